This design comes from an exercise in tuning for small area on the open sky130 flow, not from production work.
The RTL was checked by simulation tests, not by an equivalence proof against the original design.
The runs stand in the order in which they began. Some may have run side by side, so a run need not build on the results above it, and the first need not be the original design.
Some runs may be left out. An edit can pass the tests and still lose a function that they never use.
The clock port is modelled as an ideal driver, which makes a skipped or thinned clock tree look cheaper than it is; a real chip needs a root buffer or a tree.
Power and IR drop assume default switching activity.

[design/flow/design.v]
module simple_stack(in, out, clk, direction, enable);
	input [15:0] in;
	output [15:0] out;
	input clk, enable, direction;
	reg [15:0] stack[0:27];
	integer i;
	assign out = stack[0];
	always @(posedge clk) begin
		if (enable && ~direction) begin   
			for (i = 0; i < 27; i = i + 1)
				stack[i+1] <= stack[i];
			stack[0] <= in;
		end else if (enable && direction) begin   
			for (i = 0; i < 27; i = i + 1)
				stack[i] <= stack[i+1];
		end
	end
endmodule
[design/flow/run.sh]
#!/bin/bash
# synth_recipe.tcl (not shown) runs the flow's synth.tcl, then flattens the netlist and writes it again
# the make line also repeats each setting of config.mk as NAME=value (left out here)
make -C /OpenROAD-flow-scripts/flow DESIGN_CONFIG=/design/flow/config.mk WORK_HOME=/design/flow/orfs CLKGATE_MAP_FILE= SYNTH_SCRIPT=/design/flow/synth_recipe.tcl finish
[design/flow/config.mk]
export PLATFORM = sky130hd
export DESIGN_NAME = simple_stack
export DESIGN_NICKNAME = simple_stack
export VERILOG_FILES = /design/flow/design.v
export SDC_FILE = /design/flow/constraint.sdc
export NUM_CORES = 4
export LEC_CHECK = 0
export CAP_MARGIN = 20
export CORE_MARGIN = 2
export CORE_UTILIZATION = 40
export SLEW_MARGIN = 20
[design/flow/constraint.sdc]
create_clock -name core_clock -period 5.0 [get_ports {clk}]
set_input_delay 1.0000 -clock core_clock [delete_from_list [all_inputs] [get_ports {clk}]]
set_output_delay 1.0000 -clock core_clock [all_outputs]
set_load 0.01 [all_outputs]
==> flow_summary_export.csv, run 1 <==
group,metric,value,unit
timing,fin_hold_ws,450.8,ps
global_route,grt_max_degree,166,
timing,timing.final.crit_share,0.5678,
worst_setup_path,critPathMaxFanout,77,
worst_setup_path,cp_common_cell,"buf_4",
drt,drc,0,
clock_network,cts_root_buffer,"clkbuf_16",
drt,drt-pass1-iter-count,4,
drt,wirelength,25970,um
timing,grt_setup_unrepaired,"no",
worst_setup_path,cp_slowest_cell,"buf_4",
synthesis,synthCells,930,
drt,vias,7986,
clock_network,clkSlewWorstSetupHoldPaths,60,ps
clock_network,clock_sinks,448,
timing,final.min_clock_period,2839,ps
cells_and_area,reg_top3,"stack: 448 flops",
place,place_congestion,0.6457,
synthesis,syn_avg_cell_area,20.60,um2
worst_setup_path,worst_setup_path_end_kind,"register",
worst_setup_path,r2r-start,"stack[0][8]$_DFFE_PP_",
clock_network,post-cts-setup-buffers,0,
place,port_buffers,34,
drt,drtIter0Drc,418,
clock_network,post_cts_resized,0,
timing,maxSlewViolCount,0,
worst_setup_path,crit_arrival,3020,ps
job,maxCapViolCount,0,
cells_and_area,multi_input_area,0.005366,mm2
synthesis,syn-num-nets,949,
cells_and_area,top_register,"stack",
worst_setup_path,slowest_delay,900,ps
timing,report.final.hold_viol_count,0,
clock_network,cts_hold_buf,0,
hold_path,min_from,"stack[26][2]$_DFFE_PP_",
floorplan,core_area,0.04755,mm2
synthesis,ys.warnings.count,2,
cells_and_area,area_delta_synth_final,12.05,%
timing,setup_viol,0,
global_route,antenna_found_initial,0,
hold_path,min_path_type,"register to register",
synthesis,syn_area,0.01916,mm2
power,p_clk_frac,0.377,
floorplan,die-height,222.9,um
power,power_switching,0.001772,W
power,swShare,0.2080,
power,p_seq_frac,0.549,
floorplan,die_x,222.9,um
worst_setup_path,cp-startpoint,"enable",
floorplan,die-area,0.04967,mm2
worst_setup_path,cp_top_family,"buffers and inverters",
global_route,overflow,0,
power,ir_drop,0.0002555,V
global_route,grt_pass1_wl,42590,um
worst_setup_path,crit_required,5180,ps
clock_network,clk_path_buf_depth,3,
drt,ant_nets,0,
synthesis,ys_seq_area_frac,0.7021,
cells_and_area,num-nets-final,993,
timing,clock_skew,21.47,ps
power,internal_power,0.006749,W
floorplan,num_rows,80,
timing,slew_headroom,0.3407,
clock_network,clock_latency,570,ps
power,p_leak,7.672,nW
global_route,grt_use_total,0.1045,
cells_and_area,nFillCells,4079,
synthesis,synth.ff_latch_count,448,
clock_network,cts_tree,"yes",
cells_and_area,largest_reg_flops,448,
clock_network,htree_levels,2,
timing,timing.fmax,0.3523,GHz
place,dp_hpwl,13980,um
worst_setup_path,crit_buf_inv,3,
worst_setup_path,worstPathCellList,"buf_8 -> buf_4 -> buf_4",
cells_and_area,final_layout_size_suffix_gt1_frac,0.4990,
run_status,status,"finished clean",
floorplan,initial_core_util,0.4030,
cells_and_area,regArea,0.01345,mm2
worst_setup_path,critPathLaunchType,"input pin",
drt,viasPerCell,4.914,
drt,drt-wirelength-per-cell,15.98,um
power,p_comb_frac,0.074,
global_route,grt_pass1_vias,8190,
worst_setup_path,crit_type,"input pin to register",
synthesis,synth.distinct_cells,9,
power,p_per_area,396.9,mW/mm2
timing,tightest_slew,988.9,ps
clock_network,numCtsBuffers,47,
timing,fin_setup_tns,0,ps
floorplan,ios,35,
cells_and_area,antennaDiodeCount,0,
routing by layer:
layer,part of all wire,vias up,global-route usage
li1,-,3796,-
met4,0.024,0,0.04005
met5,0,-,0
met3,0.038,49,0.02713
met2,0.40,92,0.1370
met1,0.54,4049,0.1634
Yosys cell counts (all sizes together):
cell    number  area share
inv          1     0.00020
mux2       432        0.28
nand2b       1     0.00033
edfxtp     448        0.70
clkbuf       1     0.00020
buf         47       0.018
power groups by stage:
| stage | clock network [W] | logic, W | registers [W] |
|---|---|---|---|
| 2_1_floorplan | 0 | 0.000543 | 0.00471 |
| 3_3_place_gp | 0 | 0.000621 | 0.00475 |
| 3_5_place_dp | 0 | 0.000640 | 0.00475 |
| 4_1_cts | 0.00334 | 0.000643 | 0.00468 |
| 5_1_grt | 0.00345 | 0.000688 | 0.00471 |
| 6_report | 0.00321 | 0.000632 | 0.00468 |
final cells by class:
class	count	share of cell area
sequential	448	0.6266
multi-input combinational	433	0.2500
clock buffer	66	0.05909
tap	615	0.03584
timing repair buffer	43	0.02215
clock inverter	19	0.006178
inverter	1	0.0001748
through the flow:
stage	worst slack (ps)	cell area [um2]	power (W)	cells	util
after floorplan	428.1	19160	0.005248	930	-
after global placement	1595	20070	0.005369	1540	0.4221
after detailed placement	1532	20070	0.005393	1540	0.4221
after CTS	2165	21470	0.008658	1625	0.4516
after global routing	2010	21470	0.008855	1625	0.4516
final	2161	21470	0.008521	1625	0.4516
cells by family after synthesis:
group | Yosys count | share of synthesized area
muxes | 432 | 0.2794
and+or+nand+nor | 1 | 0.0003267
buffers and inverters | 49 | 0.01815
DFF | 448 | 0.7021
layout by cell type (no fill, tap or decap), drive strengths merged:
master / count
inv: 2
clkbuf: 66
edfxtp: 448
nand2b: 1
clkinv: 16
mux2: 432
clkinvlp: 1
clkdlybuf4s50: 33
buf: 10
bufinv: 1
final timing paths:
check | to | slack (ps) | depth (start not counted)
max | stack[15][12]$_DFFE_PP_ | 2160 | 3
min | stack[27][2]$_DFFE_PP_ | 450 | 0
max reg2reg | stack[1][8]$_DFFE_PP_ | 3980 | 1
min reg2reg | stack[27][2]$_DFFE_PP_ | 450 | 0
==> run 2, diff against run 1 <==
==> design/flow/design.v (replaced) <==
module simple_stack(in, out, clk, direction, enable);
	input [15:0] in;
	output [15:0] out;
	input clk, enable, direction;
	reg [15:0] t;
	reg [15:0] mem[0:26];
	reg [4:0] q;
	reg [4:0] g;
	integer i;
	wire push = enable & ~direction;
	wire pop  = enable & direction & (g != 5'd0);
	wire [4:0] q_inc = (q >= 5'd26) ? 5'd0 : q + 5'd1;
	wire [4:0] q_dec = (q == 5'd0) ? 5'd26 : q - 5'd1;
	assign out = t;
	always @(posedge clk) begin
		for (i = 0; i < 27; i = i + 1)
			if (push && q_inc == i)
				mem[i] <= t;
		if (push) begin
			t <= in;
			q <= q_inc;
			g <= (g >= 5'd27) ? 5'd27 : g + 5'd1;
		end else if (pop) begin
			t <= mem[q];
			q <= q_dec;
			g <= g - 5'd1;
		end
	end
endmodule
==> design/flow/flow/run.sh (new file) <==
#!/bin/bash
# Own layout flow: the standard flow, with an area-oriented ABC script in
# synthesis, port buffers of the smallest size and a leaner clock tree.
# Each step's output goes to a log file here; ORFS keeps its own logs in orfs/logs.
set -euo pipefail
here=$(pwd)
export AREA_ABC_SCRIPT=$here/flow/area.abc
bash standard.sh SYNTH_SCRIPT=$here/flow/my_synth.tcl synth > synth.log 2>&1
CTS="-sink_clustering_enable -repair_clock_nets -dont_use_dummy_load"
CTS="$CTS -buf_list sky130_fd_sc_hd__clkbuf_16 -sink_clustering_size 30 -sink_clustering_max_diameter 80"
bash standard.sh SYNTH_SCRIPT=$here/flow/my_synth.tcl "CTS_ARGS=$CTS" \
  "BUFFER_PORTS_ARGS=-buffer_cell sky130_fd_sc_hd__buf_1" finish > layout.log 2>&1
==> design/flow/flow/area.abc (new file) <==
strash
&get -n
&fraig -x
&put
scorr
dc2
strash
&get -n
&dch -f
&nf -R 1000
&put
==> design/flow/flow/my_synth.tcl (new file) <==
# The standard synthesis (synth_recipe.tcl), except that ABC maps the logic with
# the area-oriented script in area.abc instead of ORFS's speed script. Yosys
# maps the flip-flops before ABC runs, so the registers and their names are
# the standard synthesis's.
proc synth {args} { yosys synth -nofsm -noshare {*}$args }
proc abc {args} {
  set i [lsearch -exact $args -script]
  if {$i >= 0} { set args [lreplace $args $i [expr {$i + 1}]] }
  set i [lsearch -exact $args -D]
  if {$i >= 0} { set args [lreplace $args $i [expr {$i + 1}]] }
  yosys abc -script $::env(AREA_ABC_SCRIPT) {*}$args
}
source $::env(SCRIPTS_DIR)/synth.tcl
# left out here: clear keep_hierarchy, flatten, clean up, hide names made inside functions, write 1_2_yosys.v
==> design/flow/standard.sh (new file) <==
#!/bin/bash
# synth_recipe.tcl (not shown) runs the flow's synth.tcl, then flattens the netlist and writes it again
# the make line also repeats each setting of config.mk as NAME=value (left out here)
make -C /OpenROAD-flow-scripts/flow DESIGN_CONFIG=/design/flow/config.mk WORK_HOME=/design/flow/orfs CLKGATE_MAP_FILE= SYNTH_SCRIPT=/design/flow/synth_recipe.tcl "${@:-finish}"
==> design/flow/config.mk (replaced) <==
export PLATFORM = sky130hd
export DESIGN_NAME = simple_stack
export DESIGN_NICKNAME = simple_stack
export VERILOG_FILES = /design/flow/design.v
export SDC_FILE = /design/flow/constraint.sdc
export NUM_CORES = 4
export LEC_CHECK = 0
export CAP_MARGIN = 0
export CORE_MARGIN = 2
export CORE_UTILIZATION = 55
export SLEW_MARGIN = 0
removed: design/flow/run.sh
==> run 2 against run 1 <==
Area after synthesis decreased by 13%. Global-route usage grew 23 points. Hold slack improved by 180 ps. Synthesized cell count down 3.8%. Sequential share of layout area grew 12 points. Via count grew 27%. Total power shrank 15%. First-iteration DRC count rose to 4.4 times the previous value. Flip-flop and latch count is 10 higher. Largest power group unchanged.
==> flow_summary_export.csv, run 2 <==
group,metric,value,unit
run_status,status,"finished clean",
clock_network,numCtsBuffers,20,
drt,viasPerCell,7.236,
synthesis,syn_area,0.01661,mm2
cells_and_area,final_layout_size_suffix_gt1_frac,0.1194,
worst_setup_path,worstPathCellList,"clkinv_1 -> ha_1 -> o311a_1 -> nor2_1 -> nand3_1 -> nor2_2",
timing,final.min_clock_period,3621,ps
global_route,grt_max_degree,31,
synthesis,async_flop_share,0,
cells_and_area,reg_top3,"mem: 432 flops, t: 16 flops",
global_route,grt_pass1_vias,9699,
timing,clock_skew,53.82,ps
floorplan,core_area,0.02972,mm2
drt,vias,10150,
clock_network,clock_sinks,458,
worst_setup_path,critPathMaxFanout,16,
synthesis,ys.warnings.count,2,
floorplan,initial_core_util,0.5590,
synthesis,syn_avg_cell_area,18.56,um2
drt,drt-wirelength-per-cell,36.55,um
place,port_buffers,34,
timing,report.final.hold_viol_count,0,
synthesis,synth-edff-count,458,
power,swShare,0.2500,
cells_and_area,area_delta_synth_final,10.27,%
timing,grt_setup_unrepaired,"no",
cells_and_area,multi_input_area,0.002938,mm2
worst_setup_path,crit_buf_inv,1,
timing,timing.fmax,0.2762,GHz
power,p_comb_frac,0.111,
worst_setup_path,crit_arrival,3760,ps
synthesis,synthTopCellsByCount,"edfxtp_1 (458), nor2_1 (88), a222oi_1 (83)",
worst_setup_path,worst_setup_path_end_kind,"register",
timing,maxSlewViolCount,0,
timing,slew_headroom,0.1294,
clock_network,post-cts-setup-buffers,0,
hold_path,min_path_type,"register to register",
clock_network,clk_path_buf_depth,3,
place,dp_hpwl,31400,um
worst_setup_path,crit_required,5140,ps
global_route,antenna_found_initial,0,
drt,drc,0,
global_route,grt_use_total,0.3307,
worst_setup_path,path_depth,6,
synthesis,synth.distinct_cells,31,
drt,wirelength,51280,um
job,maxCapViolCount,0,
clock_network,post_cts_resized,0,
timing,setup_ws,1379,ps
synthesis,yosys.area.top_type_share,0.8280,
synthesis,synth_ff_type,"edfxtp_1",
power,internal_power,0.005444,W
power,p_leak,5.609,nW
cells_and_area,regArea,0.01375,mm2
clock_network,clkSlewWorstSetupHoldPaths,110,ps
cells_and_area,antennaDiodeCount,0,
power,p_clk_frac,0.248,
worst_setup_path,r2r_cells,6,
power,power_switching,0.001815,W
worst_setup_path,critPathLaunchType,"register",
timing,fin_setup_tns,0,ps
floorplan,die_x,177.8,um
power,p_seq_frac,0.641,
place,post-place-ws,1243,ps
clock_network,htree_levels,1,
cells_and_area,final_cell_mix,"edfxtp_1 (458), a222oi_1 (83), buf_4 (64)",
synthesis,ys_seq_area_frac,0.8280,
synthesis,synth.ff_latch_count,458,
drt,drtIter0Drc,1845,
global_route,grt_pass1_wl,71960,um
cells_and_area,nFillCells,2136,
power,ir_drop,0.0003580,V
drt,drt-pass1-iter-count,9,
synthesis,synth_area_leader_cell,"edfxtp_1",
drt,ant_nets,0,
floorplan,die-area,0.03161,mm2
synthesis,syn-num-nets,923,
worst_setup_path,slowest_delay,970,ps
clock_network,cts_hold_buf,0,
cells_and_area,num-nets-final,1043,
timing,timing.final.crit_share,0.7242,
global_route,overflow,0,
clock_network,clock_latency,570,ps
floorplan,ios,35,
timing,setup_viol,0,
floorplan,num_rows,63,
power,p_per_area,396.3,mW/mm2
worst_setup_path,crit_type,"register to register",
clock_network,cts_tree,"yes",
synthesis,synthCells,895,
place,place_congestion,0.9131,
clock_network,cts_root_buffer,"clkbuf_16",
floorplan,die-height,177.8,um
cells_and_area,top_register,"mem",
worst_setup_path,cp_slowest_cell,"nor2_2",
worst_setup_path,cp_top_family,"simple AND/OR/NAND/NOR gates",
timing,tightest_slew,1304,ps
cells_and_area,final_common_cell,"edfxtp_1",
synthesis,ys_top_cells_by_area,"edfxtp_1 (83%), a222oi_1 (5.0%), a22oi_1 (2.2%)",
cells_and_area,largest_reg_flops,432,
hold_path,whs_path_depth,2,
synthesis,yosysMostFrequentCell,"edfxtp_1",
## run 2: path summary, 6_finish.rpt
check	from	to	slack, ps
min reg2reg	mem[0][8]$_DFFE_PP_	t[8]$_DFFE_PP_	630
min	mem[0][8]$_DFFE_PP_	t[8]$_DFFE_PP_	630
max reg2reg	q[0]$_DFFE_PP_	mem[3][8]$_DFFE_PP_	1380
max	q[0]$_DFFE_PP_	mem[3][8]$_DFFE_PP_	1380
## run 2: power groups by stage
stage                     Clock, W  Combinational (W)  Sequential, W
after global placement           0           0.000784        0.00474
after floorplan                  0           0.000320        0.00475
after detailed placement         0           0.000794        0.00474
after global routing       0.00193           0.000851        0.00467
final                      0.00180           0.000806        0.00466
after CTS                  0.00180           0.000794        0.00465
## run 2: kinds of logic after synthesis
group | Yosys count | synth area share
buffers and inverters | 8 | 0.001808
xor gates and xnor gates | 7 | 0.003691
DFF | 458 | 0.8280
AOI/OAI and AO/OA | 207 | 0.1039
and+or+nand+nor | 206 | 0.05589
adders and majority gates | 9 | 0.006779
## run 2: area by class of cell
class,instances,area share
repair buffers,98,0.03320
flip-flops and latches,458,0.7508
clock buffers,20,0.02732
inverters,8,0.001639
well taps,390,0.02664
multi-input cells,429,0.1604
## run 2: worst reg2reg max path: cells and delay by family (launching register included)
kind	cells	cell delay, ps
flops	1	580
fa+ha+maj	1	320
simple gates	3	1650
compound gates	1	410
buf+inv	1	280
## run 2: routing by layer
| layer | GRT usage | share of wire | routed length, um |
|---|---|---|---|
| met1 | 0.4783 | 0.37 | 18910 |
| met2 | 0.5120 | 0.46 | 23740 |
| met3 | 0.06362 | 0.13 | 6766 |
| met4 | 0.1107 | 0.036 | 1860 |
| met5 | 0 | 0 | 0 |
## run 2: metrics by stage
stage	util	instance area (um2)	hold WS [ps]	cells	power, W
2_1_floorplan	-	16610	546.6	895	0.005069
5_1_grt	0.6164	18320	638.9	1403	0.007450
3_3_place_gp	0.5996	17820	591.4	1383	0.005522
4_1_cts	0.6164	18320	622.9	1403	0.007252
6_report	0.6164	18320	626.0	1403	0.007259
3_5_place_dp	0.5996	17820	598.8	1383	0.005535
==> run 3, diff against run 2 <==
==> design/flow/design.v (replaced) <==
module simple_stack(in, out, clk, direction, enable);
	input [15:0] in;
	output [15:0] out;
	input clk, enable, direction;
	reg [15:0] t;
	reg [15:0] mem[0:26];
	reg [4:0] q;
	reg [4:0] g;
	integer i;
	wire push = enable & ~direction;
	wire pop  = enable & direction & (g != 5'd0);
	reg [26:0] at;
	reg [15:0] rd;
	always @(*) begin
		for (i = 0; i < 27; i = i + 1)
			at[i] = (q == i);
		rd = 16'd0;
		for (i = 0; i < 27; i = i + 1)
			rd = rd | ({16{at[i]}} & mem[i]);
	end
	assign out = t;
	always @(posedge clk) begin
		for (i = 0; i < 27; i = i + 1)
			if (push && at[(i + 26) % 27])
				mem[i] <= t;
		if (push) begin
			t <= in;
			q <= (q >= 5'd26) ? 5'd0 : q + 5'd1;
			g <= (g >= 5'd27) ? 5'd27 : g + 5'd1;
		end else if (pop) begin
			t <= rd;
			q <= (q == 5'd0) ? 5'd26 : q - 5'd1;
			g <= g - 5'd1;
		end
	end
endmodule
==> design/flow/flow/run.sh (replaced) <==
#!/bin/bash
# Own layout flow: the standard flow, with an area-oriented ABC script in
# synthesis, port buffers of the smallest size, drivers upsized instead of
# buffered after placement, and a leaner clock tree. Each step's output goes
# to a log file here; ORFS keeps its own logs in orfs/logs.
set -euo pipefail
here=$(pwd)
export AREA_ABC_SCRIPT=$here/flow/area.abc
CTS="-sink_clustering_enable -repair_clock_nets -dont_use_dummy_load"
CTS="$CTS -buf_list sky130_fd_sc_hd__clkbuf_16 -sink_clustering_size 30 -sink_clustering_max_diameter 80"
std() {
  bash standard.sh SYNTH_SCRIPT=$here/flow/my_synth.tcl "CTS_ARGS=$CTS" \
    "BUFFER_PORTS_ARGS=-buffer_cell sky130_fd_sc_hd__buf_1" "$@"
}
std synth > synth.log 2>&1
std place > place.log 2>&1
RESULTS=$here/orfs/results/sky130hd/simple_stack/base \
DONT_USE="$(make -s -C "$FLOW_HOME" DESIGN_CONFIG=$here/config.mk WORK_HOME=$here/orfs print-DONT_USE_CELLS | sed 's/^DONT_USE_CELLS: //')" \
  openroad -no_init -exit $here/flow/upsize_place.tcl > upsize.log 2>&1
std ${LF_TARGET:-finish} > layout.log 2>&1
==> design/flow/flow/area.abc (replaced) <==
strash
&get -n
&fraig -x
&put
scorr
dc2
strash
&get -n
&dch -f
&nf -R 1000
&put
strash
&get -n
&dch -f
&nf -R 1000
&put
==> design/flow/flow/upsize_place.tcl (new file) <==
# After placement: take out the resizer's slew/cap repair buffers and upsize the
# weak drivers instead, where a bigger version of the same cell fixes the
# violation; repair_design then buffers whatever is left. Legalizes the
# placement and writes 3_place.odb back.
set P $::env(FLOW_HOME)/platforms/sky130hd
set R $::env(RESULTS)
read_lef $P/lef/sky130_fd_sc_hd.tlef
read_lef $P/lef/sky130_fd_sc_hd_merged.lef
read_liberty $P/lib/sky130_fd_sc_hd__tt_025C_1v80.lib
read_db $R/3_place.odb
read_sdc $R/3_place.sdc
source $P/setRC.tcl
set_dont_use $::env(DONT_USE)
proc master_area {m} { return [expr {[$m getWidth] * [$m getHeight]}] }
proc bigger_masters {m} {
  set name [$m getName]
  if {![regexp {^(.*)_(\d+)$} $name -> base drv]} { return {} }
  set out {}
  foreach lib [[ord::get_db] getLibs] {
    foreach mm [$lib getMasters] {
      set n [$mm getName]
      if {[regexp "^[string map {. \\.} $base]_(\\d+)\$" $n -> d] && $d > $drv} {
        if {[llength [get_lib_cells -quiet $n]]} { lappend out [list [master_area $mm] $n] }
      }
    }
  }
  return [lsort -real -index 0 $out]
}
proc slew_violators {} {
  set drivers {}
  with_output_to_variable r { report_check_types -max_slew -max_capacitance -violators }
  foreach line [split $r "\n"] {
    if {[regexp {^(\S+)/(\S+)\s+[\d.]+\s+[\d.]+\s+-[\d.]+ \(VIOLATED\)} $line -> inst pin]} {
      set p [get_pins -quiet $inst/$pin]
      if {$p eq ""} continue
      if {[get_property $p direction] eq "output"} { lappend drivers $inst } else {
        foreach d [get_pins -quiet -of_objects [get_nets -of_objects $p] -filter "direction == output"] {
          set fn [get_full_name $d]
          lappend drivers [string range $fn 0 [expr {[string last / $fn] - 1}]]
        }
      }
    }
  }
  return [lsort -unique $drivers]
}
set block [ord::get_db_block]
set bufs {}
foreach inst [$block getInsts] {
  if {[regexp {^(place|rebuffer|split|wire)\d+} [$inst getName]]} { lappend bufs [$inst getName] }
}
puts "UPSIZE removing [llength $bufs] resizer buffers"
foreach name $bufs {
  set inst [$block findInst $name]
  set in_net [[$inst findITerm A] getNet]
  set out_net [[$inst findITerm X] getNet]
  if {[llength [$out_net getBTerms]]} { continue }
  foreach it [$out_net getITerms] {
    if {[$it getInst] eq $inst} continue
    $it disconnect
    $it connect $in_net
  }
  odb::dbInst_destroy $inst
  odb::dbNet_destroy $out_net
}
estimate_parasitics -placement
for {set it 0} {$it < 8} {incr it} {
  set changed 0
  foreach name [slew_violators] {
    set inst [$block findInst $name]
    if {$inst eq "NULL"} continue
    set m [$inst getMaster]
    if {[$m isSequential]} continue
    set cands [bigger_masters $m]
    if {![llength $cands]} continue
    set new [lindex $cands 0 1]
    replace_cell [get_cells $name] [get_lib_cells $new]
    incr changed
  }
  puts "UPSIZE iteration $it: upsized $changed"
  if {!$changed} break
  estimate_parasitics -placement
}
repair_design -slew_margin 0 -cap_margin 0
detailed_placement
check_placement -verbose
estimate_parasitics -placement
report_check_types -max_slew -max_capacitance -violators
report_worst_slack -max
write_db $R/3_place.odb
==> run 3 against run 2 <==
Critical endpoint is now t[7]$_DFFE_PP_. Non-clock buffer count is 64 lower. Largest power group unchanged. Largest cell class unchanged. Combinational power shrank 29%. Highest routed layer unchanged. Routed wire length shrank 9.4%.
==> flow_summary_export.csv, run 3 <==
group,metric,value,unit
run_status,status,"finished clean",
cells_and_area,finalNonFillerCells,1306,
clock_network,post_cts_resized,0,
drt,drt-pass1-iter-count,8,
drt,wirelength,46470,um
global_route,grt_pass1_vias,9209,
floorplan,num_rows,63,
clock_network,cts_hold_buf,0,
power,ir_drop,0.0004643,V
worst_setup_path,worst_setup_path_end_kind,"register",
timing,timing.fmax,0.2509,GHz
global_route,overflow,0,
power,power_switching,0.001730,W
synthesis,syn_avg_cell_area,19.11,um2
drt,viasPerCell,7.266,
place,dp_hpwl,29690,um
cells_and_area,area_delta_synth_final,8.882,%
synthesis,synth_area_leader_cell,"edfxtp_1",
timing,final.min_clock_period,3985,ps
cells_and_area,antennaDiodeCount,0,
power,p_per_area,394.2,mW/mm2
cells_and_area,largest_reg_flops,432,
synthesis,synthCells,863,
global_route,antenna_found_initial,0,
synthesis,synth_ff_type,"edfxtp_1",
cells_and_area,fin_util,0.6076,
synthesis,yosys.area.top_type_share,0.8338,
power,swShare,0.2444,
timing,maxSlewViolCount,0,
clock_network,cts_tree,"yes",
clock_network,numCtsBuffers,19,
worst_setup_path,cp_top_family,"simple AND/OR/NAND/NOR gates",
power,p_leak,5.392,nW
floorplan,ios,35,
job,maxCapViolCount,0,
synthesis,ys_top_cells_by_area,"edfxtp_1 (83%), a222oi_1 (3.9%), a22oi_1 (3.1%)",
timing,report.final.hold_viol_count,0,
worst_setup_path,critPathLaunchType,"register",
clock_network,cts_root_buffer,"clkbuf_16",
floorplan,die-area,0.03139,mm2
clock_network,htree_levels,1,
cells_and_area,num-nets-final,946,
timing,clock_skew,25.53,ps
clock_network,clock_latency,540,ps
place,placed_cells,1354,
hold_path,min_path_type,"register to register",
global_route,grt_max_degree,54,
power,p_comb_frac,0.081,
floorplan,die-height,177.2,um
drt,ant_nets,0,
synthesis,synth-edff-count,458,
worst_setup_path,crit_type,"register to register",
global_route,grt_use_total,0.3016,
synthesis,ys.warnings.count,2,
synthesis,syn-num-nets,891,
worst_setup_path,slowest_delay,1110,ps
drt,vias,9489,
synthesis,synth.ff_latch_count,458,
cells_and_area,top_register,"mem",
timing,slew_headroom,0.05203,
cells_and_area,reg_top3,"mem: 432 flops, t: 16 flops",
synthesis,synthTopCellsByCount,"edfxtp_1 (458), a22oi_1 (69), a222oi_1 (65)",
synthesis,synth.distinct_cells,27,
worst_setup_path,cp_slowest_cell,"nand2b_1",
clock_network,clk_path_buf_depth,3,
floorplan,initial_core_util,0.5580,
floorplan,core_area,0.02956,mm2
timing,fin_setup_tns,0,ps
drt,drt-wirelength-per-cell,35.58,um
synthesis,syn_area,0.01649,mm2
worst_setup_path,worstPathCellList,"nand2b_1 -> nor2_2 -> a222oi_1 -> nand4_1 -> a221oi_1 -> nand4_1 -> a221oi_1 -> a21oi_1",
place,port_buffers,34,
timing,timing.final.crit_share,0.7970,
power,total_power,0.007079,W
power,p_seq_frac,0.670,
timing,setup_viol,0,
clock_network,post-cts-setup-buffers,0,
cells_and_area,final_cell_mix,"edfxtp_1 (458), a22oi_1 (69), a222oi_1 (65)",
power,p_clk_frac,0.249,
cells_and_area,final_common_cell,"edfxtp_1",
cells_and_area,nFillCells,2216,
worst_setup_path,critPathMaxFanout,16,
synthesis,ys_seq_area_frac,0.8338,
power,internal_power,0.005349,W
clock_network,clock_sinks,458,
floorplan,die_x,177.2,um
cells_and_area,final_layout_size_suffix_gt1_frac,0.08079,
worst_setup_path,crit_arrival,4270,ps
timing,tightest_slew,1420,ps
place,place_congestion,0.8641,
timing,grt_setup_unrepaired,"no",
global_route,grt_pass1_wl,65980,um
synthesis,yosysMostFrequentCell,"edfxtp_1",
worst_setup_path,crit_buf_inv,0,
worst_setup_path,crit_required,5280,ps
clock_network,clkSlewWorstSetupHoldPaths,110,ps
drt,drtIter0Drc,1799,
drt,drc,0,
synthesis,async_flop_share,0,
[run 3: cell types whose count changed after synthesis, moves of 8 or more]
cell and change:
nor2_1 -42, nor3_1 +21, a22oi_1 +20, a222oi_1 -18, nand2_1 -16, a221oi_1 +12
nand3_1 +8, nand4_1 -8
[run 3: final cells by class]
| cell class | count | area [um2] | share of cell area |
|---|---|---|---|
| Sequential cell | 458 | 13750 | 0.7658 |
| Multi-Input combinational cell | 399 | 3093 | 0.1722 |
| Tap cell | 390 | 488.0 | 0.02717 |
| Timing Repair Buffer | 34 | 127.6 | 0.007106 |
| Clock buffer | 19 | 475.5 | 0.02647 |
| Inverter | 6 | 22.52 | 0.001254 |
[run 3: layer usage]
layer	vias up	routed length, um	global-route usage
li1	3861	-	-
met3	74	4103	0.03071
met2	576	22900	0.4945
met1	4978	18010	0.4345
met4	0	1459	0.09091
met5	-	0	0
[run 3: power by group through the flow]
stage | combinational [W] | sequential (W) | clock, W
6_report | 0.000570 | 0.00474 | 0.00177
5_1_grt | 0.000605 | 0.00477 | 0.00189
4_1_cts | 0.000567 | 0.00474 | 0.00177
3_5_place_dp | 0.000672 | 0.00472 | 0
3_3_place_gp | 0.000653 | 0.00471 | 0
2_1_floorplan | 0.000287 | 0.00472 | 0
[run 3: tightest hold or removal path, stage by stage (launching register included)]
cell and delay, ps:
edfxtp_1 340, a221oi_1 70, a21oi_1 130
[run 3: path summary, 6_finish.rpt]
path / startpoint / end / slack [ps] / cells after the start
worst min-delay path: mem[22][7]$_DFFE_PP_ / t[7]$_DFFE_PP_ / 650 / 2
worst max register to register: q[3]$_DFFE_PP_ / t[7]$_DFFE_PP_ / 1010 / 8
worst max-delay path: q[3]$_DFFE_PP_ / t[7]$_DFFE_PP_ / 1010 / 8
worst min register to register: mem[22][7]$_DFFE_PP_ / t[7]$_DFFE_PP_ / 650 / 2
[run 3: cell families after synthesis]
family,Yosys count,share of synthesized area
DFF,458,0.8338
AOI/OAI and AO/OA,220,0.1076
and+or+nand+nor,162,0.04612
adders and majority gates,9,0.006827
xor gates and xnor gates,8,0.004248
buffers and inverters,6,0.001365
[run 3: through the flow]
step,area (um2),hold slack (ps),setup slack [ps]
2_1_floorplan,16490,574.1,1407
3_3_place_gp,17770,503.6,1502
3_5_place_dp,17770,512.5,1406
4_1_cts,17960,646.0,1039
5_1_grt,17960,679.4,788.9
6_report,17960,648.2,1015
==> run 4, diff against run 3 <==
==> design/flow/design.v (replaced) <==
module simple_stack(in, out, clk, direction, enable);
	input [15:0] in;
	output [15:0] out;
	input clk, enable, direction;
	reg [15:0] t;
	reg [15:0] mem[0:26];
	reg [4:0] q;
	reg [4:0] g;
	integer i;
	wire push = enable & ~direction;
	wire pop  = enable & direction & (g != 5'd0);
	reg [3:0] lo, lo_r, lo_w;
	reg [6:0] hi;
	reg [26:0] at_w;
	reg [15:0] rd;
	reg [26:0] sel;
	reg [15:0] grp[0:8];
	always @(*) begin
		for (i = 0; i < 4; i = i + 1) begin
			lo[i]   = (q[1:0] == i);
			lo_r[i] = lo[i] & ~push;
			lo_w[i] = lo[i] & push;
		end
		for (i = 0; i < 7; i = i + 1)
			hi[i] = (q[4:2] == i);
		for (i = 0; i < 27; i = i + 1) begin
			sel[i] = hi[i / 4] & lo_r[i % 4];
			at_w[i] = hi[i / 4] & lo_w[i % 4];
		end
		for (i = 0; i < 9; i = i + 1)
			grp[i] = ({16{sel[3*i]}} & mem[3*i]) | ({16{sel[3*i+1]}} & mem[3*i+1])
			       | ({16{sel[3*i+2]}} & mem[3*i+2]);
		rd = (({16{push}} & in) | grp[0] | grp[1]) | (grp[2] | grp[3] | grp[4])
		   | (grp[5] | grp[6] | grp[7] | grp[8]);
	end
	assign out = t;
	always @(posedge clk) begin
		for (i = 0; i < 27; i = i + 1)
			if (at_w[(i + 26) % 27])
				mem[i] <= t;
		if (push | pop)
			t <= rd;
		if (push) begin
			q <= (q >= 5'd26) ? 5'd0 : q + 5'd1;
			g <= (g >= 5'd27) ? 5'd27 : g + 5'd1;
		end else if (pop) begin
			q <= (q == 5'd0) ? 5'd26 : q - 5'd1;
			g <= g - 5'd1;
		end
	end
endmodule
==> design/flow/flow/area.abc (replaced) <==
strash
scorr
strash
&get -n
&nf -R 1000 -C 32
&put
strash
&get -n
&nf -R 1000 -C 32
&put
--- a/design/flow/flow/upsize_place.tcl
+++ b/design/flow/flow/upsize_place.tcl
@@ -11,6 +11,9 @@
 read_sdc $R/3_place.sdc
 source $P/setRC.tcl
 set_dont_use $::env(DONT_USE)
+# aim 20% below the library's slew limit, as ORFS's repair does by default,
+# so that routing does not push the slews over it
+set_max_transition 1.2 [current_design]
 proc master_area {m} { return [expr {[$m getWidth] * [$m getHeight]}] }
 proc bigger_masters {m} {
   set name [$m getName]
@@ -80,7 +83,9 @@
   if {!$changed} break
   estimate_parasitics -placement
 }
-repair_design -slew_margin 0 -cap_margin 0
+# what is left is mostly flip-flop outputs with many loads: small buffers do
+set_dont_use [concat $::env(DONT_USE) sky130_fd_sc_hd__buf_6 sky130_fd_sc_hd__buf_8 sky130_fd_sc_hd__buf_12 sky130_fd_sc_hd__buf_16 sky130_fd_sc_hd__bufbuf_*]
+repair_design
 detailed_placement
 check_placement -verbose
 estimate_parasitics -placement
--- a/design/flow/config.mk
+++ b/design/flow/config.mk
@@ -5,7 +5,7 @@
 export SDC_FILE = /design/flow/constraint.sdc
 export NUM_CORES = 4
 export LEC_CHECK = 0
-export CAP_MARGIN = 0
+export CAP_MARGIN = 20
 export CORE_MARGIN = 2
 export CORE_UTILIZATION = 55
-export SLEW_MARGIN = 0
+export SLEW_MARGIN = 20
==> run 4 against run 3 <==
Register-to-register slack better by 450 ps. First-iteration DRC count is 6.2% lower. Still clean on timing, DRC and antenna. Die area is 0.96% lower. Non-clock buffer count is 7 higher. Area after synthesis is 0.99% lower. Clock skew is 16 ps higher. Maximum frequency is 8.5% higher. Clock-buffer cell count stayed put.
==> flow_summary_export.csv, run 4 <==
group,metric,value,unit
synthesis,yosys.area.top_type_share,0.8421,
synthesis,synth_ff_type,"edfxtp_1",
clock_network,post-cts-setup-buffers,0,
cells_and_area,num-nets-final,910,
power,swShare,0.2426,
worst_setup_path,rrSetupSlack,1460,ps
clock_network,cts_root_buffer,"clkbuf_16",
cells_and_area,final_cell_mix,"edfxtp_1 (458), a222oi_1 (144), nor2_2 (51)",
clock_network,post_cts_resized,0,
global_route,grt_use_total,0.2650,
power,p_per_area,403.7,mW/mm2
floorplan,ios,35,
place,port_buffers,34,
timing,timing.fmax,0.2724,GHz
power,p_clk_frac,0.243,
synthesis,synth.ff_latch_count,458,
drt,viasPerCell,7.100,
synthesis,ys_seq_area_frac,0.8421,
clock_network,cts_tree,"yes",
floorplan,core_area,0.02940,mm2
clock_network,numCtsBuffers,19,
global_route,top_usage_layer,"met2",
cells_and_area,top_register,"mem",
cells_and_area,area_delta_synth_final,8.381,%
power,power_switching,0.001734,W
synthesis,synth-edff-count,458,
cells_and_area,reg_top3,"mem: 432 flops, t: 16 flops",
clock_network,clkSlewWorstSetupHoldPaths,110,ps
synthesis,syn-num-nets,848,
global_route,grt_max_degree,35,
synthesis,syn_area,0.01633,mm2
timing,slew_headroom,0.2354,
power,p_seq_frac,0.673,
synthesis,synth.distinct_cells,22,
cells_and_area,final_common_cell,"edfxtp_1",
clock_network,clk_path_buf_depth,3,
worst_setup_path,critPathLaunchType,"input pin",
drt,ant_nets,0,
clock_network,clock_sinks,458,
timing,report.final.hold_viol_count,0,
hold_path,min_path_type,"register to register",
place,place_congestion,0.8684,
global_route,use_met2,0.4258,
drt,drc,0,
synthesis,synthCells,821,
global_route,overflow,0,
drt,drt-pass1-iter-count,11,
floorplan,die-height,176.3,um
timing,timing.final.crit_share,0.7343,
synthesis,ys.warnings.count,3,
synthesis,syn_avg_cell_area,19.89,um2
power,internal_power,0.005412,W
worst_setup_path,critPathMaxFanout,16,
cells_and_area,final_layout_size_suffix_gt1_frac,0.09308,
synthesis,synth_area_leader_cell,"edfxtp_1",
synthesis,ys_top_cells_by_area,"edfxtp_1 (84%), a222oi_1 (8.8%), nor2_1 (1.7%)",
worst_setup_path,worstPathCellList,"buf_1 -> nand2b_1 -> nand2_1 -> nor2_2 -> a222oi_1 -> nand4_1 -> nor2_1 -> nand4_1",
drt,drt-wirelength-per-cell,32.47,um
clock_network,cts_hold_buf,0,
worst_setup_path,r2r_cells,8,
worst_setup_path,cp_slowest_cell,"a222oi_1",
worst_setup_path,worst_setup_path_end_kind,"register",
synthesis,yosysMostFrequentCell,"edfxtp_1",
timing,tightest_slew,1147,ps
timing,clock_skew,41.39,ps
power,total_power,0.007145,W
worst_setup_path,slowest_delay,810,ps
global_route,grt.met1_usage,0.3759,
global_route,grt_pass1_vias,8558,
synthesis,async_flop_share,0,
floorplan,die_x,176.3,um
timing,setup_viol,0,
worst_setup_path,cp_common_cell,"nand4_1",
worst_setup_path,cp_top_family,"simple AND/OR/NAND/NOR gates",
cells_and_area,antennaDiodeCount,0,
floorplan,die-area,0.03109,mm2
global_route,grt_pass1_wl,58570,um
worst_setup_path,crit_type,"input pin to register",
floorplan,initial_core_util,0.5555,
timing,final.min_clock_period,3672,ps
global_route,use_met3,0.04436,
cells_and_area,largest_reg_flops,432,
global_route,antenna_found_initial,0,
place,dp_hpwl,26350,um
run_status,status,"finished clean",
worst_setup_path,crit_buf_inv,1,
clock_network,clock_latency,540,ps
synthesis,synthTopCellsByCount,"edfxtp_1 (458), a222oi_1 (144), nor2_1 (75)",
worst_setup_path,path_depth,8,
drt,vias,9024,
power,p_comb_frac,0.084,
drt,wirelength,41270,um
worst_setup_path,crit_required,5240,ps
floorplan,num_rows,63,
timing,fin_setup_tns,0,ps
worst_setup_path,crit_arrival,3920,ps
job,maxCapViolCount,0,
timing,grt_setup_unrepaired,"no",
drt,drtIter0Drc,1687,
hold_path,whs_path_depth,2,
power,p_leak,5.220,nW
timing,maxSlewViolCount,0,
power,ir_drop,0.0002549,V
clock_network,htree_levels,1,
run 4: through the flow:
stage / hold slack (ps) / cell area, um2 / instances / utilization / setup WS (ps)
detailed placement: 559.4 / 17470 / 1312 / 0.5942 / 1013
CTS: 584.8 / 17600 / 1266 / 0.5987 / 1384
floorplan: 537.4 / 16330 / 821 / - / 1414
global route: 602.8 / 17700 / 1271 / 0.6020 / 1277
finish: 585.1 / 17700 / 1271 / 0.6020 / 1328
global placement: 555.1 / 17470 / 1312 / 0.5941 / 941.1
run 4: worst register-to-register path, stage by stage (launching register included):
cell and delay (ps):
edfxtp_1 450, clkinv_1 180, ha_1 280, nand2_1 380, nor2_2 290, a222oi_1 820
nand4_1 520, nor2_1 240, nand4_1 110
run 4: power by group through the flow:
| stage | registers, W | clock network, W | logic [W] |
|---|---|---|---|
| floorplan | 0.00479 | 0 | 0.000267 |
| global placement | 0.00473 | 0 | 0.000731 |
| detailed placement | 0.00473 | 0 | 0.000757 |
| CTS | 0.00486 | 0.00176 | 0.000530 |
| global route | 0.00483 | 0.00188 | 0.000640 |
| finish | 0.00481 | 0.00173 | 0.000603 |
run 4: kinds of logic after synthesis:
kind of cell | Yosys count | share of synthesized area
adders and majority gates | 8 | 0.006129
and+or+nand+nor | 178 | 0.04995
buffers and inverters | 5 | 0.001149
xor gates and xnor gates | 11 | 0.005899
DFF | 458 | 0.8421
AOI/OAI and AO/OA | 161 | 0.09477
run 4: final cells by class:
type	instances	area, um2
sequential	458	13750
tap	390	488.0
timing repair buffer	41	232.7
inverter	5	18.77
multi-input combinational	358	2733
clock buffer	19	475.5
fill	2148	11700
run 4: routing by layer:
layer | wire, um | up-vias | share of wire
li1 | - | 3763 | -
met1 | 15900 | 4667 | 0.39
met2 | 19970 | 538 | 0.48
met3 | 3975 | 56 | 0.096
met4 | 1434 | 0 | 0.035
met5 | 0 | - | 0
run 4: worst paths after layout:
check | from | to
worst max-delay path | direction | t[5]$_DFFE_PP_
worst max register to register | q[0]$_DFFE_PP_ | t[5]$_DFFE_PP_
worst min-delay path | mem[4][1]$_DFFE_PP_ | t[1]$_DFFE_PP_
worst min register to register | mem[4][1]$_DFFE_PP_ | t[1]$_DFFE_PP_
==> run 5, diff against run 4 <==
--- a/design/flow/flow/run.sh
+++ b/design/flow/flow/run.sh
@@ -17,4 +17,7 @@
 RESULTS=$here/orfs/results/sky130hd/simple_stack/base \
 DONT_USE="$(make -s -C "$FLOW_HOME" DESIGN_CONFIG=$here/config.mk WORK_HOME=$here/orfs print-DONT_USE_CELLS | sed 's/^DONT_USE_CELLS: //')" \
   openroad -no_init -exit $here/flow/upsize_place.tcl > upsize.log 2>&1
+std cts > cts.log 2>&1
+RESULTS=$here/orfs/results/sky130hd/simple_stack/base \
+  openroad -no_init -exit $here/flow/flatten_clock.tcl > flatten_clock.log 2>&1
 std ${LF_TARGET:-finish} > layout.log 2>&1
==> design/flow/flow/flatten_clock.tcl (new file) <==
# After CTS: take out the tree's middle level, so that the root buffer drives
# the leaf buffers directly. Every flip-flop keeps a leaf buffer, and all of
# them lose the same level, so the clock still reaches them together.
set P $::env(FLOW_HOME)/platforms/sky130hd
set R $::env(RESULTS)
read_lef $P/lef/sky130_fd_sc_hd.tlef
read_lef $P/lef/sky130_fd_sc_hd_merged.lef
read_liberty $P/lib/sky130_fd_sc_hd__tt_025C_1v80.lib
read_db $R/4_cts.odb
read_sdc $R/4_cts.sdc
source $P/setRC.tcl
set_propagated_clock [all_clocks]
proc clkreport {tag} {
  estimate_parasitics -placement
  set ms 0
  foreach pin [get_pins -hierarchical */CLK] {
    set s [get_property $pin slew_max]
    if {$s > $ms} { set ms $s }
  }
  puts "$tag: largest flip-flop clock slew $ms, setup slack [worst_slack -max], hold slack [worst_slack -min]"
}
clkreport before
set block [ord::get_db_block]
set root [$block findInst clkbuf_0_clk]
set rnet [[$root findITerm X] getNet]
set mids {}
foreach it [$rnet getITerms] {
  set inst [$it getInst]
  if {$inst eq $root} continue
  if {![string match sky130_fd_sc_hd__clkbuf_* [[$inst getMaster] getName]]} { set mids {}; break }
  lappend mids $inst
}
foreach inst $mids {
  set onet [[$inst findITerm X] getNet]
  foreach jt [$onet getITerms] {
    if {[$jt getInst] ne $inst} { $jt disconnect; $jt connect $rnet }
  }
  puts "removed [$inst getName]"
  odb::dbInst_destroy $inst
  odb::dbNet_destroy $onet
}
clkreport after
write_db $R/4_cts.odb
--- a/design/flow/config.mk
+++ b/design/flow/config.mk
@@ -5,7 +5,7 @@
 export SDC_FILE = /design/flow/constraint.sdc
 export NUM_CORES = 4
 export LEC_CHECK = 0
-export CAP_MARGIN = 20
+export CAP_MARGIN = 10
 export CORE_MARGIN = 2
 export CORE_UTILIZATION = 55
-export SLEW_MARGIN = 20
+export SLEW_MARGIN = 10
==> run 5 against run 4 <==
Sequential power rose by 0.8%. Synthesized cell count stayed put. Design area fell by 0.87%. Non-clock buffer count decreased by 5. Utilization shrank 0.52 points. Flip-flop and latch count unchanged. Critical path type unchanged. Critical endpoint unchanged. Largest power group unchanged. Highest routed layer unchanged.
==> flow_summary_export.csv, run 5 <==
group,metric,value,unit
run_status,status,"finished clean",
synthesis,syn_avg_cell_area,19.89,um2
timing,grt_setup_unrepaired,"no",
cells_and_area,num-nets-final,903,
worst_setup_path,rr_endpoint,"t[5]$_DFFE_PP_",
timing,report.final.hold_viol_count,0,
power,p_leak,5.154,nW
clock_network,clock_latency,510,ps
global_route,grt_pass1_vias,8525,
cells_and_area,reg_top3,"mem: 432 flops, t: 16 flops",
floorplan,die_x,176.3,um
drt,drt-pass1-iter-count,12,
synthesis,ys_seq_area_frac,0.8421,
synthesis,synthCells,821,
synthesis,syn-num-nets,848,
floorplan,ios,35,
cells_and_area,final_common_cell,"edfxtp_1",
floorplan,initial_core_util,0.5555,
place,place_congestion,0.8684,
worst_setup_path,r2r-start,"q[0]$_DFFE_PP_",
timing,timing.fmax,0.2724,GHz
drt,drc,0,
worst_setup_path,crit_required,5230,ps
worst_setup_path,crit_type,"input pin to register",
timing,slew_headroom,0.2212,
power,p_per_area,399.5,mW/mm2
cells_and_area,finalNonFillerCells,1264,
worst_setup_path,r2r_cells,8,
synthesis,synth_area_leader_cell,"edfxtp_1",
global_route,grt_use_total,0.2730,
synthesis,syn_area,0.01633,mm2
power,ir_drop,0.0002753,V
worst_setup_path,cp-startpoint,"direction",
cells_and_area,top_register,"mem",
cells_and_area,antennaDiodeCount,0,
drt,vias,8996,
global_route,overflow,0,
place,dpl_cell_area,0.01747,mm2
clock_network,post-cts-setup-buffers,0,
worst_setup_path,worstPathCellList,"buf_1 -> nand2b_1 -> nand2_1 -> nor2_2 -> a222oi_1 -> nand4_1 -> nor2_1 -> nand4_1",
drt,viasPerCell,7.117,
place,dp_hpwl,26350,um
timing,final.min_clock_period,3670,ps
synthesis,synth-edff-count,458,
worst_setup_path,cp_slowest_cell,"a222oi_1",
cells_and_area,largest_reg_flops,432,
job,maxCapViolCount,0,
floorplan,core_area,0.02940,mm2
cells_and_area,final_layout_size_suffix_gt1_frac,0.08352,
synthesis,synth.ff_latch_count,458,
drt,drt-wirelength-per-cell,32.58,um
worst_setup_path,slowest_delay,810,ps
clock_network,cts_hold_buf,0,
clock_network,clkSlewWorstSetupHoldPaths,110,ps
synthesis,yosys.area.top_type_share,0.8421,
timing,maxSlewViolCount,0,
synthesis,synth.distinct_cells,22,
synthesis,async_flop_share,0,
cells_and_area,regArea,0.01375,mm2
cells_and_area,area_delta_synth_final,7.439,%
worst_setup_path,crit_arrival,3900,ps
floorplan,die-height,176.3,um
clock_network,post_cts_resized,0,
timing,fin_setup_tns,0,ps
synthesis,synthTopCellsByCount,"edfxtp_1 (458), a222oi_1 (144), nor2_1 (75)",
cells_and_area,final_cell_area,0.01755,mm2
cells_and_area,nFillCells,2164,
synthesis,ys.warnings.count,3,
drt,drtIter0Drc,1736,
floorplan,die-area,0.03109,mm2
floorplan,num_rows,63,
place,placed_cells,1312,
global_route,grt_pass1_wl,58770,um
timing,tightest_slew,1167,ps
worst_setup_path,endpoint,"t[5]$_DFFE_PP_",
timing,timing.final.crit_share,0.7341,
global_route,antenna_found_initial,0,
drt,wirelength,41180,um
worst_setup_path,critPathLaunchType,"input pin",
worst_setup_path,rrSetupSlack,1440,ps
cells_and_area,final_cell_mix,"edfxtp_1 (458), a222oi_1 (144), nor2_2 (52)",
clock_network,clock_sinks,458,
worst_setup_path,critPathMaxFanout,16,
worst_setup_path,cp_common_cell,"nand4_1",
timing,clock_skew,50.12,ps
cells_and_area,multi_input_area,0.002713,mm2
synthesis,yosysMostFrequentCell,"edfxtp_1",
worst_setup_path,worst_setup_path_end_kind,"register",
place,port_buffers,34,
drt,ant_nets,0,
timing,setup_viol,0,
synthesis,ys_top_cells_by_area,"edfxtp_1 (84%), a222oi_1 (8.8%), nor2_1 (1.7%)",
synthesis,synth_ff_type,"edfxtp_1",
global_route,grt_max_degree,35,
hold_path,min_path_type,"register to register",
[run 5: layer usage]
layer | GRT usage | up-vias | share of wire
met5 | 0 | - | 0
met4 | 0.1198 | 0 | 0.038
met3 | 0.05426 | 62 | 0.098
met2 | 0.4286 | 523 | 0.48
met1 | 0.3772 | 4665 | 0.38
li1 | - | 3746 | -
[run 5: metrics by stage]
| stage | hold slack, ps | setup WS [ps] | total power, W | utilization |
|---|---|---|---|---|
| detailed placement | 559.4 | 1007 | 0.005491 | 0.5941 |
| floorplan | 537.4 | 1414 | 0.005062 | - |
| CTS | 584.6 | 1428 | 0.007139 | 0.5985 |
| global route | 604.6 | 1302 | 0.007221 | 0.5968 |
| global placement | 555.1 | 941.1 | 0.005457 | 0.5941 |
| finish | 583.4 | 1330 | 0.007010 | 0.5968 |
[run 5: critical path: cells and delay by family]
kind                   cells  cell delay [ps]
and+or+nand+nor            6             1930
buffers and inverters      1              140
AOI/OAI and AO/OA          1              810
[run 5: cells by family after synthesis]
| family | synth area share |
|---|---|
| DFF | 0.8421 |
| and+or+nand+nor | 0.04995 |
| AOI/OAI and AO/OA | 0.09477 |
| xor gates and xnor gates | 0.005899 |
| adders and majority gates | 0.006129 |
| buffers and inverters | 0.001149 |
[run 5: layout make-up]
class | instances | share of cell area
sequential | 458 | 0.7838
clock buffer | 17 | 0.02424
multi-input combinational | 358 | 0.1546
tap | 390 | 0.02781
inverter | 5 | 0.001070
timing repair buffer | 36 | 0.008485
[run 5: how the worst min path moves through the flow]
stage	start	endpoint	slack, ps	depth (start not counted)
2_1_floorplan	mem[4][0]$_DFFE_PP_	t[0]$_DFFE_PP_	540	2
4_1_cts	mem[4][0]$_DFFE_PP_	t[0]$_DFFE_PP_	580	2
3_5_place_dp	mem[4][0]$_DFFE_PP_	t[0]$_DFFE_PP_	560	2
6_report	mem[4][0]$_DFFE_PP_	t[0]$_DFFE_PP_	580	2
5_1_grt	mem[1][8]$_DFFE_PP_	t[8]$_DFFE_PP_	600	2
3_3_place_gp	mem[4][0]$_DFFE_PP_	t[0]$_DFFE_PP_	560	2
[run 5: where the power goes]
group | internal (W) | leakage [nW] | switching (W)
Combinational | 0.000161 | 0.785 | 0.000369
Sequential | 0.00455 | 4.16 | 0.000308
Clock | 0.000608 | 0.209 | 0.00102
==> run 6, diff against run 5 <==
--- a/design/flow/design.v
+++ b/design/flow/design.v
@@ -40,12 +40,12 @@
 				mem[i] <= t;
 		if (push | pop)
 			t <= rd;
-		if (push) begin
-			q <= (q >= 5'd26) ? 5'd0 : q + 5'd1;
-			g <= (g >= 5'd27) ? 5'd27 : g + 5'd1;
-		end else if (pop) begin
-			q <= (q == 5'd0) ? 5'd26 : q - 5'd1;
-			g <= g - 5'd1;
+		if (push | pop) begin
+			if (push & (q >= 5'd26)) q <= 5'd0;
+			else if (pop & (q == 5'd0)) q <= 5'd26;
+			else q <= q + {{4{pop}}, 1'b1};
+			if (push & (g >= 5'd27)) g <= 5'd27;
+			else g <= g + {{4{pop}}, 1'b1};
 		end
 	end
 endmodule
==> run 6 against run 5 <==
Hold slack worse by 1.8 ps. Die area is 0.31% lower. Global-route usage is 0.57 points higher. Register-to-register slack better by 210 ps. Total power is 12% higher. Design area hardly changed. Flip-flop and latch count stayed put. Largest power group unchanged. Highest routed layer is now met5.
==> flow_summary_export.csv, run 6 <==
group,metric,value,unit
worst_setup_path,critPathLaunchType,"input pin",
worst_setup_path,slowest_delay,970,ps
synthesis,synth.distinct_cells,23,
timing,final.min_clock_period,3428,ps
cells_and_area,area_delta_synth_final,7.816,%
floorplan,die-area,0.03099,mm2
clock_network,clkSlewWorstSetupHoldPaths,110,ps
worst_setup_path,worstPathCellList,"buf_1 -> nor2b_2 -> nand2_1 -> nor2_2",
worst_setup_path,crit_arrival,3570,ps
timing,timing.fmax,0.2917,GHz
synthesis,synth_area_leader_cell,"edfxtp_1",
global_route,grt_pass1_wl,59730,um
cells_and_area,regArea,0.01375,mm2
global_route,overflow,0,
global_route,grt_use_total,0.2787,
clock_network,cts_hold_buf,0,
hold_path,min_path_type,"register to register",
worst_setup_path,worst_setup_path_end_kind,"register",
timing,tightest_slew,1245,ps
global_route,grt_pass1_vias,8654,
synthesis,async_flop_share,0,
synthesis,synthCells,813,
run_status,status,"finished clean",
timing,fin_setup_tns,0,ps
synthesis,synth.ff_latch_count,458,
worst_setup_path,cp_top_family,"simple AND/OR/NAND/NOR gates",
drt,viasPerCell,7.056,
synthesis,syn_area,0.01628,mm2
power,p_per_area,448.3,mW/mm2
clock_network,clock_latency,520,ps
drt,ant_nets,0,
synthesis,ys.warnings.count,3,
cells_and_area,multi_input_area,0.002638,mm2
floorplan,die_x,176.1,um
cells_and_area,final_cell_mix,"edfxtp_1 (458), a222oi_1 (144), nor2_2 (48)",
cells_and_area,num-nets-final,904,
synthesis,yosys.area.top_type_share,0.8448,
global_route,grt_max_degree,31,
global_route,antenna_found_initial,1,
cells_and_area,reg_top3,"mem: 432 flops, t: 16 flops",
worst_setup_path,crit_required,5140,ps
cells_and_area,antennaDiodeCount,0,
power,p_leak,5.208,nW
floorplan,initial_core_util,0.5627,
synthesis,syn-num-nets,840,
synthesis,syn_avg_cell_area,20.03,um2
drt,vias,8883,
drt,drtIter0Drc,2002,
worst_setup_path,critPathMaxFanout,23,
worst_setup_path,crit_type,"input pin to register",
clock_network,post-cts-setup-buffers,0,
drt,drt-wirelength-per-cell,33.14,um
clock_network,post_cts_resized,0,
synthesis,synth-edff-count,458,
floorplan,die-height,176.1,um
cells_and_area,largest_reg_flops,432,
timing,report.final.hold_viol_count,0,
worst_setup_path,crit_buf_inv,1,
timing,setup_viol,0,
floorplan,num_rows,62,
floorplan,core_area,0.02894,mm2
job,maxCapViolCount,0,
synthesis,ys_top_cells_by_area,"edfxtp_1 (84%), a222oi_1 (8.9%), nor2_1 (1.8%)",
synthesis,synthTopCellsByCount,"edfxtp_1 (458), a222oi_1 (144), nor2_1 (76)",
drt,wirelength,41730,um
floorplan,ios,35,
timing,slew_headroom,0.1670,
cells_and_area,final_common_cell,"edfxtp_1",
synthesis,yosysMostFrequentCell,"edfxtp_1",
cells_and_area,top_register,"mem",
cells_and_area,fin_util,0.6066,
clock_network,clock_sinks,458,
power,ir_drop,0.0002866,V
synthesis,ys_seq_area_frac,0.8448,
timing,grt_setup_unrepaired,"no",
drt,drc,0,
timing,clock_skew,40.51,ps
place,port_buffers,34,
worst_setup_path,cp_slowest_cell,"nor2_2",
timing,timing.final.crit_share,0.6856,
synthesis,synth_ff_type,"edfxtp_1",
place,dp_hpwl,26440,um
cells_and_area,nFillCells,2046,
cells_and_area,final_layout_size_suffix_gt1_frac,0.08914,
place,place_congestion,0.8921,
timing,maxSlewViolCount,0,
drt,drt-pass1-iter-count,9,
## run 6: cell count changes in the layout (fill, tap and decap cells not counted), moves of 3 or more
cell,previous run,this run
nor2_1,22,28
o21ai_0,7,1
a31o_1,4,0
clkbuf_8,1,5
nand2_1,33,37
nor2_2,52,48
clkbuf_4,0,3
nor2b_1,0,3
nor3_1,4,1
## run 6: cell families after synthesis
group                      share of synthesized area
DFF                                           0.8448
and+or+nand+nor                              0.05018
AOI/OAI and AO/OA                            0.09276
xor gates and xnor gates                    0.004304
adders and majority gates                   0.007070
buffers and inverters                      0.0009220
## run 6: area by class of cell
class                      instances  area share
clock buffer                      17     0.02424
inverter                           4   0.0008554
multi-input combinational        351      0.1503
sequential                       458      0.7835
tap                              384     0.02737
timing repair buffer              45     0.01376
## run 6: worst reg2reg max path, cell delays in order (launching register included)
cell,delay (ps)
edfxtp_1,460
or4_1,540
o211ai_1,650
clkinv_1,460
ha_1,450
a21oi_1,140
nand2_1,80
xor2_1,150
o21a_1,190
## run 6: final timing paths
kind                       start  slack [ps]              endpoint  cells after the start
max                       enable        1570  mem[18][4]$_DFFE_PP_                      4
min          mem[1][2]$_DFFE_PP_         580        t[2]$_DFFE_PP_                      2
max reg2reg   g[0]$_SDFFCE_PP1P_        1650    q[3]$_SDFFCE_PP0P_                      8
min reg2reg  mem[1][2]$_DFFE_PP_         580        t[2]$_DFFE_PP_                      2
## run 6: report_power, final
group / internal [W] / switching (W)
clock: 0.000608 / 0.00102
combinational: 0.000316 / 0.000773
sequential: 0.00477 / 0.000384
## run 6: metrics by stage
| stage | cells | hold WS, ps | power [W] | cell area, um2 | worst slack [ps] |
|---|---|---|---|---|---|
| global route | 1259 | 617.6 | 0.008094 | 17550 | 1379 |
| CTS | 1261 | 579.4 | 0.007967 | 17600 | 1617 |
| global placement | 1295 | 545.3 | 0.006225 | 17370 | 1428 |
| floorplan | 813 | 537.4 | 0.005576 | 16280 | 1738 |
| detailed placement | 1295 | 563.5 | 0.006298 | 17370 | 1366 |
| finish | 1259 | 581.6 | 0.007868 | 17550 | 1572 |
## run 6: layer usage
metal  wire length (um)  global-route usage
met1              16340              0.3923
met5                 46             0.01122
met4               1508              0.1174
met2              19350              0.4198
met3               4476             0.07041
==> run 7, diff against run 6 <==
--- a/design/flow/design.v
+++ b/design/flow/design.v
@@ -18,7 +18,7 @@
 	always @(*) begin
 		for (i = 0; i < 4; i = i + 1) begin
 			lo[i]   = (q[1:0] == i);
-			lo_r[i] = lo[i] & ~push;
+			lo_r[i] = lo[i] & pop;
 			lo_w[i] = lo[i] & push;
 		end
 		for (i = 0; i < 7; i = i + 1)
@@ -30,7 +30,7 @@
 		for (i = 0; i < 9; i = i + 1)
 			grp[i] = ({16{sel[3*i]}} & mem[3*i]) | ({16{sel[3*i+1]}} & mem[3*i+1])
 			       | ({16{sel[3*i+2]}} & mem[3*i+2]);
-		rd = (({16{push}} & in) | grp[0] | grp[1]) | (grp[2] | grp[3] | grp[4])
+		rd = (({16{push}} & in) | ({16{~(push | pop)}} & t) | grp[0] | grp[1]) | (grp[2] | grp[3] | grp[4])
 		   | (grp[5] | grp[6] | grp[7] | grp[8]);
 	end
 	assign out = t;
@@ -38,14 +38,11 @@
 		for (i = 0; i < 27; i = i + 1)
 			if (at_w[(i + 26) % 27])
 				mem[i] <= t;
-		if (push | pop)
-			t <= rd;
-		if (push | pop) begin
-			if (push & (q >= 5'd26)) q <= 5'd0;
-			else if (pop & (q == 5'd0)) q <= 5'd26;
-			else q <= q + {{4{pop}}, 1'b1};
-			if (push & (g >= 5'd27)) g <= 5'd27;
-			else g <= g + {{4{pop}}, 1'b1};
-		end
+		t <= rd;
+		if (push & (q >= 5'd26)) q <= 5'd0;
+		else if (pop & (q == 5'd0)) q <= 5'd26;
+		else q <= q + {{4{pop}}, push | pop};
+		if (push & (g >= 5'd27)) g <= 5'd27;
+		else g <= g + {{4{pop}}, push | pop};
 	end
 endmodule
==> run 7 against run 6 <==
Highest routed layer is now met4. Via count down 1.7%. Worst setup slack worse by 260 ps. Combinational power shrank 19%. Critical endpoint is now q[4]$_SDFF_PP0_. Still clean on timing, DRC and antenna. Utilization decreased by 0.59 points. Global-route usage decreased by 1.2 points. Design area down 1.5%.
==> flow_summary_export.csv, run 7 <==
group,metric,value,unit
hold_path,min_from,"mem[4][3]$_DFFE_PP_",
synthesis,ys.warnings.count,3,
worst_setup_path,critPathMaxFanout,17,
synthesis,ys_seq_area_frac,0.8378,
drt,drtIter0Drc,1871,
worst_setup_path,crit_buf_inv,1,
power,p_leak,5.133,nW
worst_setup_path,slowest_delay,820,ps
run_status,status,"finished clean",
global_route,grt_pass1_vias,8435,
job,maxCapViolCount,0,
cells_and_area,antennaDiodeCount,0,
global_route,grt_pass1_wl,57690,um
drt,vias,8736,
timing,fin_setup_tns,0,ps
synthesis,synth.distinct_cells,27,
cells_and_area,final_common_cell,"edfxtp_1",
worst_setup_path,cp-startpoint,"g[2]$_SDFF_PP0_",
synthesis,ys_top_cells_by_area,"edfxtp_1 (81%), a222oi_1 (8.9%), dfxtp_1 (3.2%)",
cells_and_area,final_layout_size_suffix_gt1_frac,0.09546,
clock_network,clkSlewWorstSetupHoldPaths,110,ps
worst_setup_path,r2r-start,"g[2]$_SDFF_PP0_",
timing,clock_skew,30.58,ps
synthesis,synth_area_leader_cell,"edfxtp_1",
synthesis,syn_avg_cell_area,19.93,um2
floorplan,die-area,0.03067,mm2
timing,timing.fmax,0.2714,GHz
floorplan,initial_core_util,0.5596,
worst_setup_path,crit_type,"register to register",
cells_and_area,nFillCells,2055,
worst_setup_path,critPathLaunchType,"register",
drt,ant_nets,0,
place,dp_hpwl,25130,um
synthesis,synthTopCellsByCount,"edfxtp_1 (432), a222oi_1 (144), nor2_1 (76)",
power,ir_drop,0.0003127,V
place,dpl_cell_area,0.01724,mm2
global_route,grt_use_total,0.2669,
drt,viasPerCell,7.028,
global_route,grt_max_degree,31,
timing,timing.final.crit_share,0.7368,
synthesis,async_flop_share,0,
floorplan,ios,35,
worst_setup_path,cp_top_family,"simple AND/OR/NAND/NOR gates",
synthesis,synthCells,808,
timing,setup_viol,0,
clock_network,post_cts_resized,0,
worst_setup_path,worstPathCellList,"or3_1 -> o311a_1 -> nor2_2 -> clkinv_1 -> ha_1 -> fa_1 -> nand3_1 -> nand2_1 -> xnor2_1 -> o21a_1",
cells_and_area,reg_top3,"mem: 432 flops, t: 16 flops",
synthesis,yosysMostFrequentCell,"edfxtp_1",
timing,tightest_slew,1223,ps
place,place_congestion,0.8929,
cells_and_area,num-nets-final,890,
drt,drc,0,
synthesis,syn_area,0.01611,mm2
floorplan,core_area,0.02878,mm2
hold_path,min_path_type,"register to register",
clock_network,post-cts-setup-buffers,0,
global_route,antenna_found_initial,0,
worst_setup_path,worst_setup_path_end_kind,"register",
drt,wirelength,39500,um
timing,grt_setup_unrepaired,"no",
floorplan,num_rows,62,
cells_and_area,top_register,"mem",
clock_network,clock_latency,510,ps
cells_and_area,largest_reg_flops,432,
timing,report.final.hold_viol_count,0,
timing,maxSlewViolCount,0,
clock_network,cts_hold_buf,0,
synthesis,synth_ff_type,"edfxtp_1",
timing,final.min_clock_period,3684,ps
worst_setup_path,crit_required,5400,ps
worst_setup_path,crit_arrival,4090,ps
timing,slew_headroom,0.1809,
floorplan,die_x,175.1,um
drt,drt-wirelength-per-cell,31.78,um
power,p_per_area,473.6,mW/mm2
synthesis,syn-num-nets,837,
floorplan,die-height,175.1,um
synthesis,synth-edff-count,432,
place,port_buffers,34,
clock_network,clock_sinks,458,
drt,drt-pass1-iter-count,8,
cells_and_area,final_cell_area,0.01729,mm2
synthesis,yosys.area.top_type_share,0.8055,
synthesis,synth.ff_latch_count,458,
global_route,overflow,0,
cells_and_area,final_cell_mix,"edfxtp_1 (432), a222oi_1 (144), nor2_2 (55)",
worst_setup_path,cp_slowest_cell,"nor2_2",
cells_and_area,area_delta_synth_final,7.357,%
run 7: cell families (layout without fill, tap and decap cells):
logic type / Yosys count / count (layout) / synth area share
and+or+nand+nor: 161 / 161 / 0.04786
buffers and inverters: 1 / 52 / 0.0002328
DFF: 458 / 458 / 0.8378
xor gates and xnor gates: 7 / 7 / 0.003807
adders and majority gates: 10 / 10 / 0.008701
AOI/OAI and AO/OA: 171 / 171 / 0.1016
run 7: tightest hold or removal path, cell delays in order, from the launching register on:
cell and delay (ps):
edfxtp_1 340, a222oi_1 60, nand4_1 80
run 7: power breakdown:
group / internal (W) / total [W] / switching [W]
logic: 0.000290 / 0.000884 / 0.000594
registers: 0.00496 / 0.00569 / 0.000725
clock network: 0.000608 / 0.00161 / 0.00101
run 7: path summary, 6_finish.rpt:
kind,endpoint,slack (ps),cells after the start
min reg2reg,t[3]$_DFF_P_,500,2
max,q[4]$_SDFF_PP0_,1320,10
max reg2reg,q[4]$_SDFF_PP0_,1320,10
min,t[3]$_DFF_P_,500,2
run 7: per-layer routing:
layer	global-route usage	share of wire	wire [um]
met5	0	0	0
met3	0.05374	0.090	3565
met1	0.3999	0.42	16640
met4	0.09097	0.026	1042
met2	0.3973	0.46	18250
run 7: final cells by class:
class / instances / area (um2) / share of cell area
timing repair buffer: 34 / 127.6 / 0.007381
inverter: 1 / 3.754 / 0.0002171
tap: 384 / 480.5 / 0.02779
sequential: 458 / 13500 / 0.7810
clock buffer: 17 / 425.4 / 0.02460
multi-input combinational: 349 / 2749 / 0.1590
run 7: per-stage QoR:
step                      power (W)  setup slack (ps)  utilization  hold slack [ps]  cells
after floorplan            0.005904              1660            -            460.8    808
after global placement     0.006637              1551       0.5991            474.6   1296
after detailed placement   0.006740              1466       0.5991            479.8   1296
after CTS                  0.008309              1299       0.6025            501.3   1245
after global routing       0.008496              1031       0.6008            520.2   1243
final                      0.008188              1316       0.6008            499.8   1243
==> run 8, diff against run 7 <==
--- a/design/flow/flow/run.sh
+++ b/design/flow/flow/run.sh
@@ -7,7 +7,7 @@
 here=$(pwd)
 export AREA_ABC_SCRIPT=$here/flow/area.abc
 CTS="-sink_clustering_enable -repair_clock_nets -dont_use_dummy_load"
-CTS="$CTS -buf_list sky130_fd_sc_hd__clkbuf_16 -sink_clustering_size 30 -sink_clustering_max_diameter 80"
+CTS="$CTS -buf_list sky130_fd_sc_hd__clkbuf_16 -sink_clustering_size 34 -sink_clustering_max_diameter 80"
 std() {
   bash standard.sh SYNTH_SCRIPT=$here/flow/my_synth.tcl "CTS_ARGS=$CTS" \
     "BUFFER_PORTS_ARGS=-buffer_cell sky130_fd_sc_hd__buf_1" "$@"
==> run 8 against run 7 <==
Clock-buffer cell count shrank 2. Worst setup slack lost 22 ps. Critical path type unchanged. Via count grew 0.88%. Global-route usage grew 0.066 points. Still clean on timing, DRC and antenna.
==> flow_summary_export.csv, run 8 <==
group,metric,value,unit
run_status,status,"finished clean",
global_route,overflow,0,
synthesis,synthSimpleGateAreaFrac,0.04786,
synthesis,synth.mux.area_fraction,0,
floorplan,die-area,0.03067,mm2
synthesis,syn_avg_cell_area,19.93,um2
synthesis,synth-edff-count,432,
cells_and_area,area_delta_synth_final,7.140,%
worst_setup_path,r2r-start,"g[2]$_SDFF_PP0_",
power,p_clk_frac,0.190,
place,post-place-ws,1466,ps
power,internal_power,0.005798,W
clock_network,cts_hold_buf,0,
clock_network,post-cts-setup-buffers,0,
drt,ant_nets,0,
synthesis,synth_xor_area_frac,0.003807,
clock_network,clkSlewWorstSetupHoldPaths,110,ps
synthesis,synth-compound-area-share,0.1016,
floorplan,num_rows,62,
power,swShare,0.2863,
worst_setup_path,cp_slowest_cell,"nor2_2",
floorplan,die-height,175.1,um
drt,drt-wirelength-per-cell,31.92,um
timing,clock_skew,26.59,ps
drt,drt-pass1-iter-count,10,
place,port_buffers,34,
power,p_leak,5.116,nW
synthesis,ys_seq_area_frac,0.8378,
global_route,antenna_found_initial,1,
timing,tightest_slew,1208,ps
worst_setup_path,critPathLaunchType,"register",
timing,maxSlewViolCount,0,
timing,report.final.hold_viol_count,0,
job,maxCapViolCount,0,
floorplan,die_x,175.1,um
worst_setup_path,r2r_cells,10,
synthesis,synth_area_leader_cell,"edfxtp_1",
floorplan,ios,35,
cells_and_area,largest_reg_flops,432,
synthesis,syn-num-nets,837,
worst_setup_path,worst_setup_path_end_kind,"register",
drt,viasPerCell,7.096,
global_route,grt_pass1_vias,8422,
place,dp_hpwl,25130,um
cells_and_area,num-nets-final,889,
timing,setup_ws,1294,ps
timing,fin_setup_tns,0,ps
clock_network,clock_latency,500,ps
clock_network,post_cts_resized,0,
floorplan,core_area,0.02878,mm2
cells_and_area,final_layout_size_suffix_gt1_frac,0.09441,
timing,setup_viol,0,
power,p_seq_frac,0.701,
synthesis,synthTopCellsByCount,"edfxtp_1 (432), a222oi_1 (144), nor2_1 (76)",
cells_and_area,regArea,0.01350,mm2
worst_setup_path,crit_type,"register to register",
drt,drc,0,
synthesis,syn_area,0.01611,mm2
floorplan,initial_core_util,0.5596,
synthesis,synth_ff_type,"edfxtp_1",
clock_network,clock_sinks,458,
synthesis,synth.ff_latch_count,458,
timing,timing.fmax,0.2698,GHz
cells_and_area,antennaDiodeCount,0,
worst_setup_path,critPathMaxFanout,17,
hold_path,min_from,"mem[4][3]$_DFFE_PP_",
synthesis,yosysMostFrequentCell,"edfxtp_1",
power,p_comb_frac,0.109,
cells_and_area,nFillCells,2050,
worst_setup_path,crit_required,5390,ps
power,ir_drop,0.0003074,V
worst_setup_path,path_depth,10,
timing,final.min_clock_period,3706,ps
power,power_switching,0.002326,W
synthesis,ys.warnings.count,3,
hold_path,min_to,"t[3]$_DFF_P_",
synthesis,synth.distinct_cells,27,
synthesis,synthAdderAreaFrac,0.008701,
synthesis,synthCells,808,
global_route,grt_pass1_wl,57720,um
global_route,grt_use_total,0.2676,
worst_setup_path,crit_buf_inv,1,
timing,timing.final.crit_share,0.7412,
drt,drtIter0Drc,1970,
timing,fin_hold_ws,505.9,ps
worst_setup_path,crit_arrival,4100,ps
synthesis,yosys.area.top_type_share,0.8055,
cells_and_area,final_cell_mix,"edfxtp_1 (432), a222oi_1 (144), nor2_2 (55)",
worst_setup_path,rrSetupSlack,1290,ps
hold_path,whs_path_depth,2,
drt,vias,8813,
drt,wirelength,39640,um
cells_and_area,multi_input_area,0.002749,mm2
cells_and_area,final_common_cell,"edfxtp_1",
cells_and_area,reg_top3,"mem: 432 flops, t: 16 flops",
global_route,grt_max_degree,35,
worst_setup_path,cp_top_family,"simple AND/OR/NAND/NOR gates",
power,p_per_area,470.8,mW/mm2
synthesis,synth_top_family_by_area,"compound AO/OA/AOI/OAI gates",
synthesis,async_flop_share,0,
cells_and_area,top_register,"mem",
hold_path,min_path_type,"register to register",
timing,grt_setup_unrepaired,"no",
worst_setup_path,slowest_delay,850,ps
timing,slew_headroom,0.1937,
synthesis,ys_top_cells_by_area,"edfxtp_1 (81%), a222oi_1 (8.9%), dfxtp_1 (3.2%)",
worst_setup_path,worstPathCellList,"or3_1 -> o311a_1 -> nor2_2 -> clkinv_1 -> ha_1 -> fa_1 -> nand3_1 -> nand2_1 -> xnor2_1 -> nand2b_1",
place,place_congestion,0.8929,
worst_setup_path,rr_endpoint,"g[4]$_SDFF_PP1_",
## run 8: how the worst max path moves through the flow
stage | start | endpoint | slack, ps
after floorplan | enable | q[4]$_SDFF_PP0_ | 1660
after global placement | direction | t[12]$_DFF_P_ | 1550
after detailed placement | direction | t[10]$_DFF_P_ | 1470
after CTS | g[2]$_SDFF_PP0_ | q[4]$_SDFF_PP0_ | 1310
after global routing | g[2]$_SDFF_PP0_ | q[4]$_SDFF_PP0_ | 1040
final | g[2]$_SDFF_PP0_ | g[4]$_SDFF_PP1_ | 1290
## run 8: power by group through the flow
stage	logic [W]	registers, W	clock network, W
floorplan	0.000492	0.00541	0
global placement	0.00136	0.00527	0
detailed placement	0.00144	0.00530	0
CTS	0.000877	0.00569	0.00166
global route	0.000963	0.00577	0.00169
finish	0.000885	0.00569	0.00154
## run 8: final cells by class
cell class,count,area share
multi-input cells,349,0.1593
well taps,384,0.02784
inverters,1,0.0002175
clock buffers,15,0.02175
repair buffers,35,0.008266
flip-flops and latches,458,0.7826
## run 8: through the flow
step,area [um2],total power [W],instances,util
2_1_floorplan,16110,0.005904,808,-
5_1_grt,17260,0.008425,1242,0.5996
3_5_place_dp,17240,0.006740,1296,0.5991
3_3_place_gp,17240,0.006637,1296,0.5991
4_1_cts,17290,0.008231,1243,0.6008
6_report,17260,0.008123,1242,0.5996
## run 8: per-layer routing
layer / global-route usage / share of wire / vias up
met4: 0.08681 / 0.024 / 2
li1: - / - / 3709
met2: 0.4001 / 0.47 / 496
met5: 0 / 0.00030 / -
met3: 0.05679 / 0.095 / 38
met1: 0.3990 / 0.42 / 4568
## run 8: kinds of logic after synthesis
group	after synthesis
AND/OR/NAND/NOR	161
XOR/XNOR	7
AO/OA/AOI/OAI	171
buffers and inverters	1
flip-flops	458
adder cells (fa/ha/maj)	10
## run 8: worst reg2reg max path: stages (launching register included)
cell and delay (ps):
dfxtp_1 350, or3_1 370, o311a_1 550, nor2_2 860
clkinv_1 280, ha_1 310, fa_1 450, nand3_1 100
nand2_1 90, xnor2_1 180, nand2b_1 70

[port drivers added, routing unchanged]
Ports are ideal in the flow. The routed layouts listed here were re-timed in OpenROAD. Step 1 (the two cells are an assumption about what drives the block):
set clk [get_ports {clk}]
set_driving_cell -lib_cell sky130_fd_sc_hd__clkbuf_16 $clk
set_driving_cell -lib_cell sky130_fd_sc_hd__buf_2 [delete_from_list [all_inputs] $clk]
Step 2 adds t to the input delays and takes it off the output delays; t is the mean of the earliest and latest rising clock arrival at the registers after step 1. Input paths then give back, and output paths get back, about the clock's delay inside the block. a / b / c = ideal ports / drivers / drivers and shift; a / b = the first two.
run	t, ns	setup slack, ns	hold WS [ns]	clock arrival spread, ns	worst register clock-pin slew, ns
run 1	0.619	2.161 / 2.161 / 1.542	0.451 / 0.451 / 0.451	0.024 / 0.023	0.06 / 0.06
run 2	0.593	1.379 / 1.379 / 1.231	0.626 / 0.626 / 0.626	0.055 / 0.055	0.11 / 0.11
run 3	0.580	1.015 / 1.015 / 1.015	0.648 / 0.648 / 0.648	0.026 / 0.026	0.11 / 0.11
run 4	0.569	1.328 / 1.355 / 0.787	0.585 / 0.585 / 0.585	0.044 / 0.045	0.11 / 0.11
run 5	0.536	1.330 / 1.355 / 0.820	0.583 / 0.583 / 0.583	0.053 / 0.053	0.11 / 0.11
run 6	0.550	1.572 / 1.600 / 1.050	0.582 / 0.582 / 0.582	0.041 / 0.041	0.11 / 0.11
run 7	0.538	1.316 / 1.316 / 0.929	0.500 / 0.500 / 0.500	0.031 / 0.031	0.11 / 0.11
run 8	0.536	1.294 / 1.294 / 0.978	0.506 / 0.506 / 0.506	0.030 / 0.031	0.12 / 0.12
After both steps every run listed still meets setup and hold. For run 1, which loses most, drivers alone change the setup slack by 0.000 ns; drivers and shift together by -0.619 ns.
